Source: an optimization exercise on an open RTL-to-GDS flow (aim: small area). Production flows keep margins and buffers that such runs may drop.
In this exercise RTL edits were held to simulation tests only and were not proved equivalent to the original.
Order is by start time. A run may have started before the one above it ended, and the first run may already hold edits.
Not every run is shown, and edits may drop behaviour that the tests do not exercise.
The clock cells of runs 12 and 13 come from the design's own scripts or RTL, not from TritonCTS.
The clock port is modelled as an ideal driver, which makes a skipped or thinned clock tree look cheaper than it is; a real chip needs a root buffer or a tree.
Power is estimated from default activity; no workload was simulated.

==> flow/design.v <==
`timescale 1ns / 100ps
module tick_gen #(
    parameter CLK_IN_RATE_HZ = 1_000_000
    )(
    input wire clk_in,
    input wire reset,
    output reg clk_out_1Hz,
    output reg clk_out_5Hz,
    output wire tick_1Hz,
    output wire tick_5Hz
);
    localparam SRC_CYCLES_PER_5HZ_CYCLE = CLK_IN_RATE_HZ / 5;
    parameter COUNTER_WIDTH = $clog2(SRC_CYCLES_PER_5HZ_CYCLE) + 1;
    reg[COUNTER_WIDTH-1:0] counter;
    reg[2:0] counter_1Hz;
    wire half_period_done = counter == SRC_CYCLES_PER_5HZ_CYCLE / 2 - 1;
    assign tick_5Hz = !reset && half_period_done && !clk_out_5Hz;
    assign tick_1Hz = !reset && half_period_done && counter_1Hz == 3'd4 && !clk_out_1Hz;
    always @(posedge clk_in) begin
        if (reset) begin
            counter <= 1'b0;
            counter_1Hz <= 1'b0;
            clk_out_1Hz <= 1'b0;
            clk_out_5Hz <= 1'b0;
        end else begin
            if (half_period_done) begin
                counter <= 1'b0;
                clk_out_5Hz <= ~clk_out_5Hz;
                if (counter_1Hz == 3'd4) begin
                    counter_1Hz <= 1'b0;
                    clk_out_1Hz <= ~clk_out_1Hz;
                end else begin
                    counter_1Hz <= counter_1Hz + 1'b1;
                end
            end else begin
                counter <= counter + 1'b1;
            end
        end
    end
endmodule
`timescale 1ns / 100ps
module time_register #(
    parameter HOURS_STYLE_AMERICAN = 1
    )(
    output wire[23:0] time_bcd,
    input wire[23:0] time_to_load_bcd,
    input wire clk,
    input wire reset,
    input wire enable,
    input wire load_new,
    input wire increment_hours,
    input wire increment_minutes,
    input wire increment_seconds,
    output wire will_wraparound_hours,
    output wire will_wraparound_minutes,
    output wire will_wraparound_seconds
);
    reg[7:0] hours;
    reg[7:0] minutes;
    reg[7:0] seconds;
    function [7:0] inc_bcd;
        input[7:0] bcd_value;
        begin
            inc_bcd = bcd_value[3:0] >= 4'd9
                        ? {bcd_value[7:4] + 4'b1, 4'b0}
                        : bcd_value + 8'b1;
        end
    endfunction
    function should_wrap;
        input[7:0] bcd_value;
        input[7:0] threshold;
        begin
            should_wrap = bcd_value[7:4] > threshold[7:4]
                            || (bcd_value[7:4] == threshold[7:4] && bcd_value[3:0] >= threshold[3:0]); 
        end
    endfunction
    assign time_bcd = {hours, minutes, seconds};
    assign will_wraparound_hours = should_wrap(hours, (HOURS_STYLE_AMERICAN ? 8'h12 : 8'h23));
    assign will_wraparound_minutes = should_wrap(minutes, 8'h59);
    assign will_wraparound_seconds = should_wrap(seconds, 8'h59);
    always @(posedge clk) begin
        if (reset) begin
            {hours, minutes, seconds} <= 24'h0;
        end else if (enable) begin
            if (load_new) begin
                {hours, minutes, seconds} <= time_to_load_bcd;
            end else begin
                if (increment_hours) begin
                    hours <= will_wraparound_hours ? (HOURS_STYLE_AMERICAN ? 8'h1 : 8'h0) : inc_bcd(hours);
                end
                if (increment_minutes) begin
                    minutes <= will_wraparound_minutes ? 8'h0 : inc_bcd(minutes);
                end
                if (increment_seconds) begin
                    seconds <= will_wraparound_seconds ? 8'h0 : inc_bcd(seconds);
                end
            end
        end
    end
endmodule
`timescale 1ns / 100ps
module mode_control(
    input wire next_mode,
    input wire reset,
    input wire timer_clk,
    input wire adjuster_clk,
    input wire clk,
    output reg timer_load,
    output reg adjuster_load,
    output wire reg_select,
    output reg[2:0] adjust_mode
);
    assign reg_select = |adjust_mode;
    reg prev_next_mode;
    reg prev_timer_clk;
    reg prev_adjuster_clk;
    always @(posedge clk) begin
        if (reset) begin
            timer_load <= 1'b0;
            adjuster_load <= 1'b0;
            adjust_mode <= 3'b000;
            prev_next_mode <= 1'b0;
            prev_timer_clk <= 1'b0;
            prev_adjuster_clk <= 1'b0;
        end else begin
            prev_next_mode <= next_mode;
            if (!prev_next_mode && next_mode && !adjuster_load && !timer_load) begin
                case (adjust_mode)
                    3'b000: adjuster_load <= 1'b1;
                    3'b100: adjust_mode <= 3'b010;
                    3'b010: adjust_mode <= 3'b001;
                    3'b001: timer_load <= 1'b1;
                endcase
            end
            prev_timer_clk <= timer_clk;
            if (!prev_timer_clk && timer_clk && timer_load) begin
                timer_load <= 1'b0;
                adjust_mode <= 3'b000;
            end
            prev_adjuster_clk <= adjuster_clk;
            if (!prev_adjuster_clk && adjuster_clk && adjuster_load) begin
                adjuster_load <= 1'b0;
                adjust_mode <= 3'b100;
            end
        end
    end
endmodule
`timescale 1ns / 100ps
module adjust_inc_control #(
    parameter SINGLE_TO_CONTINUOUS_DELAY_TICKS = 5
    )(
    input wire adjust_increment,
    input wire[2:0] adjust_mode,
    input wire clk,
    input wire reset,
    input wire enable,
    output wire increment_hours,
    output wire increment_minutes,
    output wire increment_seconds
);
    parameter TICKS_VAL_WIDTH = $clog2(SINGLE_TO_CONTINUOUS_DELAY_TICKS) + 1;
    reg[TICKS_VAL_WIDTH - 1:0] ticks_to_cont;
    reg[2:0] mode_latch;
    wire do_inc;
    assign {increment_hours, increment_minutes, increment_seconds} =
                mode_latch & {3{do_inc}};
    assign do_inc = adjust_increment
                    && (ticks_to_cont == SINGLE_TO_CONTINUOUS_DELAY_TICKS 
                        || ticks_to_cont == 1'b0);
    always @(posedge clk) begin
        if (reset) begin
            mode_latch <= 3'b000;
            ticks_to_cont <= SINGLE_TO_CONTINUOUS_DELAY_TICKS;
        end else if (enable) begin
            mode_latch <= adjust_mode;
            if (!adjust_increment) begin
                ticks_to_cont <= SINGLE_TO_CONTINUOUS_DELAY_TICKS;
            end else begin
                if (mode_latch != adjust_mode) begin
                    ticks_to_cont <= SINGLE_TO_CONTINUOUS_DELAY_TICKS + 1'b1;
                end else if (ticks_to_cont) begin
                    ticks_to_cont <= ticks_to_cont - {{TICKS_VAL_WIDTH-1{1'b0}}, 1'b1};
                end
            end
        end
    end
endmodule
`timescale 1ns / 100ps
module blinker(
    input wire blink_pulse,
    input wire[2:0] blink_control,
    output wire[5:0] blink_out
);
    assign blink_out = {
        blink_control[2] ? {2{blink_pulse}} : 2'b11,
        blink_control[1] ? {2{blink_pulse}} : 2'b11,
        blink_control[0] ? {2{blink_pulse}} : 2'b11
    };
endmodule
`timescale 1ns/100ps
module led_display_driver #(
    parameter CLK_RATE_HZ = 390625
    )(
    input wire[23:0] data,
    input wire[5:0] digit_enable_mask,
     input wire[5:0] decimal_point_enable_mask, 
    output reg[7:0] display_led_segments,
    output wire[5:0] display_led_enable_mask,
    input wire reset,
    input wire clk
);
    localparam DISPLAY_REFRESH_RATE_HZ = 80;
    localparam DIGIT_REFRESH_RATE_HZ = DISPLAY_REFRESH_RATE_HZ * 6;
    parameter CLK_DIVIDER_STAGES = $clog2(CLK_RATE_HZ / DIGIT_REFRESH_RATE_HZ) - 1;
    reg[CLK_DIVIDER_STAGES-1:0] div_stages;
    always @(posedge clk) begin
        if (reset) begin
            div_stages <= {CLK_DIVIDER_STAGES{1'b0}};
        end else begin
            div_stages <= div_stages + 1'b1;
        end
    end
    wire digit_refresh_tick = !reset
            && div_stages == {1'b0, {CLK_DIVIDER_STAGES-1{1'b1}}};
    function[7:0] bcd_to_7seg;
        input[3:0] bcd;
        begin
            bcd_to_7seg = bcd == 4'h0 ? 8'b11111100 :
                          bcd == 4'h1 ? 8'b01100000 :
                          bcd == 4'h2 ? 8'b11011010 :
                          bcd == 4'h3 ? 8'b11110010 :
                          bcd == 4'h4 ? 8'b01100110 :
                          bcd == 4'h5 ? 8'b10110110 :
                          bcd == 4'h6 ? 8'b10111110 :
                          bcd == 4'h7 ? 8'b11100000 :
                          bcd == 4'h8 ? 8'b11111110 :
                          bcd == 4'h9 ? 8'b11110110 :
                                        8'b00000000;
        end
    endfunction
    reg[5:0] current_active;
    assign display_led_enable_mask = current_active & digit_enable_mask;
    always @(posedge clk) begin
        if (reset) begin
            current_active <= 6'b0;
            display_led_segments <= 8'b0;
        end else if (digit_refresh_tick) begin
        case (current_active)
            6'b1 << 0 : begin
                current_active <= 6'b1 << 1;
                display_led_segments <= bcd_to_7seg(data[7:4])
                                        | decimal_point_enable_mask[1];
            end
            6'b1 << 1 : begin
                current_active <= 6'b1 << 2;
                display_led_segments <= bcd_to_7seg(data[11:8])
                                        | decimal_point_enable_mask[2];
            end
            6'b1 << 2 : begin
                current_active <= 6'b1 << 3;
                display_led_segments <= bcd_to_7seg(data[15:12])
                                        | decimal_point_enable_mask[3];
            end
            6'b1 << 3 : begin
                current_active <= 6'b1 << 4;
                display_led_segments <= bcd_to_7seg(data[19:16])
                                        | decimal_point_enable_mask[4];
            end
            6'b1 << 4 : begin
                current_active <= 6'b1 << 5;
                display_led_segments <= bcd_to_7seg(data[23:20])
                                        | decimal_point_enable_mask[5];
            end
            default : begin
                current_active <= 6'b1 << 0;
                display_led_segments <= bcd_to_7seg(data[3:0])
                                        | decimal_point_enable_mask[0];
            end
        endcase
        end
    end
endmodule
`timescale 1ns / 100ps
module watchdog #(
    parameter NUM_SENSE_INPUTS = 4,
    parameter TICK_TO_BARK = 10
    )(
    input wire[NUM_SENSE_INPUTS-1:0] sense_inputs,
    input clk,
    input wire reset,
    input wire enable,
    output wire bark
);
    parameter COUNTER_WIDTH = $clog2(TICK_TO_BARK) + 1;
    reg[COUNTER_WIDTH-1:0] counter;
    reg out_enable;
    assign bark = out_enable && counter == TICK_TO_BARK;
    always @(posedge clk) begin
        if (reset) begin
            counter <= 1'b1;
            out_enable <= 1'b1;
        end else if (enable) begin
            if (sense_inputs) begin
                counter <= 1'b1;
                out_enable <= 1'b1;
            end else if (counter != TICK_TO_BARK) begin
                counter <= counter + 1'b1;
            end else begin
                out_enable <= 1'b0;
            end
        end
    end
endmodule
`timescale 1ns/100ps
module wall_clock #(
    parameter CLK_RATE_HZ = 32_768,
    parameter HOURS_STYLE_AMERICAN = 0
    )(
    output wire[7:0] display_led_segments,
    output wire[5:0] display_led_enable_mask,
    input wire adjustment_next,
    input wire adjustment_increment,
    input wire clk,
     input wire reset
);
    wire clk_1Hz;
    wire clk_adjust_reg;
    wire tick_1Hz;
    wire tick_adjust_reg;
     wire[5:0] decimal_point_enable_mask;
    tick_gen #(
        .CLK_IN_RATE_HZ(CLK_RATE_HZ)
        ) tick_generator (
        .clk_in(clk), 
        .reset(reset), 
        .clk_out_1Hz(clk_1Hz), 
        .clk_out_5Hz(clk_adjust_reg),
        .tick_1Hz(tick_1Hz),
        .tick_5Hz(tick_adjust_reg)
        );
    wire[23:0] timer_out;
    wire timer_load;
    wire timer_will_wraparound_minutes;
    wire timer_will_wraparound_seconds;
    wire[23:0] adjust_out;
    wire adjust_load;
    wire adjust_increment_hours;
    wire adjust_increment_minutes;
    wire adjust_increment_seconds;
    wire select_reg;
    wire[2:0] adjust_mode;
    wire[5:0] blink_out;
    wire mode_ctrl_reset;
    time_register #(.HOURS_STYLE_AMERICAN(HOURS_STYLE_AMERICAN)) timer_reg (
        .time_bcd(timer_out), 
        .time_to_load_bcd(adjust_out), 
        .clk(clk), 
        .reset(reset), 
        .enable(tick_1Hz), 
        .load_new(timer_load), 
        .increment_hours(timer_will_wraparound_minutes && timer_will_wraparound_seconds), 
        .increment_minutes(timer_will_wraparound_seconds), 
        .increment_seconds(1'b1), 
        .will_wraparound_hours(), 
        .will_wraparound_minutes(timer_will_wraparound_minutes), 
        .will_wraparound_seconds(timer_will_wraparound_seconds)
        );
    time_register #(.HOURS_STYLE_AMERICAN(HOURS_STYLE_AMERICAN)) adjust_reg (
        .time_bcd(adjust_out), 
        .time_to_load_bcd(timer_out), 
        .clk(clk), 
        .reset(reset), 
        .enable(tick_adjust_reg), 
        .load_new(adjust_load), 
        .increment_hours(adjust_increment_hours), 
        .increment_minutes(adjust_increment_minutes), 
        .increment_seconds(adjust_increment_seconds), 
        .will_wraparound_hours(), 
        .will_wraparound_minutes(), 
        .will_wraparound_seconds()
        );
    blinker led_blinker (
        .blink_pulse(clk_1Hz), 
        .blink_control(adjust_mode), 
        .blink_out(blink_out)
        );
     assign decimal_point_enable_mask = {
        1'b0, clk_1Hz, 1'b0, clk_1Hz, 1'b0, 1'b0
    };
    led_display_driver #(.CLK_RATE_HZ(CLK_RATE_HZ)) leds (
        .data(select_reg ? adjust_out : timer_out), 
        .digit_enable_mask(blink_out),
        .decimal_point_enable_mask(decimal_point_enable_mask),
        .display_led_segments(display_led_segments), 
        .display_led_enable_mask(display_led_enable_mask), 
        .reset(reset), 
        .clk(clk)
        );
    adjust_inc_control #(.SINGLE_TO_CONTINUOUS_DELAY_TICKS(5)) adjust_pulse_gen (
        .adjust_increment(adjustment_increment), 
        .adjust_mode(adjust_mode), 
        .clk(clk), 
        .reset(reset), 
        .enable(tick_adjust_reg), 
        .increment_hours(adjust_increment_hours), 
        .increment_minutes(adjust_increment_minutes), 
        .increment_seconds(adjust_increment_seconds)
        );
    mode_control mode_ctrl (
        .next_mode(adjustment_next), 
        .reset(reset || mode_ctrl_reset), 
        .timer_clk(clk_1Hz), 
        .adjuster_clk(clk_adjust_reg), 
        .clk(clk), 
        .timer_load(timer_load), 
        .adjuster_load(adjust_load), 
        .reg_select(select_reg), 
        .adjust_mode(adjust_mode)
        );
    watchdog #(
        .NUM_SENSE_INPUTS(2),
        .TICK_TO_BARK(10)
        ) mode_watchdog (
        .sense_inputs({adjustment_next, adjustment_increment}), 
        .clk(clk), 
        .reset(reset), 
        .enable(tick_1Hz), 
        .bark(mode_ctrl_reset)
        );
endmodule
==> flow/run.sh <==
#!/bin/bash
# synth_recipe.tcl (not shown) runs the flow's synth.tcl, then flattens the netlist and writes it again
# the make line also repeats each setting of config.mk as NAME=value (left out here)
make -C /OpenROAD-flow-scripts/flow DESIGN_CONFIG=/design/flow/config.mk WORK_HOME=/design/flow/orfs CLKGATE_MAP_FILE= SYNTH_SCRIPT=/design/flow/synth_recipe.tcl finish
==> flow/config.mk <==
export PLATFORM = sky130hd
export DESIGN_NAME = wall_clock
export DESIGN_NICKNAME = wall_clock
export VERILOG_FILES = /design/flow/design.v
export SDC_FILE = /design/flow/constraint.sdc
export NUM_CORES = 4
export LEC_CHECK = 0
export CAP_MARGIN = 20
export CORE_MARGIN = 2
export CORE_UTILIZATION = 40
export SLEW_MARGIN = 20
==> flow/constraint.sdc <==
create_clock -name core_clock -period 10.0 [get_ports {clk}]
set_input_delay 2.0000 -clock core_clock [delete_from_list [all_inputs] [get_ports {clk}]]
set_output_delay 2.0000 -clock core_clock [all_outputs]
set_load 0.01 [all_outputs]
==> impl_metrics.tcl, run 1 <==
set metrics [dict create \
    p_sw_mw 0.215 \
    core_mm2 0.0209 \
    rows 53 \
    synth_mux_area_share_pct 5.45 \
    maxCapViolCount 0 \
    synth-simple-area-share_pct 28.1 \
    drc 0 \
    skew_ns 0.0168 \
    clock_latency_ns 0.37 \
    yosys_warnings 6 \
    syn_to_final_growth_pct 5.15 \
    outcome "timing/DRC/antenna clean" \
    holdWs_ns 0.468 \
    arrival_ns 4.22 \
    p_int_mw 0.641 \
    vias 7946 \
    wl_um 23200 \
    avgRoutedWirePerCell_um 17.2 \
    cts.sinks 108 \
    numPortBuffers 17 \
    initial_core_util_pct 40.6 \
    antenna_found_initial 0 \
    p_leak_nw 3.19 \
    synth_top_family_by_area "simple AND/OR/NAND/NOR gates" \
    instances_no_fill 1355 \
    path_clk_slew_ns 0.08 \
    synth-seq-cells 108 \
    first_pass_iters 5 \
    ir_worst_vdd_mv 0.0807 \
    dieHeight_um 150 \
    synthFlopType "dfxtp_1" \
    period_share_pct 40.0 \
    placed_cells 1339 \
    clock_power_share_pct 45.8 \
    dr.first_iter.drc_count 693 \
    die_w_um 150 \
    fin_nets 1121 \
    ctsResizeCount 0 \
    hold_viol_final 0 \
    max_clock_freq_mhz 250 \
    rsz0062_at_grt "no" \
    setup_viol 0 \
    io_pins 18 \
    worst-r2r-cell-count 7 \
    synthesis.area_mm2 0.00848 \
    swShare_pct 25.1 \
    cp.required_ns 10.23 \
    n_antenna_cell 0 \
    seq_power_share_pct 50.7 \
    cts_root_buf "clkbuf_16" \
    power_frac_comb_pct 3.5 \
    dp_hpwl_um 15900 \
    syn_avg_cell_area_um2 7.44 \
    final_layout_size_suffix_gt1_share_pct 5.56 \
    whs_path_depth 1 \
    slew_violations 0 \
    total_power_mw 0.856 \
    cts-htree-levels 3 \
    clk_path_buf_depth 2 \
    synth_xor_area_share_pct 3.82 \
    grt_first_pass_wirelength_um 38900 \
    ant_nets 0 \
    cp_max_fo 16 \
    ys_seq_area_share_pct 25.5 \
    grt_max_degree 84 \
    end_kind "flip-flop" \
    cts_buffers 9 \
    max_slew_margin_pct 38.2 \
    syn-num-nets 1186 \
    synth_fa_ha_area_share_pct 6.20 \
    synthArstFlopShare_pct 0 \
    postSynthCellCount 1140 \
    synth_cell_types 79 \
    powerDensity_mw_per_mm2 96.1 \
    hold_buffers 0 \
    grt-ovfl-total 0 \
    critPathKind "in2reg" \
    track_usage_pct 21.3 \
    gp_congestion 0.846 \
    synth-compound-area-share_pct 23.7 \
    cts_tree "done" \
    worstHoldPathType "reg2reg" \
    fin_crit_ns 4.00 \
    viasPerCell 5.86 \
    synth_edf_count 0 \
    timing.setup.tns_ns 0 \
    cp-start-kind "primary input" \
    worstMarginPinSlew_ns 0.927 \
    dieArea_mm2 0.0224 \
    grt_pass1_vias 7365 \
    cts_setup_buffers 0 \
]
-- path summary, 6_finish.rpt --
kind / startpoint / endpoint / slack [ns]
worst max register to register: mode_ctrl.adjust_mode[1] / leds.display_led_segments[2] / 6.45
worst min register to register: leds.div_stages[0] / leds.div_stages[0] / 0.47
worst min-delay path: leds.div_stages[0] / leds.div_stages[0] / 0.47
worst max-delay path: adjustment_increment / adjust_reg.minutes[2] / 6.00
-- flip-flops by register name, summed over array words and instances (netlist names), 3 cells and up --
register,cells
tick_generator.counter,14
adjust_reg.hours,8
adjust_reg.minutes,8
adjust_reg.seconds,8
leds.display_led_segments,8
timer_reg.hours,8
timer_reg.minutes,8
timer_reg.seconds,8
leds.current_active,6
leds.div_stages,6
mode_watchdog.counter,5
adjust_pulse_gen.ticks_to_cont,4
adjust_pulse_gen.mode_latch,3
mode_ctrl.adjust_mode,3
tick_generator.counter_1Hz,3
-- power groups by stage --
stage | combinational (mW) | clock [mW] | sequential, mW
4_1_cts | 0.0295 | 0.401 | 0.435
2_1_floorplan | 0.0205 | 0 | 0.444
3_5_place_dp | 0.0294 | 0 | 0.445
5_1_grt | 0.0326 | 0.417 | 0.435
6_report | 0.0296 | 0.392 | 0.435
3_3_place_gp | 0.0295 | 0 | 0.445
-- cells by family after synthesis --
group                    Yosys count
flip-flops                       108
AND/OR/NAND/NOR                  456
XOR/XNOR                          37
adder cells (fa/ha/maj)           42
AO/OA/AOI/OAI                    308
multiplexers                      45
buffers and inverters            144
-- metal layers --
layer	share of wire (%)	GRT usage (%)
met5	0	0
met2	47	35.4
met4	2.1	6.38
met1	47	28.7
met3	4.1	2.90
-- layout by cell type, fill, tap and decap left out, types with 16 or more instances in the layout --
cell type	n
xor2_1	20
dfxtp_1	108
inv_1	44
a21oi_1	92
clkdlybuf4s50_1	16
o21ai_0	70
nand2_1	120
and2_1	16
nor3_1	46
ha_1	42
xnor2_1	17
o211ai_1	17
nor2_1	106
nand2b_1	22
a211oi_1	19
nand3_1	51
mux2i_1	36
-- final cells by class --
| class | instances | area [um2] |
|---|---|---|
| flip-flops and latches | 108 | 2160 |
| clock inverters | 7 | 91.3 |
| inverters | 44 | 165 |
| multi-input cells | 888 | 5710 |
| repair buffers | 24 | 220 |
| fillers | 2193 | 12000 |
| well taps | 275 | 344 |
| clock buffers | 9 | 225 |
-- critical path, cell delays in order --
cell,delay [ns]
clkdlybuf4s50_1,0.59
nor2b_1,0.40
a31oi_1,0.20
nor4_4,0.60
o21ai_0,0.19
a22oi_1,0.18
nor2_1,0.05
-- Yosys cell counts (9+ instances only) --
master / instances / area, um2
a211oi_1: 19 / 143
a21oi_1: 92 / 460
a22oi_1: 9 / 67.6
a31oi_1: 13 / 81.3
and2_1: 16 / 100
and3_1: 9 / 56.3
buf_2: 14 / 70.1
clkbuf_1: 70 / 263
dfxtp_1: 108 / 2160
ha_1: 42 / 526
inv_1: 44 / 165
mux2_2: 9 / 101
mux2i_1: 36 / 360
nand2_1: 120 / 450
nand2b_1: 22 / 138
nand3_1: 51 / 255
nor2_1: 106 / 398
nor2b_1: 11 / 68.8
nor3_1: 46 / 230
o211ai_1: 17 / 128
o21ai_0: 70 / 350
or3_1: 14 / 87.6
xnor2_1: 17 / 149
xor2_1: 20 / 175
-- metrics by stage --
| stage | util (%) | setup slack [ns] | area [um2] |
|---|---|---|---|
| after floorplan | - | 6.49 | 8480 |
| after global placement | 41.2 | 5.68 | 8600 |
| after detailed placement | 41.2 | 5.63 | 8600 |
| after CTS | 42.7 | 6.01 | 8910 |
| after global routing | 42.7 | 5.86 | 8910 |
| final | 42.7 | 6.00 | 8910 |
==> inputs of run 2 (changes only) <==
==> flow/design.v (replaced) <==
`timescale 1ns/100ps
module wall_clock #(
    parameter CLK_RATE_HZ = 32_768,
    parameter HOURS_STYLE_AMERICAN = 0
    )(
    output wire[7:0] display_led_segments,
    output wire[5:0] display_led_enable_mask,
    input wire adjustment_next,
    input wire adjustment_increment,
    input wire clk,
    input wire reset
);
    reg[1:0] lo;
    reg[9:0] hp;
    reg[2:0] c1;
    reg clk1;
    reg hd_d;                        
    wire lo_full = &lo;
    wire half_done = lo_full && hp == 10'd818;
    wire clk5 = c1[0] ^ clk1;
    wire c1_last = c1[2];            
    wire tick5 = half_done && !clk5;
    wire tick1 = half_done && c1_last && !clk1;
    wire e5 = hd_d && clk5;
    wire e1 = hd_d && clk1 && c1 == 3'd0;
    always @(posedge clk) begin
        hd_d <= half_done;
        if (reset) begin
            lo <= 2'd0;
            hp <= 10'd0;
            c1 <= 3'd0;
            clk1 <= 1'b0;
        end else begin
            lo <= lo + 2'd1;
            if (half_done) begin
                hp <= 10'd0;
                c1 <= c1_last ? 3'd0 : c1 + 3'd1;
                clk1 <= clk1 ^ c1_last;
            end else if (lo_full) begin
                hp <= hp + 10'd1;
            end
        end
    end
    reg[3:0] wd;
    wire bark = wd == 4'd14;
    always @(posedge clk) begin
        if (reset) begin
            wd <= 4'd5;
        end else if (tick1) begin
            if (adjustment_next || adjustment_increment)
                wd <= 4'd5;
            else if (wd != 4'd15)
                wd <= wd + 4'd1;
        end
    end
    wire mc_reset = reset || bark;
    reg timer_load;
    reg adjuster_load;
    reg[2:0] mode;
    reg prev_next;
    wire select = |mode;
    wire rise = !prev_next && adjustment_next && !adjuster_load && !timer_load;
    wire e5_al = e5 && adjuster_load;
    wire e1_tl = e1 && timer_load;
    always @(posedge clk) begin
        if (mc_reset) begin
            timer_load <= 1'b0;
            adjuster_load <= 1'b0;
            mode <= 3'b000;
            prev_next <= 1'b0;
        end else begin
            prev_next <= adjustment_next;
            if (rise) begin
                case (mode)
                    3'b000: adjuster_load <= 1'b1;
                    3'b100: mode <= 3'b010;
                    3'b010: mode <= 3'b001;
                    3'b001: timer_load <= 1'b1;
                    default: ;
                endcase
            end
            if (e1_tl) begin
                timer_load <= 1'b0;
                mode <= 3'b000;
            end
            if (e5_al) begin
                adjuster_load <= 1'b0;
                mode <= 3'b100;
            end
        end
    end
    reg[2:0] mode_latch;
    reg[2:0] ttc;
    wire do_inc = adjustment_increment && (ttc == 3'd5 || ttc == 3'd0);
    wire[2:0] inc_f = mode_latch & {3{do_inc && tick5}};
    always @(posedge clk) begin
        if (reset) begin
            mode_latch <= 3'b000;
        end else if (tick5) begin
            mode_latch <= mode;
        end
        if (tick5) begin
            if (!adjustment_increment)
                ttc <= 3'd5;
            else if (mode_latch != mode)
                ttc <= 3'd6;
            else if (ttc != 3'd0)
                ttc <= ttc - 3'd1;
        end
    end
    reg[3:0] tm_su, tm_mu, tm_hu;
    reg[2:0] tm_st, tm_mt;
    reg[1:0] tm_ht;
    reg[3:0] ad_su, ad_mu, ad_hu;
    reg[2:0] ad_st, ad_mt;
    reg[1:0] ad_ht;
    wire tm_s59 = tm_su[3] && tm_su[0] && tm_st[2] && tm_st[0];
    wire tm_m59 = tm_mu[3] && tm_mu[0] && tm_mt[2] && tm_mt[0];
    always @(posedge clk) begin
        if (reset) begin
            {tm_ht, tm_hu, tm_mt, tm_mu, tm_st, tm_su} <= 20'd0;
        end else if (tick1) begin
            if (timer_load) begin
                {tm_ht, tm_hu, tm_mt, tm_mu, tm_st, tm_su} <=
                    {ad_ht, ad_hu, ad_mt, ad_mu, ad_st, ad_su};
            end else begin
                if (tm_su[3] && tm_su[0]) begin
                    tm_su <= 4'd0;
                    tm_st <= tm_st[2] && tm_st[0] ? 3'd0 : tm_st + 3'd1;
                end else begin
                    tm_su <= tm_su + 4'd1;
                end
                if (tm_s59) begin
                    if (tm_mu[3] && tm_mu[0]) begin
                        tm_mu <= 4'd0;
                        tm_mt <= tm_mt[2] && tm_mt[0] ? 3'd0 : tm_mt + 3'd1;
                    end else begin
                        tm_mu <= tm_mu + 4'd1;
                    end
                end
                if (tm_s59 && tm_m59) begin
                    if (tm_ht[1] && tm_hu[1] && tm_hu[0]) begin
                        tm_hu <= 4'd0;
                        tm_ht <= 2'd0;
                    end else if (tm_hu[3] && tm_hu[0]) begin
                        tm_hu <= 4'd0;
                        tm_ht <= tm_ht + 2'd1;
                    end else begin
                        tm_hu <= tm_hu + 4'd1;
                    end
                end
            end
        end
    end
    always @(posedge clk) begin
        if (reset) begin
            {ad_ht, ad_hu, ad_mt, ad_mu, ad_st, ad_su} <= 20'd0;
        end else if (tick5 && adjuster_load) begin
            {ad_ht, ad_hu, ad_mt, ad_mu, ad_st, ad_su} <=
                {tm_ht, tm_hu, tm_mt, tm_mu, tm_st, tm_su};
        end else begin
            if (inc_f[0]) begin
                if (ad_su[3] && ad_su[0]) begin
                    ad_su <= 4'd0;
                    ad_st <= ad_st[2] && ad_st[0] ? 3'd0 : ad_st + 3'd1;
                end else begin
                    ad_su <= ad_su + 4'd1;
                end
            end
            if (inc_f[1]) begin
                if (ad_mu[3] && ad_mu[0]) begin
                    ad_mu <= 4'd0;
                    ad_mt <= ad_mt[2] && ad_mt[0] ? 3'd0 : ad_mt + 3'd1;
                end else begin
                    ad_mu <= ad_mu + 4'd1;
                end
            end
            if (inc_f[2]) begin
                if (ad_ht[1] && ad_hu[1] && ad_hu[0]) begin
                    ad_hu <= 4'd0;
                    ad_ht <= 2'd0;
                end else if (ad_hu[3] && ad_hu[0]) begin
                    ad_hu <= 4'd0;
                    ad_ht <= ad_ht + 2'd1;
                end else begin
                    ad_hu <= ad_hu + 4'd1;
                end
            end
        end
    end
    reg[6:0] dq;
    reg[3:0] dig;
    reg dp;
    wire[3:0] d_su = select ? ad_su : tm_su;
    wire[2:0] d_st = select ? ad_st : tm_st;
    wire[3:0] d_mu = select ? ad_mu : tm_mu;
    wire[2:0] d_mt = select ? ad_mt : tm_mt;
    wire[3:0] d_hu = select ? ad_hu : tm_hu;
    wire[1:0] d_ht = select ? ad_ht : tm_ht;
    wire refresh = lo_full && &dq[3:0];
    wire[2:0] slot = dq[6:4];
    always @(posedge clk) begin
        if (reset) begin
            dq <= 7'd120;
        end else if (lo_full) begin
            dq <= dq == 7'd95 ? 7'd0 : dq + 7'd1;
        end
    end
    always @(posedge clk) begin
        if (reset) begin
            dig <= 4'd15;
            dp <= 1'b0;
        end else if (refresh) begin
            case (slot)
                3'd0: begin dig <= {1'b0, d_st}; dp <= 1'b0; end
                3'd1: begin dig <= d_mu;         dp <= clk1; end
                3'd2: begin dig <= {1'b0, d_mt}; dp <= 1'b0; end
                3'd3: begin dig <= d_hu;         dp <= clk1; end
                3'd4: begin dig <= {2'b0, d_ht}; dp <= 1'b0; end
                default: begin dig <= d_su;      dp <= 1'b0; end
            endcase
        end
    end
    wire x3 = dig[3], x2 = dig[2], x1 = dig[1], x0 = dig[0];
    wire[6:0] seg = {
        !x2&!x0 | x2&!x1&x0 | x3&!x2 | !x3&x1,
        !x1&!x0 | !x3&x1&x0 | !x2,
        x2&!x0 | !x3&x0 | !x1,
        !x2&x1 | x3&!x2 | !x2&!x0 | x1&!x0 | x2&!x1&x0,
        !x2&!x0 | x1&!x0,
        !x1&!x0 | x2&!x0 | x3&!x2 | x2&!x1,
        x2&!x0 | !x2&x1 | x3&!x2 | x2&!x1
    };
    assign display_led_segments = {seg, dp};
    wire[5:0] active = {slot == 3'd5, slot == 3'd4, slot == 3'd3,
                        slot == 3'd2, slot == 3'd1, slot == 3'd0};
    wire[5:0] blink = {{2{!mode[2] || clk1}}, {2{!mode[1] || clk1}},
                       {2{!mode[0] || clk1}}};
    assign display_led_enable_mask = active & blink;
endmodule
==> impl_metrics.tcl, run 2 <==
set metrics [dict create \
    outcome "timing/DRC/antenna clean" \
    dieHeight_um 117 \
    cpPeakStageDelay_ns 0.82 \
    grt-ovfl-total 0 \
    grt_first_pass_wirelength_um 22400 \
    synth-seq-cells 85 \
    largest_reg_flops 10 \
    synthFlopType "dfxtp_1" \
    powerDensity_mw_per_mm2 123 \
    ant_nets 0 \
    postLayoutCellArea_mm2 0.00560 \
    vias 4721 \
    fin_crit_ns 4.28 \
    layout_common_cells "nand2_1, dfxtp_1, a21oi_1, nor2_1" \
    dp_hpwl_um 9460 \
    syn_avg_cell_area_um2 7.77 \
    synth.area.top_cells "dfxtp_1, nand2_1, a21oi_1" \
    cts_setup_buffers 0 \
    wl_met1_um 6280 \
    wl_met2_um 6330 \
    holdWs_ns 0.417 \
    cts.sinks 85 \
    dieArea_mm2 0.0136 \
    ctsResizeCount 0 \
    top_regs "hp: 10 flops, dq: 7 flops" \
    final_layout_size_suffix_gt1_share_pct 6.18 \
    synth_common_cells "nand2_1, dfxtp_1, a21oi_1" \
    cts_root_buf "clkbuf_16" \
    setup_viol 0 \
    p_leak_nw 1.95 \
    placed_cells 803 \
    synth_xor_area_share_pct 3.10 \
    rsz0062_at_grt "no" \
    die_w_um 117 \
    io_pins 18 \
    skew_ns 0.00665 \
    initial_core_util_pct 40.7 \
    worstReg2RegEnd "ad_st[2]" \
    route.top_layer_used "met4" \
    grt_pass1_vias 4493 \
    final_common_cell "nand2_1" \
    cts_buffers 9 \
    drc 0 \
    synth_top_area_share_pct 32.3 \
    fillers 1323 \
    gp_congestion 0.828 \
    max_slew_margin_pct 39.2 \
    grt_max_degree 64 \
    period_share_pct 42.8 \
    r2r_slack_ns 6.54 \
    ys_seq_area_share_pct 34.0 \
    hold_buffers 0 \
    synth_area_leader_cell "dfxtp_1" \
    reg2reg_from "lo[0]" \
    worstHoldPathType "reg2reg" \
    antenna_found_initial 0 \
    max_clock_freq_mhz 233 \
    cts-htree-levels 3 \
    avgRoutedWirePerCell_um 16.6 \
    end_kind "output port" \
    first_pass_iters 5 \
    viasPerCell 5.76 \
    synth-simple-area-share_pct 25.9 \
    worst-r2r-cell-count 6 \
    synth_mux_area_share_pct 4.99 \
    n_antenna_cell 0 \
    core_mm2 0.0125 \
    syn_to_final_growth_pct 10.1 \
    hold_viol_final 0 \
    synth-compound-area-share_pct 21.2 \
    instances_no_fill 819 \
    yosys_warnings 1 \
    cp.required_ns 8.00 \
    whs_path_depth 1 \
    maxCapViolCount 0 \
    yosysMostFrequentCell "nand2_1" \
    syn-num-nets 680 \
    crit_path_top_delay_cell "dfxtp_1" \
    synthesis.area_mm2 0.00509 \
    synth_fa_ha_area_share_pct 5.16 \
    track_usage_pct 20.8 \
    cp-start-kind "flip-flop" \
    clock_latency_ns 0.34 \
    slew_violations 0 \
    synth_top_family_by_area "simple AND/OR/NAND/NOR gates" \
    arrival_ns 2.28 \
    worstMarginPinSlew_ns 0.909 \
    synth_edf_count 3 \
    path_cells "nor2b_1 > nor3b_1 > clkdlybuf4s50_1" \
    place_area_mm2 0.00532 \
    cp_max_fo 23 \
    synth_cell_types 63 \
    min_to "lo[0]" \
    clk_path_buf_depth 2 \
    cts_tree "done" \
    wl_um 13600 \
    max_flop_register "hp" \
    synthArstFlopShare_pct 0 \
    ir_worst_vdd_mv 0.0955 \
    final_util_pct 44.8 \
    fin_nets 667 \
    path_clk_slew_ns 0.06 \
    critPathKind "reg2out" \
    rows 41 \
    dr.first_iter.drc_count 298 \
    hp-start "lo[0]" \
    postSynthCellCount 655 \
    numPortBuffers 17 \
    wl_met3_um 670 \
    timing.setup.tns_ns 0 \
]
## run 2: changes by cell type in the layout (fill, tap and decap cells not counted), sizes merged, moves of 20 or more
cell   before  now
nor2      106   56
o21ai      73   26
a21oi      92   59
nand3      51   22
nor3       47   20
dfxtp     108   82
nand2     120   95
mux2i      36   13
ha         42   21
inv        48   28
## run 2: cell families after synthesis
| family | count (synthesis) |
|---|---|
| buffers and inverters | 71 |
| and+or+nand+nor | 271 |
| DFF | 85 |
| AOI/OAI and AO/OA | 168 |
| xor gates and xnor gates | 18 |
| muxes | 21 |
| adders and majority gates | 21 |
## run 2: how the worst max path moves through the flow
stage	start	endpoint	slack [ns]	cells after the start
6_report	dq[4]	display_led_enable_mask[1]	5.72	3
5_1_grt	dq[4]	display_led_enable_mask[1]	5.55	3
4_1_cts	dq[4]	display_led_enable_mask[1]	5.70	3
3_5_place_dp	adjustment_increment	ad_st[2]	6.03	5
3_3_place_gp	adjustment_increment	ad_hu[3]	6.11	6
2_1_floorplan	reset	ad_hu[3]	6.71	6
## run 2: area by class of cell
type                            count  area [um2]  area share [%]
Tap cell                          172         215            3.84
Inverter                           26        97.6            1.74
Multi-Input combinational cell    499        3080            54.9
Sequential cell                    85        1730            30.9
Clock inverter                      6        46.3           0.826
Timing Repair Buffer               21         195            3.48
Clock buffer                       10         239            4.27
## run 2: through the flow
step                      total power, mW  worst slack [ns]
after global routing                0.711              5.55
final                               0.688              5.72
after detailed placement            0.375              6.03
after floorplan                     0.368              6.71
after CTS                           0.696              5.70
after global placement              0.374              6.11
## run 2: routing by layer
| metal | up-vias | global-route usage, % |
|---|---|---|
| li1 | 2330 | - |
| met1 | 2248 | 27.3 |
| met2 | 119 | 33.7 |
| met3 | 24 | 5.25 |
| met4 | 0 | 6.98 |
| met5 | - | 0 |
## run 2: where the power goes
| part | internal (mW) | total (mW) | switching, mW |
|---|---|---|---|
| logic | 0.00675 | 0.0202 | 0.0134 |
| registers | 0.343 | 0.347 | 0.00439 |
| clock network | 0.177 | 0.320 | 0.143 |
## run 2: worst max-delay path: cells and delay by family (launching register included)
family	cells	cell delay, ns
buffers and inverters	1	0.57
flip-flops	1	0.82
AND/OR/NAND/NOR	2	0.55
==> inputs of run 3 (changes only) <==
==> flow/design.v (replaced) <==
`timescale 1ns/100ps
module wall_clock #(
    parameter CLK_RATE_HZ = 32_768,
    parameter HOURS_STYLE_AMERICAN = 0
    )(
    output wire[7:0] display_led_segments,
    output wire[5:0] display_led_enable_mask,
    input wire adjustment_next,
    input wire adjustment_increment,
    input wire clk,
    input wire reset
);
    reg[1:0] lo;
    reg[9:0] hp;
    reg[2:0] c1;
    reg clk1;
    reg hd_d;                        
    wire lo_full = &lo;
    wire half_done = lo_full && hp[9] && hp[8] && hp[5] && hp[4] && hp[1];
    wire clk5 = c1[0] ^ clk1;
    wire c1_last = c1[2];            
    wire tick5 = half_done && !clk5;
    wire tick1 = half_done && c1_last && !clk1;
    wire e5 = hd_d && clk5;
    wire e1 = hd_d && clk1 && c1 == 3'd0;
    always @(posedge clk) begin
        hd_d <= half_done;
        if (reset) begin
            lo <= 2'd0;
            hp <= 10'd0;
            c1 <= 3'd0;
            clk1 <= 1'b0;
        end else begin
            lo <= lo + 2'd1;
            if (half_done) begin
                hp <= 10'd0;
                c1 <= c1_last ? 3'd0 : c1 + 3'd1;
                clk1 <= clk1 ^ c1_last;
            end else begin
                hp <= hp + {9'd0, lo_full};
            end
        end
    end
    reg[3:0] wd;
    wire bark = wd == 4'd14;
    always @(posedge clk) begin
        if (reset) begin
            wd <= 4'd5;
        end else if (tick1) begin
            if (adjustment_next || adjustment_increment)
                wd <= 4'd5;
            else if (wd != 4'd15)
                wd <= wd + 4'd1;
        end
    end
    wire mc_reset = reset || bark;
    reg[2:0] ms;
    reg prev_next;
    wire adjuster_load = !ms[1] && ms[0];
    wire timer_load = ms[2] && !ms[1];
    wire[2:0] mode = {!ms[2] && ms[1], ms[2] && ms[0], ms[2] && !ms[0]};
    wire select = ms[2] || ms[1];
    wire rise = !prev_next && adjustment_next && !adjuster_load && !timer_load;
    wire e5_al = e5 && adjuster_load;
    wire e1_tl = e1 && timer_load;
    always @(posedge clk) begin
        if (mc_reset) begin
            ms <= 3'b000;
            prev_next <= 1'b0;
        end else begin
            prev_next <= adjustment_next;
            if (rise || e5_al || e1_tl)
                ms <= {ms[1], ms[0], !ms[2]};
        end
    end
    reg[2:0] mode_latch;
    reg[2:0] ttc;
    wire do_inc = adjustment_increment && (ttc == 3'd5 || ttc == 3'd0);
    wire[2:0] inc_f = mode_latch & {3{do_inc && tick5}};
    always @(posedge clk) begin
        if (reset) begin
            mode_latch <= 3'b000;
        end else if (tick5) begin
            mode_latch <= mode;
        end
        if (tick5) begin
            if (!adjustment_increment)
                ttc <= 3'd5;
            else if (mode_latch != mode)
                ttc <= 3'd6;
            else if (ttc != 3'd0)
                ttc <= ttc - 3'd1;
        end
    end
    reg[3:0] tm_su, tm_mu, tm_hu;
    reg[2:0] tm_st, tm_mt;
    reg[1:0] tm_ht;
    reg[3:0] ad_su, ad_mu, ad_hu;
    reg[2:0] ad_st, ad_mt;
    reg[1:0] ad_ht;
    function u9;                     
        input[3:0] u;
        u9 = u[3] && u[0];
    endfunction
    function t5;                     
        input[2:0] t;
        t5 = t[2] && !t[1];
    endfunction
    function h23;                    
        input[1:0] t;
        input[3:0] u;
        h23 = t[1] && u[1] && u[0];
    endfunction
    function[2:0] jinc;
        input[2:0] t;
        jinc = {t[1], t[0], !t[2]};
    endfunction
    wire tm_s59 = u9(tm_su) && t5(tm_st);
    wire tm_m59 = u9(tm_mu) && t5(tm_mt);
    always @(posedge clk) begin
        if (reset) begin
            {tm_ht, tm_hu, tm_mt, tm_mu, tm_st, tm_su} <= 20'd0;
        end else if (tick1) begin
            if (timer_load) begin
                {tm_ht, tm_hu, tm_mt, tm_mu, tm_st, tm_su} <=
                    {ad_ht, ad_hu, ad_mt, ad_mu, ad_st, ad_su};
            end else begin
                if (u9(tm_su)) begin
                    tm_su <= 4'd0;
                    tm_st <= t5(tm_st) ? 3'd0 : jinc(tm_st);
                end else begin
                    tm_su <= tm_su + 4'd1;
                end
                if (tm_s59) begin
                    if (u9(tm_mu)) begin
                        tm_mu <= 4'd0;
                        tm_mt <= t5(tm_mt) ? 3'd0 : jinc(tm_mt);
                    end else begin
                        tm_mu <= tm_mu + 4'd1;
                    end
                end
                if (tm_s59 && tm_m59) begin
                    if (h23(tm_ht, tm_hu)) begin
                        tm_hu <= 4'd0;
                        tm_ht <= 2'd0;
                    end else if (u9(tm_hu)) begin
                        tm_hu <= 4'd0;
                        tm_ht <= {tm_ht[0], !tm_ht[1] && !tm_ht[0]};
                    end else begin
                        tm_hu <= tm_hu + 4'd1;
                    end
                end
            end
        end
    end
    always @(posedge clk) begin
        if (reset) begin
            {ad_ht, ad_hu, ad_mt, ad_mu, ad_st, ad_su} <= 20'd0;
        end else if (tick5 && adjuster_load) begin
            {ad_ht, ad_hu, ad_mt, ad_mu, ad_st, ad_su} <=
                {tm_ht, tm_hu, tm_mt, tm_mu, tm_st, tm_su};
        end else begin
            if (inc_f[0]) begin
                if (u9(ad_su)) begin
                    ad_su <= 4'd0;
                    ad_st <= t5(ad_st) ? 3'd0 : jinc(ad_st);
                end else begin
                    ad_su <= ad_su + 4'd1;
                end
            end
            if (inc_f[1]) begin
                if (u9(ad_mu)) begin
                    ad_mu <= 4'd0;
                    ad_mt <= t5(ad_mt) ? 3'd0 : jinc(ad_mt);
                end else begin
                    ad_mu <= ad_mu + 4'd1;
                end
            end
            if (inc_f[2]) begin
                if (h23(ad_ht, ad_hu)) begin
                    ad_hu <= 4'd0;
                    ad_ht <= 2'd0;
                end else if (u9(ad_hu)) begin
                    ad_hu <= 4'd0;
                    ad_ht <= {ad_ht[0], !ad_ht[1] && !ad_ht[0]};
                end else begin
                    ad_hu <= ad_hu + 4'd1;
                end
            end
        end
    end
    reg[6:0] dq;
    reg[3:0] dig;
    reg dp;
    wire refresh = lo_full && &dq[3:0];
    wire[2:0] slot = dq[6:4];
    always @(posedge clk) begin
        if (reset) begin
            dq <= 7'd120;
        end else if (refresh && dq[6] && !dq[5] && dq[4]) begin
            dq <= 7'd0;              
        end else begin
            dq <= dq + {6'd0, lo_full};
        end
    end
    wire[5:0] act = {slot == 3'd5, slot == 3'd4, slot == 3'd3,
                     slot == 3'd2, slot == 3'd1, slot == 3'd0};
    wire to0 = act[5] || slot == 3'd7;
    wire[2:0] nt = {3{act[0]}} & (select ? ad_st : tm_st)
                 | {3{act[2]}} & (select ? ad_mt : tm_mt);
    wire[2:0] nt_bcd = {nt[2] && !nt[0], nt[1] && nt[0], nt[2] ^ nt[1] ^ nt[0]};
    wire[3:0] next_dig =
          {4{to0}}    & (select ? ad_su : tm_su)
        | {4{act[1]}} & (select ? ad_mu : tm_mu)
        | {4{act[3]}} & (select ? ad_hu : tm_hu)
        | {4{act[4]}} & {2'b00, select ? ad_ht : tm_ht}
        | {1'b0, nt_bcd};
    always @(posedge clk) begin
        if (reset) begin
            dig <= 4'd15;
            dp <= 1'b0;
        end else if (refresh) begin
            dig <= next_dig;
            dp <= clk1 && (act[1] || act[3]);
        end
    end
    wire x3 = dig[3], x2 = dig[2], x1 = dig[1], x0 = dig[0];
    wire[6:0] seg = {
        !x2&!x0 | x2&!x1&x0 | x3&!x2 | !x3&x1,
        !x1&!x0 | !x3&x1&x0 | !x2,
        x2&!x0 | !x3&x0 | !x1,
        !x2&x1 | x3&!x2 | !x2&!x0 | x1&!x0 | x2&!x1&x0,
        !x2&!x0 | x1&!x0,
        !x1&!x0 | x2&!x0 | x3&!x2 | x2&!x1,
        x2&!x0 | !x2&x1 | x3&!x2 | x2&!x1
    };
    assign display_led_segments = {seg, dp};
    wire[5:0] blink = {{2{!mode[2] || clk1}}, {2{!mode[1] || clk1}},
                       {2{!mode[0] || clk1}}};
    assign display_led_enable_mask = act & blink;
endmodule
==> impl_metrics.tcl, run 3 <==
set metrics [dict create \
    placed_cells 773 \
    synth_top_area_share_pct 32.3 \
    cts_buffers 9 \
    dieHeight_um 115 \
    synth-seq-cells 83 \
    antenna_found_initial 0 \
    dr.first_iter.drc_count 321 \
    total_power_mw 0.705 \
    syn_avg_cell_area_um2 7.95 \
    ir_worst_vdd_mv 0.0885 \
    grt_max_degree 69 \
    ys_seq_area_share_pct 34.1 \
    critPathKind "reg2out" \
    drc 0 \
    clk_path_buf_depth 2 \
    synthesis.area_mm2 0.00496 \
    synth_area_leader_cell "dfxtp_1" \
    rsz0062_at_grt "no" \
    synth_edf_count 3 \
    cts_setup_buffers 0 \
    worstHoldPathType "reg2reg" \
    postSynthCellCount 624 \
    path_cells "nand2b_1 > nor2_1 > nor4_1 > clkdlybuf4s50_1" \
    largest_reg_flops 10 \
    syn-num-nets 646 \
    maxCapViolCount 0 \
    worst-path-buf-inv 1 \
    grtUsageMet3_pct 4.32 \
    dp_hpwl_um 9260 \
    multi_input_area_mm2 0.00303 \
    grt-ovfl-total 0 \
    synth.area.top_cells "dfxtp_1, nor2_1, a21oi_1" \
    crit_path_top_delay_cell "dfxtp_1" \
    io_pins 18 \
    wl_um 13200 \
    p_leak_nw 1.98 \
    grt_first_pass_wirelength_um 22000 \
    synth_cell_types 69 \
    hold_viol_final 0 \
    slew_violations 0 \
    worstMarginPinSlew_ns 0.936 \
    first_pass_iters 5 \
    fillers 1201 \
    crit_family "flip-flops" \
    cts_root_buf "clkbuf_16" \
    use_met2_pct 34.3 \
    cpPeakStageDelay_ns 0.86 \
    synthArstFlopShare_pct 0 \
    cp_max_fo 26 \
    cts_tree "done" \
    arrival_ns 2.32 \
    viasPerCell 5.85 \
    yosys_warnings 1 \
    holdWs_ns 0.435 \
    path_clk_slew_ns 0.06 \
    ctsResizeCount 0 \
    met1_usage_pct 26.7 \
    startpoint "ms[2]" \
    timing.setup.tns_ns 0 \
    powerDensity_mw_per_mm2 128 \
    n_antenna_cell 0 \
    skew_ns 0.00635 \
    cts.sinks 83 \
    synthFlopType "dfxtp_1" \
    hold_buffers 0 \
    end_kind "output port" \
    numPortBuffers 17 \
    max_flop_register "hp" \
    final_common_cell "dfxtp_1" \
    gp_congestion 0.911 \
    grt_pass1_vias 4360 \
    fin_nets 638 \
    reg2reg_from "ms[2]" \
    cts-htree-levels 3 \
    synth_common_cells "dfxtp_1, nor2_1, nand2_1" \
    track_usage_pct 21.2 \
    syn_to_final_growth_pct 11.3 \
    setup_viol 0 \
    avgRoutedWirePerCell_um 16.8 \
    cp.required_ns 8.00 \
    hp-start "lo[0]" \
    final_layout_size_suffix_gt1_share_pct 7.25 \
    yosysMostFrequentCell "dfxtp_1" \
    die_w_um 115 \
    seqCellArea_mm2 0.00169 \
    initial_core_util_pct 41.2 \
    outcome "timing/DRC/antenna clean" \
    period_share_pct 43.2 \
    core_mm2 0.0121 \
    max_slew_margin_pct 37.3 \
    top_regs "hp: 10 flops, dq: 7 flops" \
    ant_nets 0 \
    layout_common_cells "dfxtp_1, nor2_1, nand2_1, a21oi_1, o21ai_0" \
    instances_no_fill 789 \
    cp-start-kind "flip-flop" \
    max_clock_freq_mhz 231 \
    rows 40 \
    busiest_layer "met2" \
    fin_crit_ns 4.32 \
    final_util_pct 45.8 \
    vias 4612 \
    clock_latency_ns 0.36 \
    dieArea_mm2 0.0133 \
]
run 3: per-stage QoR:
step / instance area [um2] / setup WS (ns)
floorplan: 4960 / 6.64
global placement: 5220 / 6.14
detailed placement: 5220 / 6.05
CTS: 5520 / 5.66
global route: 5520 / 5.52
finish: 5520 / 5.68
run 3: layout make-up:
cell class	count	area share, %
clock buffers	11	4.78
clock inverters	5	0.770
inverters	25	1.70
multi-input cells	476	54.8
flip-flops and latches	83	30.6
well taps	168	3.81
repair buffers	21	3.53
run 3: layer usage:
layer	vias to the layer above	share of wire, %	wire (um)
met3	29	5.9	781
met4	0	3.1	405
met2	165	48	6320
li1	2230	-	-
met5	-	0	0
met1	2188	43	5720
run 3: kinds of logic (layout without fill, tap and decap cells):
kind of cell	after synthesis	after routing	synth area share (%)
AND/OR/NAND/NOR	253	253	26.1
AO/OA/AOI/OAI	160	160	21.0
flip-flops	83	83	34.1
buffers and inverters	65	62	5.04
multiplexers	26	26	5.90
XOR/XNOR	19	19	3.35
adder cells (fa/ha/maj)	18	18	4.54
run 3: worst register-to-register path, delay by kind of cell (launching register included):
family          cells  cell delay (ns)
flops               1             0.86
simple gates        3             0.99
mux                 1             0.24
compound gates      1             0.84
run 3: report_power, final:
| part | switching, mW | internal, mW |
|---|---|---|
| clock network | 0.148 | 0.193 |
| logic | 0.0177 | 0.00812 |
| registers | 0.00333 | 0.334 |
run 3: worst paths after layout:
kind | to | slack, ns | cells past startpoint
worst max-delay path | display_led_enable_mask[4] | 5.68 | 4
worst min-delay path | lo[0] | 0.43 | 1
worst min register to register | lo[0] | 0.43 | 1
worst max register to register | tm_ht[0] | 6.91 | 5
==> inputs of run 4 (changes only) <==
==> flow/flow/run.sh (new file) <==
#!/bin/bash
set -euo pipefail
W=$(pwd)
rm -rf "$W/scripts_area"
cp -r "$FLOW_HOME/scripts" "$W/scripts_area"
cp "$W/flow/abc.script" "$W/scripts_area/abc_speed.script"
cp "$W/flow/abc.script" "$W/scripts_area/abc_area.script"
export SCRIPTS_DIR="$W/scripts_area"
bash standard.sh synth > "$W/synth.log" 2>&1
bash standard.sh finish > "$W/layout.log" 2>&1
test -f "$W/out/final.def"
==> flow/flow/abc.script (new file) <==
strash
&get -n
&deepsyn -T 90
&put
dch -f
amap
topo
==> flow/standard.sh (new file) <==
#!/bin/bash
# synth_recipe.tcl (not shown) runs the flow's synth.tcl, then flattens the netlist and writes it again
# the make line also repeats each setting of config.mk as NAME=value (left out here)
make -C /OpenROAD-flow-scripts/flow DESIGN_CONFIG=/design/flow/config.mk WORK_HOME=/design/flow/orfs CLKGATE_MAP_FILE= SYNTH_SCRIPT=/design/flow/synth_recipe.tcl "${@:-finish}"
removed: flow/run.sh
==> impl_metrics.tcl, run 4 <==
set metrics [dict create \
    worstHoldPathType "reg2reg" \
    synthArstFlopShare_pct 0 \
    path_cells "clkdlybuf4s50_1 > clkinv_1 > nand2_1 > nor2_1 > nor2_1 > clkinv_1 > o22ai_1 > clkinv_1 > o22ai_1" \
    top_regs "hp: 10 flops, dq: 7 flops" \
    cts_root_buf "clkbuf_8" \
    cpMostUsedCell "clkinv_1" \
    hold_buffers 0 \
    synth_mux_area_share_pct 0 \
    cts_tree "done" \
    gp_congestion 0.933 \
    clk_path_buf_depth 2 \
    fin_nets 582 \
    yosys_warnings 1 \
    initial_core_util_pct 41.3 \
    grt_pass1_vias 3610 \
    worst-r2r-cell-count 19 \
    clock_latency_ns 0.37 \
    die_w_um 105 \
    dr.first_iter.drc_count 267 \
    period_share_pct 49.0 \
    hold_viol_final 0 \
    yosysMostFrequentCell "clkinv_1" \
    placed_cells 682 \
    rows 36 \
    syn_to_final_growth_pct 12.3 \
    synth.area.top_cells "dfxtp_1, clkinv_1, nor2_1" \
    final_common_cell "clkinv_1" \
    skew_ns 0.0146 \
    ctsResizeCount 0 \
    numPortBuffers 17 \
    cts_buffers 9 \
    synth-compound-area-share_pct 25.5 \
    setup_viol 0 \
    first_pass_iters 5 \
    synth_common_cells "clkinv_1, nor2_1, dfxtp_1" \
    grt_max_degree 23 \
    track_usage_pct 20.2 \
    ys_seq_area_share_pct 41.7 \
    max_flop_register "hp" \
    drc 0 \
    layout_common_cells "clkinv_1, nor2_1, dfxtp_1, nand2_1, o22ai_1" \
    synth-simple-area-share_pct 18.4 \
    syn_avg_cell_area_um2 7.61 \
    critPathKind "in2reg" \
    dieHeight_um 105 \
    path_clk_slew_ns 0.09 \
    grt_first_pass_wirelength_um 17500 \
    cts.sinks 83 \
    fin_crit_ns 4.90 \
    antenna_found_initial 0 \
    ir_worst_vdd_mv 0.0934 \
    arrival_ns 5.19 \
    cpPeakStageDelay_ns 0.70 \
    instances_no_fill 698 \
    synthFlopType "dfxtp_1" \
    ant_nets 0 \
    synth_fa_ha_area_share_pct 5.55 \
    max_clock_freq_mhz 204 \
    cts_setup_buffers 0 \
    n_antenna_cell 0 \
    crit_path_top_delay_cell "clkdlybuf4s50_1" \
    io_pins 18 \
    vias 3846 \
    min_to "lo[0]" \
    grt-ovfl-total 0 \
    hp-start "lo[0]" \
    cp.required_ns 10.28 \
    core_mm2 0.00982 \
    avgRoutedWirePerCell_um 15.4 \
    synth_top_area_share_pct 39.5 \
    timing.setup.tns_ns 0 \
    postSynthCellCount 533 \
    synth_cell_types 38 \
    reg2reg_from "lo[0]" \
    max_slew_margin_pct 54.1 \
    largest_reg_flops 10 \
    p_leak_nw 1.57 \
    synth_xor_area_share_pct 0 \
    viasPerCell 5.51 \
    slew_violations 0 \
    final_layout_size_suffix_gt1_share_pct 2.48 \
    dieArea_mm2 0.0110 \
    whs_path_depth 1 \
    maxCapViolCount 0 \
    synth_top_family_by_area "compound AO/OA/AOI/OAI gates" \
    cp_max_fo 22 \
    rsz0062_at_grt "no" \
    wl_um 10800 \
    cp-start-kind "primary input" \
    end_kind "flip-flop" \
    syn-num-nets 555 \
    fillers 1037 \
    r2r_slack_ns 5.89 \
    synth-seq-cells 83 \
    outcome "timing/DRC/antenna clean" \
    powerDensity_mw_per_mm2 129 \
    synth_area_leader_cell "dfxtp_1" \
    synth_edf_count 3 \
    dp_hpwl_um 8440 \
    cts-htree-levels 3 \
    worstMarginPinSlew_ns 0.682 \
    worstReg2RegEnd "tm_ht[1]" \
    startpoint "reset" \
    synthesis.area_mm2 0.00406 \
]
## run 4: changes by cell type after synthesis, sizes merged, moves of 9 or more
cell,before,now
a21oi,45,20
nor2,74,86
mux2i,18,0
nand2b,11,0
clkinv,0,94
clkbuf,34,0
inv,25,0
nand2,59,49
nor3,19,10
o22ai,3,46
xnor2,11,0
## run 4: layout make-up
type | instances | area [um2] | area share [%]
repair buffers | 17 | 170 | 3.74
clock inverters | 6 | 42.5 | 0.934
well taps | 133 | 166 | 3.65
flip-flops and latches | 83 | 1690 | 37.1
multi-input cells | 355 | 2000 | 44.0
inverters | 94 | 353 | 7.75
clock buffers | 10 | 128 | 2.80
## run 4: stage by stage
stage                     worst slack, ns  utilization [%]  instance area, um2  total power [mW]  hold slack (ns)
after floorplan                      6.30                -                4060             0.367            0.395
after global placement               4.96             44.6                4380             0.377            0.407
after detailed placement             4.79             44.6                4380             0.378            0.434
after CTS                            5.19             46.4                4550             0.593            0.447
after global routing                 4.82             46.4                4550             0.614            0.465
final                                5.10             46.4                4550             0.588            0.436
## run 4: worst max path at each step
| stage | endpoint | slack (ns) | cells after the start |
|---|---|---|---|
| 6_report | ad_hu[3] | 5.10 | 9 |
| 5_1_grt | ad_hu[3] | 4.82 | 9 |
| 4_1_cts | ad_hu[3] | 5.19 | 9 |
| 3_5_place_dp | ad_hu[3] | 4.79 | 9 |
| 3_3_place_gp | ad_hu[3] | 4.96 | 9 |
| 2_1_floorplan | ad_hu[3] | 6.30 | 8 |
## run 4: power breakdown
part           internal, mW  switching [mW]  total [mW]  leakage [nW]
combinational       0.00936          0.0219      0.0313         0.813
sequential            0.337         0.00286       0.340         0.674
clock                0.0903           0.127       0.217        0.0839
## run 4: cells by family after synthesis
kind of cell | count (synthesis)
flip-flops | 83
buffers and inverters | 95
adder cells (fa/ha/maj) | 18
AO/OA/AOI/OAI | 160
AND/OR/NAND/NOR | 177
## run 4: per-layer routing
metal | global-route usage [%] | vias to the layer above | part of all wire (%)
met3 | 4.05 | 21 | 4.2
met5 | 0 | - | 0
met4 | 7.05 | 0 | 2.1
met2 | 33.9 | 91 | 49
li1 | - | 1957 | -
met1 | 25.8 | 1777 | 45
## run 4: worst max-delay path: cells and delay by family
family | cells | cell delay, ns
compound gates | 2 | 0.51
buf+inv | 4 | 1.79
simple gates | 3 | 0.88
==> inputs of run 5 (changes only) <==
--- a/flow/flow/run.sh
+++ b/flow/flow/run.sh
@@ -5,6 +5,9 @@
 cp -r "$FLOW_HOME/scripts" "$W/scripts_area"
 cp "$W/flow/abc.script" "$W/scripts_area/abc_speed.script"
 cp "$W/flow/abc.script" "$W/scripts_area/abc_area.script"
+# Leave adders to ABC instead of pre-mapping them to half/full adder cells.
+sed -i 's/\[env_var_exists_and_non_empty ADDER_MAP_FILE\] &&/0 \&\&/' "$W/scripts_area/synth.tcl"
+grep -q '^  0 &&$' "$W/scripts_area/synth.tcl"
 export SCRIPTS_DIR="$W/scripts_area"
 bash standard.sh synth > "$W/synth.log" 2>&1
 bash standard.sh finish > "$W/layout.log" 2>&1
==> impl_metrics.tcl, run 5 <==
set metrics [dict create \
    worstHoldPathType "reg2reg" \
    initial_core_util_pct 41.1 \
    max_flop_register "hp" \
    period_share_pct 50.9 \
    syn-num-nets 513 \
    setup_viol 0 \
    rsz0062_at_grt "no" \
    min_to "lo[0]" \
    cp_max_fo 21 \
    fillers 926 \
    antenna_found_initial 0 \
    cts_tree "done" \
    syn_avg_cell_area_um2 7.42 \
    skew_ns 0.0132 \
    worst-r2r-cell-count 21 \
    synth_area_leader_cell "dfxtp_1" \
    cts_buffers 9 \
    top_regs "hp: 10 flops, dq: 7 flops" \
    cts-htree-levels 3 \
    cts_setup_buffers 0 \
    grt_first_pass_wirelength_um 16900 \
    synth_cell_types 41 \
    grt_max_degree 22 \
    dr.first_iter.drc_count 220 \
    worstReg2RegEnd "tm_ht[1]" \
    max_clock_freq_mhz 197 \
    path_clk_slew_ns 0.10 \
    hold_viol_final 0 \
    max_slew_margin_pct 44.2 \
    final_common_cell "nor2_1" \
    dieArea_mm2 0.0102 \
    io_pins 18 \
    arrival_ns 5.31 \
    yosys_warnings 1 \
    dieHeight_um 101 \
    holdWs_ns 0.438 \
    multi_input_area_mm2 0.00178 \
    largest_reg_flops 10 \
    end_kind "flip-flop" \
    p_leak_nw 1.44 \
    outcome "timing/DRC/antenna clean" \
    ctsResizeCount 0 \
    synth-seq-cells 83 \
    hp-start "lo[0]" \
    yosysMostFrequentCell "nor2_1" \
    ys_seq_area_share_pct 44.8 \
    n_antenna_cell 0 \
    worstMarginPinSlew_ns 0.835 \
    grt_pass1_vias 3380 \
    vias 3702 \
    drc 0 \
    fin_crit_ns 5.09 \
    maxCapViolCount 0 \
    first_pass_iters 5 \
    postSynthCellCount 509 \
    layout_common_cells "nor2_1, dfxtp_1, clkinv_1, nand2_1, o21ai_0" \
    fin_nets 540 \
    critPathKind "in2reg" \
    avgRoutedWirePerCell_um 16.0 \
    hold_buffers 0 \
    numPortBuffers 17 \
    ant_nets 0 \
    clk_path_buf_depth 2 \
    core_mm2 0.00920 \
    dp_hpwl_um 7770 \
    cts_root_buf "clkbuf_8" \
    whs_path_depth 1 \
    r2r_slack_ns 5.41 \
    total_power_mw 0.639 \
    synthFlopType "dfxtp_1" \
    cts.sinks 83 \
    powerDensity_mw_per_mm2 149 \
    wl_um 10500 \
    timing.setup.tns_ns 0 \
    ir_worst_vdd_mv 0.0714 \
    seqCellArea_mm2 0.00169 \
    viasPerCell 5.68 \
    slew_violations 0 \
    synth_common_cells "nor2_1, dfxtp_1, clkinv_1" \
    synth_edf_count 3 \
    rows 35 \
    synthesis.area_mm2 0.00378 \
    synth.area.top_cells "dfxtp_1, nor2_1, clkinv_1" \
    die_w_um 101 \
    grt-ovfl-total 0 \
    final_layout_size_suffix_gt1_share_pct 2.96 \
    synth_top_area_share_pct 42.4 \
    cp-start-kind "primary input" \
    synthArstFlopShare_pct 0 \
    gp_congestion 0.925 \
    syn_to_final_growth_pct 13.5 \
    reg2reg_from "lo[0]" \
    cp.required_ns 10.23 \
    track_usage_pct 21.3 \
    clock_latency_ns 0.38 \
]
-- run 5: cell type report --
class | count | share of cell area (%)
inverters | 79 | 6.92
flip-flops and latches | 83 | 39.5
repair buffers | 17 | 3.97
clock inverters | 7 | 1.93
well taps | 111 | 3.24
multi-input cells | 346 | 41.6
clock buffers | 9 | 2.89
-- run 5: metal layers --
metal  track usage [%]  vias up  wire length, um
li1                  -     1843                -
met1              31.0     1721             5220
met2              30.8      119             4390
met3              4.42       19              611
met4              8.42        0              236
met5                 0        -                0
-- run 5: logic make-up after synthesis --
family | share of synthesized area, %
buf+inv | 8.05
simple gates | 24.8
flops | 44.8
compound gates | 22.3
-- run 5: critical path, cell delays in order --
cell	delay (ns)
clkdlybuf4s50_1	0.76
clkinv_1	0.57
nand3_1	0.79
nand2_1	0.41
nor4_1	0.42
and3_1	0.24
o32ai_1	0.09
-- run 5: where the power goes --
part	total (mW)	internal (mW)	switching, mW	leakage (nW)
combinational	0.0379	0.0119	0.0261	0.656
sequential	0.341	0.338	0.00336	0.674
clock	0.259	0.120	0.139	0.107
total	0.639	0.470	0.169	1.44
-- run 5: worst max-delay path by stage --
| stage | start | to | depth (start not counted) |
|---|---|---|---|
| after floorplan | reset | ad_ht[0] | 8 |
| after global placement | reset | ad_ht[0] | 9 |
| after detailed placement | reset | ad_hu[2] | 7 |
| after CTS | reset | ad_hu[2] | 7 |
| after global routing | reset | ad_su[2] | 7 |
| final | reset | ad_hu[2] | 7 |
-- run 5: stage by stage --
stage                     utilization (%)  instance area (um2)  std cells  setup WS, ns
after global placement               44.3                 4080        636          4.75
after CTS                            46.6                 4280        652          4.98
after floorplan                         -                 3780        509          6.23
after global routing                 46.6                 4280        652          4.75
after detailed placement             44.3                 4080        636          4.60
final                                46.6                 4280        652          4.91
==> inputs of run 6 (changes only) <==
--- a/flow/flow/run.sh
+++ b/flow/flow/run.sh
@@ -9,6 +9,9 @@
 sed -i 's/\[env_var_exists_and_non_empty ADDER_MAP_FILE\] &&/0 \&\&/' "$W/scripts_area/synth.tcl"
 grep -q '^  0 &&$' "$W/scripts_area/synth.tcl"
 export SCRIPTS_DIR="$W/scripts_area"
+# Smallest buffer on each port; a small clock tree without dummy loads.
+export BUFFER_PORTS_ARGS="-buffer_cell sky130_fd_sc_hd__buf_1"
+export CTS_ARGS="-sink_clustering_enable -repair_clock_nets -dont_use_dummy_load -buf_list sky130_fd_sc_hd__clkbuf_4 -root_buf sky130_fd_sc_hd__clkbuf_4 -sink_clustering_size 30"
 bash standard.sh synth > "$W/synth.log" 2>&1
 bash standard.sh finish > "$W/layout.log" 2>&1
 test -f "$W/out/final.def"
==> impl_metrics.tcl, run 6 <==
set metrics [dict create \
    antenna_found_initial 0 \
    power_frac_comb_pct 7.0 \
    fillers 943 \
    grt_first_pass_wirelength_um 16300 \
    synthFlopType "dfxtp_1" \
    setup_viol 0 \
    cts_setup_buffers 0 \
    grt_pass1_vias 3203 \
    rows 35 \
    syn-num-nets 513 \
    max_flop_register "hp" \
    seq_power_share_pct 65.6 \
    die_w_um 101 \
    worstHoldPathType "reg2reg" \
    critPathKind "in2reg" \
    synth_cell_types 41 \
    crit_family "simple AND/OR/NAND/NOR gates" \
    p_sw_mw 0.129 \
    io_pins 18 \
    dieArea_mm2 0.0102 \
    worst_slack_ns 5.35 \
    clock_power_share_pct 27.4 \
    top_regs "hp: 10 flops, dq: 7 flops" \
    cts_tree "done" \
    vias 3661 \
    cts-htree-levels 3 \
    worstMarginPinSlew_ns 0.792 \
    end_kind "flip-flop" \
    ir_worst_vdd_mv 0.0510 \
    wl_um 9780 \
    dr.first_iter.drc_count 205 \
    dieHeight_um 101 \
    p_int_mw 0.391 \
    drc 0 \
    synth_edf_count 3 \
    max_clock_freq_mhz 215 \
    crit_path_top_delay_cell "nand3_1" \
    grt_max_degree 22 \
    cp.required_ns 10.32 \
    cts.sinks 83 \
    initial_core_util_pct 41.1 \
    yosys_warnings 1 \
    cp_max_fo 21 \
    cp-start-kind "primary input" \
    final_common_cell "nor2_1" \
    clock_latency_ns 0.42 \
    avgRoutedWirePerCell_um 15.2 \
    arrival_ns 4.97 \
    cpPeakStageDelay_ns 0.75 \
    maxCapViolCount 0 \
    outcome "timing/DRC/antenna clean" \
    slew_violations 0 \
    track_usage_pct 20.4 \
    syn_to_final_growth_pct 6.96 \
    hold_viol_final 0 \
    pre_cts_slack_ns 4.97 \
    fin_crit_ns 4.65 \
    first_pass_iters 4 \
    clk_path_buf_depth 2 \
    r2r_slack_ns 5.47 \
    synth_area_leader_cell "dfxtp_1" \
    path_cells "buf_1 > clkinv_1 > nand3_1 > nand2_1 > nor4_1 > nor2_1 > o32ai_1" \
    synthArstFlopShare_pct 0 \
    synth_common_cells "nor2_1, dfxtp_1, clkinv_1" \
    cts_buffers 9 \
    period_share_pct 46.5 \
    layout_common_cells "nor2_1, dfxtp_1, clkinv_1, nand2_1, o21ai_0" \
    synth.area.top_cells "dfxtp_1, nor2_1, clkinv_1" \
    ant_nets 0 \
    synth_top_area_share_pct 42.4 \
    powerDensity_mw_per_mm2 129 \
    gp_congestion 0.897 \
    hold_buffers 0 \
    fin_nets 540 \
    skew_ns 0.0243 \
    synthesis.area_mm2 0.00378 \
    n_antenna_cell 0 \
    path_clk_slew_ns 0.12 \
    viasPerCell 5.68 \
    syn_avg_cell_area_um2 7.42 \
    cts_root_buf "clkbuf_4" \
    postSynthCellCount 509 \
    ctsResizeCount 0 \
    max_slew_margin_pct 47.0 \
    p_leak_nw 1.33 \
    grt-ovfl-total 0 \
    numPortBuffers 17 \
    timing.setup.tns_ns 0 \
    ys_seq_area_share_pct 44.8 \
    worst-path-buf-inv 2 \
    core_mm2 0.00920 \
    swShare_pct 24.8 \
    yosysMostFrequentCell "nor2_1" \
    synth-seq-cells 83 \
    largest_reg_flops 10 \
    rsz0062_at_grt "no" \
    dp_hpwl_um 7500 \
    final_layout_size_suffix_gt1_share_pct 1.69 \
]
run 6: cell types whose count changed in the layout (fill, tap and decap cells not counted):
| cell | change |
|---|---|
| buf_1 | +17 |
| bufinv_16 | -1 |
| clkbuf_4 | +9 |
| clkbuf_8 | -9 |
| clkdlybuf4s50_1 | -17 |
| clkinv_4 | -2 |
| inv_4 | -1 |
| inv_6 | -2 |
| inv_8 | -1 |
run 6: cell type report:
class | instances | area [um2] | share of cell area (%)
multi-input combinational | 346 | 1780 | 44.1
inverter | 79 | 297 | 7.34
sequential | 83 | 1690 | 41.9
clock buffer | 9 | 67.6 | 1.67
tap | 111 | 139 | 3.44
timing repair buffer | 17 | 63.8 | 1.58
run 6: kinds of logic after synthesis:
kind of cell,Yosys count,share of synthesized area (%)
buffers and inverters,80,8.05
AO/OA/AOI/OAI,128,22.3
flip-flops,83,44.8
AND/OR/NAND/NOR,218,24.8
run 6: power by group through the flow:
stage	Combinational (mW)	Clock, mW	Sequential, mW
3_5_place_dp	0.0363	0	0.349
6_report	0.0366	0.143	0.341
3_3_place_gp	0.0360	0	0.349
2_1_floorplan	0.0265	0	0.348
4_1_cts	0.0364	0.148	0.341
5_1_grt	0.0416	0.158	0.342
run 6: through the flow:
| step | power, mW | util [%] | cell area (um2) | hold WS, ns | cells |
|---|---|---|---|---|---|
| 3_5_place_dp | 0.385 | 43.2 | 3970 | 0.424 | 636 |
| 4_1_cts | 0.526 | 43.9 | 4040 | 0.441 | 645 |
| 5_1_grt | 0.542 | 43.9 | 4040 | 0.457 | 645 |
| 6_report | 0.521 | 43.9 | 4040 | 0.436 | 645 |
| 2_1_floorplan | 0.375 | - | 3780 | 0.403 | 509 |
| 3_3_place_gp | 0.385 | 43.2 | 3970 | 0.419 | 636 |
run 6: metal layers:
layer | GRT usage [%] | wire, um | vias to the layer above | part of all wire [%]
met1 | 31.0 | 4970 | 1695 | 51
met5 | 0 | 0 | - | 0
li1 | - | - | 1844 | -
met3 | 4.49 | 539 | 13 | 5.5
met4 | 6.24 | 157 | 0 | 1.6
met2 | 28.7 | 4120 | 109 | 42
run 6: final timing paths:
check / cells after the start / endpoint / from
max: 7 / ad_hu[2] / reset
min: 1 / lo[0] / lo[0]
max reg2reg: 21 / tm_ht[0] / lo[0]
min reg2reg: 1 / lo[0] / lo[0]
==> inputs of run 7 (changes only) <==
--- a/flow/design.v
+++ b/flow/design.v
@@ -73,20 +73,23 @@
                 ms <= {ms[1], ms[0], !ms[2]};
         end
     end
-    reg[2:0] mode_latch;
+    reg[1:0] mode_latch;
     reg[2:0] ttc;
-    wire do_inc = adjustment_increment && (ttc == 3'd5 || ttc == 3'd0);
-    wire[2:0] inc_f = mode_latch & {3{do_inc && tick5}};
-    always @(posedge clk) begin
-        if (reset) begin
-            mode_latch <= 3'b000;
+    wire[1:0] field = {ms[2], ms[1] && ms[0]};
+    wire do_inc = adjustment_increment && (ttc == 3'd5 || ttc == 3'd0) && tick5;
+    wire[2:0] inc_f = {!mode_latch[1] && mode_latch[0],
+                       mode_latch[1] && mode_latch[0],
+                       mode_latch[1] && !mode_latch[0]} & {3{do_inc}};
+    always @(posedge clk) begin
+        if (reset) begin
+            mode_latch <= 2'b00;
         end else if (tick5) begin
-            mode_latch <= mode;
+            mode_latch <= field;
         end
         if (tick5) begin
             if (!adjustment_increment)
                 ttc <= 3'd5;
-            else if (mode_latch != mode)
+            else if (mode_latch != field)
                 ttc <= 3'd6;
             else if (ttc != 3'd0)
                 ttc <= ttc - 3'd1;
--- a/flow/flow/run.sh
+++ b/flow/flow/run.sh
@@ -11,7 +11,7 @@
 export SCRIPTS_DIR="$W/scripts_area"
 # Smallest buffer on each port; a small clock tree without dummy loads.
 export BUFFER_PORTS_ARGS="-buffer_cell sky130_fd_sc_hd__buf_1"
-export CTS_ARGS="-sink_clustering_enable -repair_clock_nets -dont_use_dummy_load -buf_list sky130_fd_sc_hd__clkbuf_4 -root_buf sky130_fd_sc_hd__clkbuf_4 -sink_clustering_size 30"
+export CTS_ARGS="-sink_clustering_enable -repair_clock_nets -dont_use_dummy_load -buf_list sky130_fd_sc_hd__clkbuf_8 -root_buf sky130_fd_sc_hd__clkbuf_8 -sink_clustering_size 20 -sink_clustering_max_diameter 120"
 bash standard.sh synth > "$W/synth.log" 2>&1
 bash standard.sh finish > "$W/layout.log" 2>&1
 test -f "$W/out/final.def"
==> impl_metrics.tcl, run 7 <==
set metrics [dict create \
    synth-seq-cells 82 \
    grt_pass1_vias 3480 \
    synthesis.area_mm2 0.00378 \
    n_antenna_cell 0 \
    largest_reg_flops 10 \
    top_regs "hp: 10 flops, dq: 7 flops" \
    syn_to_final_growth_pct 8.65 \
    cp.required_ns 10.25 \
    layout_common_cells "nor2_1, clkinv_1, dfxtp_1, o21ai_0, nand2_1" \
    synth_top_family_by_area "simple AND/OR/NAND/NOR gates" \
    gp_congestion 0.901 \
    startpoint "reset" \
    setup_viol 0 \
    dr.first_iter.drc_count 243 \
    cts_setup_buffers 0 \
    end_kind "flip-flop" \
    clk_path_buf_depth 2 \
    place_area_mm2 0.00398 \
    max_flop_register "hp" \
    vias 3661 \
    yosys_warnings 1 \
    max_clock_freq_mhz 212 \
    drc 0 \
    rows 35 \
    first_pass_iters 6 \
    synthFlopType "dfxtp_1" \
    worst_slack_ns 5.28 \
    pre_cts_slack_ns 4.88 \
    antenna_found_initial 0 \
    path_cells "buf_1 > clkinv_1 > nand3_1 > nand2_1 > nor2_1 > clkinv_1 > o32ai_1" \
    hold_viol_final 0 \
    crit_path_top_delay_cell "nand3_1" \
    synth.area.top_cells "dfxtp_1, nor2_1, clkinv_1" \
    ant_nets 0 \
    synth_xor_area_share_pct 0 \
    critPathKind "in2reg" \
    timing.setup.tns_ns 0 \
    period_share_pct 47.2 \
    clock_latency_ns 0.37 \
    hold_buffers 0 \
    path_clk_slew_ns 0.08 \
    ir_worst_vdd_mv 0.0782 \
    final_layout_size_suffix_gt1_share_pct 1.87 \
    syn-num-nets 513 \
    slew_violations 0 \
    synth_fa_ha_area_share_pct 0 \
    cpMostUsedCell "clkinv_1" \
    ys_seq_area_share_pct 44.3 \
    worst-path-buf-inv 3 \
    cts.sinks 82 \
    wl_um 9610 \
    max_slew_margin_pct 48.2 \
    synth_edf_count 3 \
    cts_buffers 9 \
    skew_ns 0.0312 \
    io_pins 18 \
    hp-start "lo[0]" \
    synth_area_leader_cell "dfxtp_1" \
    powerDensity_mw_per_mm2 132 \
    final_common_cell "nor2_1" \
    grt_max_degree 22 \
    crit_family "simple AND/OR/NAND/NOR gates" \
    dieHeight_um 101 \
    dieArea_mm2 0.0102 \
    cts-htree-levels 3 \
    worstMarginPinSlew_ns 0.775 \
    cp_max_fo 21 \
    synth_mux_area_share_pct 0 \
    avgRoutedWirePerCell_um 14.9 \
    synth_top_area_share_pct 41.9 \
    cp-start-kind "primary input" \
    postLayoutCellArea_mm2 0.00410 \
    fin_crit_ns 4.72 \
    syn_avg_cell_area_um2 7.42 \
    numPortBuffers 17 \
    arrival_ns 4.97 \
    synth_cell_types 37 \
    grt-ovfl-total 0 \
    worstHoldPathType "reg2reg" \
    synth-compound-area-share_pct 23.7 \
    fin_nets 541 \
    grt_first_pass_wirelength_um 16300 \
    outcome "timing/DRC/antenna clean" \
    synth-simple-area-share_pct 24.0 \
    p_leak_nw 1.31 \
    die_w_um 101 \
    cpPeakStageDelay_ns 0.76 \
    rsz0062_at_grt "no" \
    initial_core_util_pct 41.1 \
    viasPerCell 5.67 \
    cts_root_buf "clkbuf_8" \
    synthArstFlopShare_pct 0 \
    cts_tree "done" \
    reg2reg_from "lo[0]" \
    postSynthCellCount 509 \
    ctsResizeCount 0 \
    track_usage_pct 20.2 \
    dp_hpwl_um 7220 \
    core_mm2 0.00920 \
    yosysMostFrequentCell "nor2_1" \
    maxCapViolCount 0 \
    synth_common_cells "nor2_1, clkinv_1, dfxtp_1" \
]
## run 7: cell types whose count changed after synthesis, sizes merged, moves of 4 or more
cell	previous run	this run
nor3	26	30
a31oi	4	11
nor2	118	104
o221ai	11	7
o21ai	33	40
o22ai	25	18
## run 7: layout make-up
cell class | count | area, um2
Tap cell | 111 | 139
Multi-Input combinational cell | 347 | 1800
Clock buffer | 9 | 124
Sequential cell | 82 | 1670
Inverter | 79 | 297
Fill cell | 960 | 5090
Timing Repair Buffer | 18 | 71.3
## run 7: cell families (layout without fill, tap and decap cells)
family | after synthesis | in the layout
and+or+nand+nor | 209 | 209
buffers and inverters | 80 | 106
AOI/OAI and AO/OA | 138 | 138
DFF | 82 | 82
## run 7: path summary, 6_finish.rpt
path                                  to  slack [ns]  cells past startpoint
worst max-delay path            ad_mu[2]        5.28                      7
worst min register to register     lo[0]        0.45                      1
worst min-delay path               lo[0]        0.45                      1
worst max register to register  tm_hu[2]        5.41                     19
## run 7: per-layer routing
metal	wire [um]	global-route usage [%]	vias up
li1	-	-	1850
met1	4320	25.3	1692
met2	4600	33.9	100
met3	460	4.97	19
met4	218	6.86	0
met5	0	0	-
## run 7: per-stage QoR
stage / total power, mW / utilization, % / hold WS, ns / std cells
floorplan: 0.354 / - / 0.403 / 509
detailed placement: 0.362 / 43.3 / 0.425 / 637
CTS: 0.546 / 44.6 / 0.446 / 646
finish: 0.540 / 44.6 / 0.447 / 646
global route: 0.565 / 44.6 / 0.496 / 646
global placement: 0.361 / 43.3 / 0.418 / 637
## run 7: where the power goes
group          leakage [nW]  switching (mW)  total [mW]  internal (mW)
clock                0.0647           0.106       0.186         0.0805
sequential            0.665         0.00187       0.333          0.331
combinational         0.578          0.0158      0.0215        0.00565
total                  1.31           0.123       0.540          0.417
==> inputs of run 8 (changes only) <==
==> flow/flow/run.sh (replaced) <==
#!/bin/bash
# The standard layout (standard.sh), except for how synthesis maps the
# logic: ABC runs an area-oriented script (deepsyn, then area mapping) in
# place of ORFS's speed script, adders are left to ABC, and the synthesis is
# run with four deepsyn seeds, keeping the smallest netlist. Registers come
# from the standard synthesis passes unchanged. Port buffers use the smallest
# buffer and the clock tree uses no dummy loads.
set -euo pipefail
W=$(pwd)
SEEDS="1 2 3 4"
rm -rf "$W/scripts_base"
cp -r "$FLOW_HOME/scripts" "$W/scripts_base"
sed -i 's/\[env_var_exists_and_non_empty ADDER_MAP_FILE\] &&/0 \&\&/' "$W/scripts_base/synth.tcl"
grep -q '^  0 &&$' "$W/scripts_base/synth.tcl"
export BUFFER_PORTS_ARGS="-buffer_cell sky130_fd_sc_hd__buf_1"
export CTS_ARGS="-sink_clustering_enable -repair_clock_nets -dont_use_dummy_load -buf_list sky130_fd_sc_hd__clkbuf_4 -root_buf sky130_fd_sc_hd__clkbuf_8 -sink_clustering_size 10 -sink_clustering_max_diameter 60"

for s in $SEEDS; do
  rm -rf "$W/scripts_$s" "$W/try_$s"
  cp -r "$W/scripts_base" "$W/scripts_$s"
  sed "s/@SEED@/$s/" "$W/flow/abc.script" > "$W/scripts_$s/abc_speed.script"
  cp "$W/scripts_$s/abc_speed.script" "$W/scripts_$s/abc_area.script"
  sed "s|$W/orfs|$W/try_$s|g" "$W/standard.sh" > "$W/standard_$s.sh"
  (SCRIPTS_DIR="$W/scripts_$s" bash "$W/standard_$s.sh" synth > "$W/synth_$s.log" 2>&1 || true) &
done
wait

best=""; best_area=""
for s in $SEEDS; do
  f="$W/try_$s/reports/sky130hd/wall_clock/base/synth_stat.txt"
  [[ -f "$f" && -f "$W/try_$s/results/sky130hd/wall_clock/base/1_synth.odb" ]] || continue
  a=$(awk '/Chip area for module/ {print $NF}' "$f" | tail -1)
  echo "seed $s: synthesis area $a" | tee -a "$W/seeds.log"
  if [[ -z "$best" ]] || awk -v a="$a" -v b="$best_area" 'BEGIN {exit !(a < b)}'; then
    best=$s; best_area=$a
  fi
done
[[ -n "$best" ]]
echo "using seed $best" | tee -a "$W/seeds.log"
rm -rf "$W/orfs"
mv "$W/try_$best" "$W/orfs"
export SCRIPTS_DIR="$W/scripts_$best"
bash standard.sh finish > "$W/layout.log" 2>&1
test -f "$W/out/final.def"
==> flow/flow/abc.script (replaced) <==
strash
&get -n
&deepsyn -T 90 -S @SEED@
&put
dch -f
amap
topo
==> impl_metrics.tcl, run 8 <==
set metrics [dict create \
    synth.area.top_cells "dfxtp_1, nor2_1, clkinv_1" \
    wl_um 10200 \
    drc 0 \
    layout_common_cells "nor2_1, clkinv_1, dfxtp_1, o21ai_0, nand2_1" \
    clk_path_buf_depth 2 \
    synth_area_leader_cell "dfxtp_1" \
    hold_buffers 0 \
    worstMarginPinSlew_ns 0.702 \
    cp_max_fo 18 \
    dieHeight_um 101 \
    synthFlopType "dfxtp_1" \
    ctsResizeCount 0 \
    avgRoutedWirePerCell_um 15.7 \
    max_flop_register "hp" \
    powerDensity_mw_per_mm2 135 \
    dp_hpwl_um 7820 \
    path_clk_slew_ns 0.06 \
    cpPeakStageDelay_ns 0.69 \
    synth_common_cells "nor2_1, clkinv_1, dfxtp_1" \
    yosysMostFrequentCell "nor2_1" \
    postSynthCellCount 515 \
    p_leak_nw 1.33 \
    cts_tree "done" \
    worstHoldPathType "reg2reg" \
    dieArea_mm2 0.0102 \
    fin_nets 546 \
    cts_setup_buffers 0 \
    first_pass_iters 6 \
    yosys_warnings 1 \
    synthesis.area_mm2 0.00375 \
    final_util_pct 44.5 \
    cpMostUsedCell "clkinv_1" \
    synthArstFlopShare_pct 0 \
    syn_avg_cell_area_um2 7.28 \
    grt-ovfl-total 0 \
    startpoint "reset" \
    syn_to_final_growth_pct 8.51 \
    cts.sinks 82 \
    clock_latency_ns 0.36 \
    cts_buffers 9 \
    vias 3657 \
    grt_pass1_vias 3500 \
    arrival_ns 5.30 \
    grt_first_pass_wirelength_um 17000 \
    ant_nets 0 \
    core_mm2 0.00915 \
    cts-htree-levels 3 \
    cts_root_buf "clkbuf_8" \
    numPortBuffers 17 \
    largest_reg_flops 10 \
    max_slew_margin_pct 53.1 \
    cp-start-kind "primary input" \
    critPathKind "in2reg" \
    initial_core_util_pct 41.0 \
    die_w_um 101 \
    skew_ns 0.0224 \
    fin_crit_ns 5.05 \
    timing.setup.tns_ns 0 \
    rsz0062_at_grt "no" \
    period_share_pct 50.5 \
    dr.first_iter.drc_count 262 \
    maxCapViolCount 0 \
    crit_family "buffers and inverters" \
    synth_top_area_share_pct 42.2 \
    ys_seq_area_share_pct 44.6 \
    grt_max_degree 19 \
    syn-num-nets 519 \
    synth_edf_count 3 \
    worst-path-buf-inv 4 \
    antenna_found_initial 0 \
    top_regs "hp: 10 flops, dq: 7 flops" \
    track_usage_pct 21.6 \
    setup_viol 0 \
    final_common_cell "nor2_1" \
    synth_cell_types 35 \
    final_layout_size_suffix_gt1_share_pct 1.67 \
    path_cells "buf_1 > clkinv_1 > nand3_1 > clkinv_1 > nor2_1 > clkinv_1 > nor3_1 > nand3_1 > o221ai_1" \
    hold_viol_final 0 \
    ir_worst_vdd_mv 0.0515 \
    slew_violations 0 \
    cp.required_ns 10.25 \
    reg2reg_from "lo[0]" \
    max_clock_freq_mhz 198 \
    viasPerCell 5.62 \
    synth-seq-cells 82 \
    outcome "timing/DRC/antenna clean" \
    crit_path_top_delay_cell "nand3_1" \
    io_pins 18 \
    gp_congestion 0.944 \
    rows 35 \
    n_antenna_cell 0 \
    end_kind "flip-flop" \
    hp-start "lo[0]" \
    fillers 940 \
]
run 8: cell count changes after synthesis, moves of 3 or more:
cell      delta
nor3_1       -4
nand2_1      +4
o211ai_1     -3
clkinv_1     +3
o22ai_1      +9
nor2_1       +9
a31oi_1      -7
o21ai_0      +7
or3_1        -4
o31ai_1      +4
run 8: layout make-up:
cell class | count | area [um2] | share of cell area, %
Sequential cell | 82 | 1670 | 41.1
Clock buffer | 9 | 124 | 3.04
Timing Repair Buffer | 17 | 63.8 | 1.57
Tap cell | 111 | 139 | 3.41
Multi-Input combinational cell | 350 | 1760 | 43.3
Inverter | 82 | 308 | 7.56
run 8: layer usage:
metal  routed length [um]  track usage [%]  part of all wire, %
met3                  479             3.47                  4.7
met2                 4680             35.2                   46
met4                  270             10.3                  2.6
met1                 4770             28.0                   47
met5                    0                0                    0
run 8: worst register-to-register path, cell delays in order (launching register included):
cell and delay, ns:
dfxtp_1 0.34, and2_0 0.31, nand4_1 0.28, clkinv_1 0.13, nand2_1 0.09, nor2_1 0.30
clkinv_1 0.19, nor2_1 0.19, clkinv_1 0.15, nor2_1 0.24, nor2_1 0.16, nor3_1 0.38
nand2_1 0.18, nor2_1 0.22, clkinv_1 0.14, nor3_1 0.41, nand2_1 0.15, nand2_1 0.17
clkinv_1 0.10, o32ai_1 0.26
run 8: worst paths after layout:
kind / cells after the start / end / slack [ns]
worst min register to register: 1 / lo[0] / 0.44
worst max-delay path: 9 / ad_hu[3] / 4.95
worst max register to register: 19 / tm_hu[1] / 5.53
worst min-delay path: 1 / lo[0] / 0.44
run 8: cell families after synthesis:
kind of cell / share of synthesized area (%)
buffers and inverters: 8.41
AOI/OAI and AO/OA: 23.0
DFF: 44.6
and+or+nand+nor: 24.0
run 8: power breakdown:
part / switching [mW] / internal [mW]
registers: 0.00253 / 0.332
logic: 0.0205 / 0.00756
clock network: 0.107 / 0.0806
run 8: through the flow:
stage | cell area, um2 | power (mW) | hold WS (ns) | setup slack (ns) | cells
after floorplan | 3750 | 0.361 | 0.403 | 6.20 | 515
after global placement | 3950 | 0.369 | 0.422 | 4.84 | 642
after detailed placement | 3950 | 0.370 | 0.440 | 4.65 | 642
after CTS | 4070 | 0.554 | 0.449 | 5.00 | 651
after global routing | 4070 | 0.572 | 0.485 | 4.62 | 651
final | 4070 | 0.550 | 0.442 | 4.95 | 651
==> inputs of run 9 (changes only) <==
--- a/flow/flow/run.sh
+++ b/flow/flow/run.sh
@@ -13,7 +13,7 @@
 sed -i 's/\[env_var_exists_and_non_empty ADDER_MAP_FILE\] &&/0 \&\&/' "$W/scripts_base/synth.tcl"
 grep -q '^  0 &&$' "$W/scripts_base/synth.tcl"
 export BUFFER_PORTS_ARGS="-buffer_cell sky130_fd_sc_hd__buf_1"
-export CTS_ARGS="-sink_clustering_enable -repair_clock_nets -dont_use_dummy_load -buf_list sky130_fd_sc_hd__clkbuf_4 -root_buf sky130_fd_sc_hd__clkbuf_8 -sink_clustering_size 10 -sink_clustering_max_diameter 60"
+export CTS_ARGS="-sink_clustering_enable -repair_clock_nets -dont_use_dummy_load -buf_list sky130_fd_sc_hd__clkbuf_4 -root_buf sky130_fd_sc_hd__clkbuf_4"
 
 for s in $SEEDS; do
   rm -rf "$W/scripts_$s" "$W/try_$s"
--- a/flow/config.mk
+++ b/flow/config.mk
@@ -7,5 +7,5 @@
 export LEC_CHECK = 0
 export CAP_MARGIN = 20
 export CORE_MARGIN = 2
-export CORE_UTILIZATION = 40
+export CORE_UTILIZATION = 70
 export SLEW_MARGIN = 20
==> impl_metrics.tcl, run 9 <==
set metrics [dict create \
    worstMarginPinSlew_ns 0.704 \
    synth_area_leader_cell "dfxtp_1" \
    max_flop_register "hp" \
    synth_xor_area_share_pct 0 \
    cts_buffers 9 \
    maxCapViolCount 0 \
    synth-simple-area-share_pct 24.0 \
    viasPerCell 6.33 \
    final_layout_size_suffix_gt1_share_pct 1.67 \
    first_pass_iters 7 \
    rows 26 \
    place_area_mm2 0.00389 \
    dr.first_iter.drc_count 407 \
    synthesis.area_mm2 0.00375 \
    yosys_warnings 1 \
    largest_reg_flops 10 \
    core_mm2 0.00514 \
    postSynthCellCount 515 \
    max_slew_margin_pct 53.0 \
    synthFlopType "dfxtp_1" \
    fin_nets 546 \
    ctsResizeCount 0 \
    initial_core_util_pct 73.0 \
    cp.required_ns 10.32 \
    dieHeight_um 77.2 \
    worstHoldPathType "reg2reg" \
    synth_cell_types 35 \
    cp_max_fo 18 \
    ys_seq_area_share_pct 44.6 \
    cts.sinks 82 \
    final_common_cell "nor2_1" \
    skew_ns 0.0298 \
    clock_latency_ns 0.44 \
    total_power_mw 0.506 \
    critPathKind "in2reg" \
    synth-compound-area-share_pct 23.0 \
    vias 3860 \
    cts_setup_buffers 0 \
    p_leak_nw 1.31 \
    track_usage_pct 33.9 \
    rsz0062_at_grt "no" \
    ir_worst_vdd_mv 0.118 \
    syn-num-nets 519 \
    period_share_pct 48.8 \
    synth_fa_ha_area_share_pct 0 \
    top_regs "hp: 10 flops, dq: 7 flops" \
    synth.area.top_cells "dfxtp_1, nor2_1, clkinv_1" \
    avgRoutedWirePerCell_um 15.8 \
    grt_pass1_vias 3556 \
    synthArstFlopShare_pct 0 \
    synth-seq-cells 82 \
    cts_tree "done" \
    cp-start-kind "primary input" \
    hold_buffers 0 \
    r2r_slack_ns 5.23 \
    end_kind "flip-flop" \
    fin_crit_ns 4.88 \
    postLayoutCellArea_mm2 0.00396 \
    wl_um 9620 \
    cts-htree-levels 3 \
    grt_first_pass_wirelength_um 16000 \
    arrival_ns 5.20 \
    synth_top_area_share_pct 42.2 \
    setup_viol 0 \
    clk_path_buf_depth 2 \
    drc 0 \
    powerDensity_mw_per_mm2 128 \
    outcome "timing/DRC/antenna clean" \
    layout_common_cells "nor2_1, clkinv_1, dfxtp_1, o21ai_0, nand2_1" \
    io_pins 18 \
    holdWs_ns 0.450 \
    numPortBuffers 17 \
    fillers 402 \
    synth_top_family_by_area "simple AND/OR/NAND/NOR gates" \
    n_antenna_cell 0 \
    hold_viol_final 0 \
    syn_to_final_growth_pct 5.64 \
    slew_violations 0 \
    antenna_found_initial 0 \
    ant_nets 0 \
    max_clock_freq_mhz 205 \
    synth_common_cells "nor2_1, clkinv_1, dfxtp_1" \
    syn_avg_cell_area_um2 7.28 \
    cts_root_buf "clkbuf_4" \
    grt_max_degree 19 \
    path_clk_slew_ns 0.12 \
    die_w_um 77.2 \
    timing.setup.tns_ns 0 \
    dieArea_mm2 0.00596 \
    yosysMostFrequentCell "nor2_1" \
    synth_mux_area_share_pct 0 \
    gp_congestion 0.960 \
    synth_edf_count 3 \
    dp_hpwl_um 7330 \
    grt-ovfl-total 0 \
]
==> run 9: cell types whose count changed in the layout (fill, tap and decap cells not counted) <==
cell / before / now
clkbuf_4: 0 / 9
clkbuf_8: 9 / 0
==> run 9: layout make-up <==
cell class	instances	area (um2)	share of cell area (%)
multi-input combinational	350	1760	44.5
sequential	82	1670	42.2
inverter	82	308	7.77
tap	70	87.6	2.21
clock buffer	9	67.6	1.71
timing repair buffer	17	63.8	1.61
==> run 9: metrics by stage <==
stage	std cells	utilization, %	setup WS [ns]
finish	610	77.1	5.12
detailed placement	601	75.8	4.80
global route	610	77.1	4.94
global placement	601	75.8	4.99
CTS	610	77.1	5.25
floorplan	515	-	6.20
==> run 9: cells by family after synthesis <==
kind of cell	Yosys count
AO/OA/AOI/OAI	137
flip-flops	82
buffers and inverters	83
AND/OR/NAND/NOR	213
==> run 9: path summary, 6_finish.rpt <==
check | start | end | cells past startpoint
setup / recovery | reset | ad_hu[2] | 9
hold / removal | lo[0] | lo[0] | 1
setup reg to reg | lo[0] | tm_hu[1] | 19
hold reg to reg | lo[0] | lo[0] | 1
==> run 9: per-layer routing <==
metal / GRT usage [%] / up-vias / share of wire [%]
met5: 0 / - / 0
met4: 13.4 / 0 / 3.6
met3: 9.76 / 37 / 9.4
met2: 56.9 / 230 / 47
met1: 40.9 / 1751 / 40
li1: - / 1842 / -
==> run 9: worst max-delay path: stages <==
cell,delay [ns]
buf_1,0.49
clkinv_1,0.56
nand3_1,0.67
clkinv_1,0.29
nor2_1,0.26
clkinv_1,0.29
nor3_1,0.29
nand3_1,0.14
o221ai_1,0.20
==> run 9: report_power, final <==
part / total (mW) / internal [mW] / switching (mW)
Combinational: 0.0278 / 0.00756 / 0.0202
Sequential: 0.335 / 0.332 / 0.00273
Clock: 0.143 / 0.0419 / 0.101
==> inputs of run 10 (changes only) <==
--- a/flow/flow/run.sh
+++ b/flow/flow/run.sh
@@ -13,7 +13,7 @@
 sed -i 's/\[env_var_exists_and_non_empty ADDER_MAP_FILE\] &&/0 \&\&/' "$W/scripts_base/synth.tcl"
 grep -q '^  0 &&$' "$W/scripts_base/synth.tcl"
 export BUFFER_PORTS_ARGS="-buffer_cell sky130_fd_sc_hd__buf_1"
-export CTS_ARGS="-sink_clustering_enable -repair_clock_nets -dont_use_dummy_load -buf_list sky130_fd_sc_hd__clkbuf_4 -root_buf sky130_fd_sc_hd__clkbuf_4"
+export CTS_ARGS="-sink_clustering_enable -repair_clock_nets -dont_use_dummy_load -buf_list sky130_fd_sc_hd__clkbuf_8 -root_buf sky130_fd_sc_hd__clkbuf_8 -sink_clustering_size 20 -sink_clustering_max_diameter 120"
 
 for s in $SEEDS; do
   rm -rf "$W/scripts_$s" "$W/try_$s"
--- a/flow/config.mk
+++ b/flow/config.mk
@@ -7,5 +7,5 @@
 export LEC_CHECK = 0
 export CAP_MARGIN = 20
 export CORE_MARGIN = 2
-export CORE_UTILIZATION = 70
+export CORE_UTILIZATION = 40
 export SLEW_MARGIN = 20
==> impl_metrics.tcl, run 10 <==
set metrics [dict create \
    cts_tree "done" \
    setup_viol 0 \
    ant_nets 0 \
    slew_violations 0 \
    first_pass_iters 5 \
    cts.sinks 82 \
    grt_max_degree 17 \
    instances_no_fill 627 \
    gp_congestion 0.892 \
    syn-num-nets 494 \
    cp-start-kind "flip-flop" \
    ir_worst_vdd_mv 0.0862 \
    final_layout_size_suffix_gt1_share_pct 1.94 \
    ctsResizeCount 0 \
    synthFlopType "dfxtp_1" \
    path_clk_slew_ns 0.09 \
    top_regs "hp: 10 flops, dq: 7 flops" \
    yosys_warnings 1 \
    postSynthCellCount 490 \
    wl_um 9520 \
    clock_latency_ns 0.36 \
    syn_to_final_growth_pct 8.83 \
    dieHeight_um 100 \
    cp.required_ns 10.22 \
    antenna_found_initial 0 \
    track_usage_pct 19.8 \
    clk_path_buf_depth 2 \
    dr.first_iter.drc_count 165 \
    synth.area.top_cells "dfxtp_1, nor2_1, clkinv_1" \
    fin_nets 522 \
    dieArea_mm2 0.0100 \
    hold_buffers 0 \
    synthArstFlopShare_pct 0 \
    fin_crit_ns 5.05 \
    placed_cells 618 \
    grt_pass1_vias 3346 \
    worstMarginPinSlew_ns 0.773 \
    io_pins 18 \
    postLayoutCellArea_mm2 0.00402 \
    place_area_mm2 0.00390 \
    ys_seq_area_share_pct 45.2 \
    die_w_um 100 \
    cts_setup_buffers 0 \
    grt-ovfl-total 0 \
    timing.setup.tns_ns 0 \
    layout_common_cells "nor2_1, dfxtp_1, clkinv_1, o21ai_0, nand2_1" \
    yosysMostFrequentCell "nor2_1" \
    initial_core_util_pct 40.6 \
    grt_first_pass_wirelength_um 15800 \
    cts_root_buf "clkbuf_8" \
    final_common_cell "nor2_1" \
    max_flop_register "hp" \
    holdWs_ns 0.439 \
    drc 0 \
    powerDensity_mw_per_mm2 135 \
    p_leak_nw 1.30 \
    cts_buffers 9 \
    hold_viol_final 0 \
    syn_avg_cell_area_um2 7.55 \
    synth-seq-cells 82 \
    synthesis.area_mm2 0.00370 \
    core_mm2 0.00911 \
    max_clock_freq_mhz 198 \
    cp_max_fo 7 \
    critPathKind "reg2reg" \
    synth_cell_types 33 \
    arrival_ns 5.27 \
    dp_hpwl_um 7280 \
    outcome "timing/DRC/antenna clean" \
    end_kind "flip-flop" \
    synth_top_area_share_pct 42.8 \
    worstHoldPathType "reg2reg" \
    synth_area_leader_cell "dfxtp_1" \
    avgRoutedWirePerCell_um 15.2 \
    synth_edf_count 3 \
    rsz0062_at_grt "no" \
    max_slew_margin_pct 48.0 \
    viasPerCell 5.65 \
    period_share_pct 50.5 \
    largest_reg_flops 10 \
    numPortBuffers 17 \
    maxCapViolCount 0 \
    cts-htree-levels 3 \
    synth_common_cells "nor2_1, dfxtp_1, clkinv_1" \
    rows 35 \
    n_antenna_cell 0 \
    skew_ns 0.0266 \
    vias 3544 \
]
## run 10: per-stage QoR
step                setup slack, ns  power (mW)  util [%]
finish                         4.95       0.543      44.2
CTS                            4.90       0.550      44.2
global placement               4.89       0.366      42.8
detailed placement             4.71       0.367      42.8
floorplan                      6.18       0.359         -
global route                   4.31       0.564      44.2
## run 10: cells by family (layout without fill, tap and decap cells)
| kind of cell | count (synthesis) | in the layout | synth area share, % |
|---|---|---|---|
| buf+inv | 78 | 104 | 8.02 |
| flops | 82 | 82 | 45.2 |
| compound gates | 142 | 142 | 24.8 |
| simple gates | 188 | 188 | 22.0 |
## run 10: layer usage
layer  global-route usage [%]  wire length (um)
met3                     4.74               468
met5                        0                 0
met1                     25.2              4330
met2                     32.1              4400
met4                     8.54               318
## run 10: critical path: stages (launching register included)
cell and delay (ns):
dfxtp_1 0.35, and2_0 0.32, nand4_1 0.35, nor3_1 0.44, clkinv_1 0.28, nor2_1 0.22
clkinv_1 0.11, nor2_1 0.23, clkinv_1 0.19, nor3_1 0.37, nand2_1 0.20, nor2_1 0.30
clkinv_1 0.20, nor3_1 0.52, nand2_1 0.20, nor2_1 0.28, a21o_1 0.22, o221ai_1 0.11
## run 10: worst paths after layout
kind          from       end  slack, ns  cells past startpoint
max reg2reg  lo[0]  tm_ht[1]       4.95                     17
min          lo[0]     lo[0]       0.44                      1
min reg2reg  lo[0]     lo[0]       0.44                      1
max          lo[0]  tm_ht[1]       4.95                     17
## run 10: power by group
part,total [mW],internal (mW),leakage (nW),switching (mW)
combinational,0.0260,0.00787,0.571,0.0181
clock,0.183,0.0804,0.0647,0.103
sequential,0.334,0.332,0.665,0.00221
total,0.543,0.420,1.30,0.123
## run 10: layout make-up
type                    instances  area [um2]
clock buffers                   9         124
fillers                       938        5080
inverters                      77         289
multi-input cells             330        1730
flip-flops and latches         82        1670
well taps                     111         139
repair buffers                 18        71.3
==> inputs of run 11 (changes only) <==
--- a/flow/flow/run.sh
+++ b/flow/flow/run.sh
@@ -2,12 +2,12 @@
 # The standard layout (standard.sh), except for how synthesis maps the
 # logic: ABC runs an area-oriented script (deepsyn, then area mapping) in
 # place of ORFS's speed script, adders are left to ABC, and the synthesis is
-# run with four deepsyn seeds, keeping the smallest netlist. Registers come
+# run with eight deepsyn seeds, keeping the smallest netlist. Registers come
 # from the standard synthesis passes unchanged. Port buffers use the smallest
 # buffer and the clock tree uses no dummy loads.
 set -euo pipefail
 W=$(pwd)
-SEEDS="1 2 3 4"
+SEEDS="1 2 3 4 5 6 7 8"
 rm -rf "$W/scripts_base"
 cp -r "$FLOW_HOME/scripts" "$W/scripts_base"
 sed -i 's/\[env_var_exists_and_non_empty ADDER_MAP_FILE\] &&/0 \&\&/' "$W/scripts_base/synth.tcl"
@@ -22,6 +22,7 @@
   cp "$W/scripts_$s/abc_speed.script" "$W/scripts_$s/abc_area.script"
   sed "s|$W/orfs|$W/try_$s|g" "$W/standard.sh" > "$W/standard_$s.sh"
   (SCRIPTS_DIR="$W/scripts_$s" bash "$W/standard_$s.sh" synth > "$W/synth_$s.log" 2>&1 || true) &
+  if (( s % 4 == 0 )); then wait; fi
 done
 wait
 
==> flow/flow/abc.script (replaced) <==
strash
&get -n
&deepsyn -T 120 -S @SEED@
&put
dch -f
amap
topo
==> impl_metrics.tcl, run 11 <==
set metrics [dict create \
    synth_common_cells "nor2_1, clkinv_1, dfxtp_1" \
    yosys_warnings 1 \
    wl_um 9560 \
    gp_congestion 0.917 \
    ys_seq_area_share_pct 44.9 \
    synthesis.area_mm2 0.00372 \
    reg2reg_from "lo[0]" \
    io_pins 18 \
    postSynthCellCount 501 \
    outcome "timing/DRC/antenna clean" \
    grt_pass1_vias 3138 \
    numPortBuffers 17 \
    largest_reg_flops 10 \
    dieHeight_um 100 \
    fillers 924 \
    end_kind "flip-flop" \
    worstReg2RegEnd "tm_hu[2]" \
    antenna_found_initial 0 \
    core_mm2 0.00915 \
    top_regs "hp: 10 flops, dq: 7 flops" \
    viasPerCell 5.52 \
    fin_crit_ns 5.13 \
    whs_path_depth 1 \
    vias 3519 \
    final_util_pct 44.2 \
    clock_latency_ns 0.36 \
    timing.setup.tns_ns 0 \
    p_leak_nw 1.30 \
    synthFlopType "dfxtp_1" \
    arrival_ns 5.38 \
    worstHoldPathType "reg2reg" \
    final_layout_size_suffix_gt1_share_pct 1.71 \
    synth_area_leader_cell "dfxtp_1" \
    powerDensity_mw_per_mm2 137 \
    n_antenna_cell 0 \
    cts_setup_buffers 0 \
    synth-seq-cells 82 \
    syn-num-nets 505 \
    postLayoutCellArea_mm2 0.00404 \
    startpoint "reset" \
    skew_ns 0.0324 \
    die_w_um 100 \
    synth_cell_types 35 \
    wl_met2_um 4160 \
    ant_nets 0 \
    holdWs_ns 0.436 \
    rows 35 \
    hp-start "lo[0]" \
    dp_hpwl_um 7300 \
    cp_max_fo 17 \
    cp-start-kind "primary input" \
    ir_worst_vdd_mv 0.0716 \
    initial_core_util_pct 40.7 \
    slew_violations 0 \
    route.top_layer_used "met4" \
    hold_viol_final 0 \
    clk_path_buf_depth 2 \
    ctsResizeCount 0 \
    max_slew_margin_pct 33.7 \
    layout_common_cells "nor2_1, clkinv_1, dfxtp_1, o21ai_0, nand2_1" \
    wl_met3_um 572 \
    min_to "lo[0]" \
    cts_buffers 9 \
    syn_to_final_growth_pct 8.57 \
    hold_buffers 0 \
    r2r_slack_ns 5.80 \
    cts-htree-levels 3 \
    cts_root_buf "clkbuf_8" \
    drc 0 \
    path_clk_slew_ns 0.08 \
    cts.sinks 82 \
    synth_top_area_share_pct 42.5 \
    cp.required_ns 10.25 \
    total_power_mw 0.555 \
    wl_met1_um 4500 \
    track_usage_pct 19.6 \
    place_area_mm2 0.00392 \
    cts_tree "done" \
    fin_nets 532 \
    synth_edf_count 3 \
    grt_first_pass_wirelength_um 15500 \
    period_share_pct 51.3 \
    yosysMostFrequentCell "nor2_1" \
    final_common_cell "nor2_1" \
    grt-ovfl-total 0 \
    worstMarginPinSlew_ns 0.991 \
    setup_viol 0 \
    critPathKind "in2reg" \
    avgRoutedWirePerCell_um 15.0 \
    synth.area.top_cells "dfxtp_1, nor2_1, clkinv_1" \
    dieArea_mm2 0.0101 \
    rsz0062_at_grt "no" \
    first_pass_iters 5 \
    max_clock_freq_mhz 195 \
    worst-r2r-cell-count 20 \
    grt_max_degree 18 \
    dr.first_iter.drc_count 203 \
    max_flop_register "hp" \
    synthArstFlopShare_pct 0 \
    syn_avg_cell_area_um2 7.43 \
    maxCapViolCount 0 \
]
-- run 11: cell families after synthesis --
| family | synth area share [%] |
|---|---|
| flip-flops | 44.9 |
| AND/OR/NAND/NOR | 22.3 |
| buffers and inverters | 8.47 |
| AO/OA/AOI/OAI | 24.3 |
-- run 11: routing by layer --
metal	global-route usage (%)	up-vias
met2	30.2	110
met5	0	-
met3	4.92	26
li1	-	1810
met1	25.9	1573
met4	9.17	0
-- run 11: worst max path at each step --
stage | end | slack, ns | depth (start not counted)
floorplan | ad_su[2] | 6.09 | 8
global placement | ad_su[2] | 4.75 | 9
detailed placement | ad_su[2] | 4.62 | 9
CTS | ad_su[2] | 4.99 | 9
global route | ad_su[2] | 4.58 | 9
finish | ad_su[2] | 4.87 | 9
-- run 11: area by class of cell --
type / instances / area (um2) / share of cell area [%]
clock buffer: 9 / 124 / 3.07
timing repair buffer: 17 / 63.8 / 1.58
tap: 111 / 139 / 3.44
multi-input combinational: 336 / 1740 / 42.9
inverter: 82 / 308 / 7.62
sequential: 82 / 1670 / 41.4
-- run 11: through the flow --
stage,setup slack [ns],instances
finish,4.87,637
global route,4.58,637
CTS,4.99,637
detailed placement,4.62,628
global placement,4.75,628
floorplan,6.09,501
-- run 11: power by group --
part | internal, mW | switching (mW)
clock network | 0.0805 | 0.105
logic | 0.00947 | 0.0219
registers | 0.334 | 0.00440
total | 0.424 | 0.131
-- run 11: critical path, stage by stage --
cell	delay [ns]
buf_1	0.38
clkinv_1	0.45
nand3_1	0.62
clkinv_1	0.41
nor2_1	0.43
clkinv_1	0.35
nor2_1	0.31
clkinv_1	0.13
o32ai_1	0.28
==> inputs of run 12 (changes only) <==
--- a/flow/flow/run.sh
+++ b/flow/flow/run.sh
@@ -4,7 +4,7 @@
 # place of ORFS's speed script, adders are left to ABC, and the synthesis is
 # run with eight deepsyn seeds, keeping the smallest netlist. Registers come
 # from the standard synthesis passes unchanged. Port buffers use the smallest
-# buffer and the clock tree uses no dummy loads.
+# buffer and the clock tree is built by flow/manual_cts.tcl.
 set -euo pipefail
 W=$(pwd)
 SEEDS="1 2 3 4 5 6 7 8"
@@ -12,8 +12,11 @@
 cp -r "$FLOW_HOME/scripts" "$W/scripts_base"
 sed -i 's/\[env_var_exists_and_non_empty ADDER_MAP_FILE\] &&/0 \&\&/' "$W/scripts_base/synth.tcl"
 grep -q '^  0 &&$' "$W/scripts_base/synth.tcl"
+# Clock tree: the hand-built tree of flow/manual_cts.tcl in place of TritonCTS.
+cp "$W/flow/manual_cts.tcl" "$W/scripts_base/manual_cts.tcl"
+sed -i 's|^log_cmd clock_tree_synthesis {\*}$cts_args$|source $::env(SCRIPTS_DIR)/manual_cts.tcl|' "$W/scripts_base/cts.tcl"
+grep -q '^source $::env(SCRIPTS_DIR)/manual_cts.tcl$' "$W/scripts_base/cts.tcl"
 export BUFFER_PORTS_ARGS="-buffer_cell sky130_fd_sc_hd__buf_1"
-export CTS_ARGS="-sink_clustering_enable -repair_clock_nets -dont_use_dummy_load -buf_list sky130_fd_sc_hd__clkbuf_8 -root_buf sky130_fd_sc_hd__clkbuf_8 -sink_clustering_size 20 -sink_clustering_max_diameter 120"
 
 for s in $SEEDS; do
   rm -rf "$W/scripts_$s" "$W/try_$s"
==> flow/flow/manual_cts.tcl (new file) <==
set mcts_buf sky130_fd_sc_hd__clkbuf_4
set mcts_root sky130_fd_sc_hd__clkbuf_8
set mcts_cols 3
set mcts_rows 3
set mcts_block [ord::get_db_block]
set mcts_db [ord::get_db]
set mcts_master [$mcts_db findMaster $::mcts_buf]
set mcts_clk [$mcts_block findNet clk]
set mcts_sinks {}
foreach it [$mcts_clk getITerms] {
  set inst [$it getInst]
  set bb [$inst getBBox]
  lappend mcts_sinks [list [expr {([$bb xMin] + [$bb xMax]) / 2}] [expr {([$bb yMin] + [$bb yMax]) / 2}] $it]
}
set mcts_sinks [lsort -integer -index 0 $mcts_sinks]
set mcts_n [llength $mcts_sinks]
set mcts_groups {}
for {set c 0} {$c < $::mcts_cols} {incr c} {
  set col [lrange $mcts_sinks [expr {$c * $mcts_n / $::mcts_cols}] [expr {($c + 1) * $mcts_n / $::mcts_cols - 1}]]
  set col [lsort -integer -index 1 $col]
  set m [llength $col]
  for {set r 0} {$r < $::mcts_rows} {incr r} {
    lappend mcts_groups [lrange $col [expr {$r * $m / $::mcts_rows}] [expr {($r + 1) * $m / $::mcts_rows - 1}]]
  }
}
set mcts_src $mcts_clk
if {[llength $mcts_groups] > 4} {
  set rmaster [$mcts_db findMaster $::mcts_root]
  set root [odb::dbInst_create $mcts_block $rmaster "clkbuf_root"]
  set rnet [odb::dbNet_create $mcts_block "clknet_root"]
  $rnet setSigType CLOCK
  [$root findITerm A] connect $mcts_clk
  [$root findITerm X] connect $rnet
  set sx 0; set sy 0
  foreach s $mcts_sinks { incr sx [lindex $s 0]; incr sy [lindex $s 1] }
  $root setLocation [expr {$sx / $mcts_n - [$rmaster getWidth] / 2}] [expr {$sy / $mcts_n - [$rmaster getHeight] / 2}]
  $root setPlacementStatus PLACED
  set mcts_src $rnet
}
set k 0
foreach grp $mcts_groups {
  set sx 0; set sy 0
  foreach s $grp { incr sx [lindex $s 0]; incr sy [lindex $s 1] }
  set cx [expr {$sx / [llength $grp]}]
  set cy [expr {$sy / [llength $grp]}]
  set buf [odb::dbInst_create $mcts_block $mcts_master "clkbuf_leaf_$k"]
  set net [odb::dbNet_create $mcts_block "clknet_leaf_$k"]
  $net setSigType CLOCK
  [$buf findITerm A] connect $mcts_src
  [$buf findITerm X] connect $net
  foreach s $grp {
    set it [lindex $s 2]
    $it disconnect
    $it connect $net
  }
  $buf setLocation [expr {$cx - [$mcts_master getWidth] / 2}] [expr {$cy - [$mcts_master getHeight] / 2}]
  $buf setPlacementStatus PLACED
  incr k
}
$mcts_clk setSigType CLOCK
puts "manual clock tree: [llength $mcts_groups] x $::mcts_buf for $mcts_n registers"
==> impl_metrics.tcl, run 12 <==
set metrics [dict create \
    timing.setup.tns_ns 0 \
    dieHeight_um 100 \
    worstMarginPinSlew_ns 0.950 \
    critPathKind "in2reg" \
    initial_core_util_pct 40.7 \
    pre_cts_slack_ns 4.62 \
    skew_ns 0.0122 \
    crit_family "buffers and inverters" \
    first_pass_iters 5 \
    antenna_found_initial 0 \
    core_mm2 0.00915 \
    final_layout_size_suffix_gt1_share_pct 1.90 \
    max_slew_margin_pct 36.4 \
    rsz0062_at_grt "no" \
    grt_max_degree 18 \
    outcome "timing/DRC/antenna clean" \
    largest_reg_flops 10 \
    synthFlopType "dfxtp_1" \
    path_cells "buf_1 > clkinv_1 > nand3_1 > clkinv_1 > nor2_1 > clkinv_1 > nor2_1 > clkinv_1 > o32ai_1" \
    end_kind "flip-flop" \
    cp-start-kind "primary input" \
    setup_viol 0 \
    route.top_layer_used "met4" \
    ys_seq_area_share_pct 44.9 \
    syn-num-nets 505 \
    rows 35 \
    cpPeakStageDelay_ns 0.61 \
    max_flop_register "hp" \
    path_clk_slew_ns 0.10 \
    worstHoldPathType "reg2reg" \
    ant_nets 0 \
    postSynthCellCount 501 \
    cp_max_fo 17 \
    wl_um 9500 \
    gp_congestion 0.917 \
    io_pins 18 \
    synth_area_leader_cell "dfxtp_1" \
    total_power_mw 0.522 \
    syn_to_final_growth_pct 7.43 \
    wl_met2_um 4120 \
    final_common_cell "nor2_1" \
    cpMostUsedCell "clkinv_1" \
    cp.required_ns 10.28 \
    viasPerCell 5.51 \
    powerDensity_mw_per_mm2 130 \
    slew_violations 0 \
    top_regs "hp: 10 flops, dq: 7 flops" \
    layout_common_cells "nor2_1, clkinv_1, dfxtp_1, o21ai_0, nand2_1" \
    fin_nets 533 \
    ctsResizeCount 0 \
    synthArstFlopShare_pct 0 \
    maxCapViolCount 0 \
    worst-path-buf-inv 5 \
    p_leak_nw 1.28 \
    max_clock_freq_mhz 197 \
    arrival_ns 5.35 \
    syn_avg_cell_area_um2 7.43 \
    dr.first_iter.drc_count 202 \
    synth.area.top_cells "dfxtp_1, nor2_1, clkinv_1" \
    die_w_um 100 \
    synth_edf_count 3 \
    hold_buffers 0 \
    cts_setup_buffers 0 \
    synthesis.area_mm2 0.00372 \
    period_share_pct 50.6 \
    dieArea_mm2 0.0101 \
    hold_viol_final 0 \
    ir_worst_vdd_mv 0.0769 \
    dp_hpwl_um 7300 \
    track_usage_pct 18.6 \
    wl_met3_um 452 \
    yosys_warnings 1 \
    crit_path_top_delay_cell "nand3_1" \
    synth-seq-cells 82 \
    vias 3514 \
    n_antenna_cell 0 \
    numPortBuffers 17 \
    synth_common_cells "nor2_1, clkinv_1, dfxtp_1" \
    worst_slack_ns 4.94 \
    drc 0 \
    wl_met1_um 4560 \
    grt_first_pass_wirelength_um 15500 \
    grt_pass1_vias 3163 \
    fin_crit_ns 5.06 \
    grt-ovfl-total 0 \
    synth_cell_types 35 \
    avgRoutedWirePerCell_um 14.9 \
    yosysMostFrequentCell "nor2_1" \
    final_util_pct 43.7 \
    synth_top_area_share_pct 42.5 \
    clock_latency_ns 0.38 \
]
## run 12: final timing paths
kind / start / endpoint / slack, ns / cells past startpoint
min reg2reg: lo[0] / lo[0] / 0.44 / 1
min: lo[0] / lo[0] / 0.44 / 1
max reg2reg: lo[0] / tm_hu[2] / 5.80 / 20
max: reset / ad_su[2] / 4.94 / 9
## run 12: area by class of cell
type | instances | area, um2
Fill cell | 929 | 5150
Multi-Input combinational cell | 336 | 1740
Sequential cell | 82 | 1670
Inverter | 82 | 308
Tap cell | 111 | 139
Buffer | 10 | 81.3
Timing Repair Buffer | 17 | 63.8
## run 12: where the power goes
group / total [mW] / internal [mW] / switching [mW]
Combinational: 0.0311 / 0.00947 / 0.0217
Sequential: 0.338 / 0.334 / 0.00440
Clock: 0.153 / 0.0512 / 0.101
Total: 0.522 / 0.394 / 0.127
## run 12: metal layers
metal	vias up	track usage (%)
met5	-	0
met4	0	6.43
met3	24	2.01
met2	93	29.6
met1	1581	26.4
li1	1816	-
## run 12: cell families (layout without fill, tap and decap cells)
family	count (synthesis)	count (layout)	synth area share (%)
buf+inv	83	109	8.47
simple gates	198	198	22.3
flops	82	82	44.9
compound gates	138	138	24.3
## run 12: metrics by stage
step | area (um2) | hold slack (ns) | cells
floorplan | 3720 | 0.403 | 501
global placement | 3920 | 0.419 | 628
detailed placement | 3920 | 0.429 | 628
CTS | 4000 | 0.429 | 638
global route | 4000 | 0.475 | 638
finish | 4000 | 0.439 | 638
==> inputs of run 13 (changes only) <==
--- a/flow/flow/run.sh
+++ b/flow/flow/run.sh
@@ -2,12 +2,12 @@
 # The standard layout (standard.sh), except for how synthesis maps the
 # logic: ABC runs an area-oriented script (deepsyn, then area mapping) in
 # place of ORFS's speed script, adders are left to ABC, and the synthesis is
-# run with eight deepsyn seeds, keeping the smallest netlist. Registers come
+# run with twelve deepsyn seeds, keeping the smallest netlist. Registers come
 # from the standard synthesis passes unchanged. Port buffers use the smallest
 # buffer and the clock tree is built by flow/manual_cts.tcl.
 set -euo pipefail
 W=$(pwd)
-SEEDS="1 2 3 4 5 6 7 8"
+SEEDS="1 2 3 4 5 6 7 8 9 10 11 12"
 rm -rf "$W/scripts_base"
 cp -r "$FLOW_HOME/scripts" "$W/scripts_base"
 sed -i 's/\[env_var_exists_and_non_empty ADDER_MAP_FILE\] &&/0 \&\&/' "$W/scripts_base/synth.tcl"
==> flow/flow/abc.script (replaced) <==
strash
&get -n
&deepsyn -T 150 -S @SEED@
&put
dch -f
amap
topo
==> impl_metrics.tcl, run 13 <==
set metrics [dict create \
    outcome "timing/DRC/antenna clean" \
    postLayoutCellArea_mm2 0.00397 \
    powerDensity_mw_per_mm2 132 \
    n_antenna_cell 0 \
    worstHoldPathType "reg2reg" \
    synth-seq-cells 82 \
    ant_nets 0 \
    layout_common_cells "nor2_1, dfxtp_1, clkinv_1, o21ai_0, nand2_1" \
    place_area_mm2 0.00388 \
    end_kind "flip-flop" \
    maxCapViolCount 0 \
    cts_setup_buffers 0 \
    slew_violations 0 \
    grt_first_pass_wirelength_um 15900 \
    fin_nets 527 \
    dieHeight_um 100 \
    period_share_pct 45.0 \
    multi_input_area_mm2 0.00173 \
    path_clk_slew_ns 0.10 \
    top_regs "hp: 10 flops, dq: 7 flops" \
    syn_avg_cell_area_um2 7.45 \
    hp-start "lo[0]" \
    worstReg2RegEnd "tm_hu[2]" \
    dp_hpwl_um 7350 \
    rows 35 \
    reg2reg_from "lo[0]" \
    ctsResizeCount 0 \
    ys_seq_area_share_pct 45.3 \
    hold_buffers 0 \
    final_layout_size_suffix_gt1_share_pct 2.11 \
    critPathKind "in2reg" \
    die_w_um 100 \
    grt_pass1_vias 3347 \
    synth_edf_count 3 \
    synth.area.top_cells "dfxtp_1, nor2_1, clkinv_1" \
    wl_um 9590 \
    yosysMostFrequentCell "nor2_1" \
    grt-ovfl-total 0 \
    synth_cell_types 37 \
    synth_area_leader_cell "dfxtp_1" \
    syn-num-nets 499 \
    cp_max_fo 11 \
    largest_reg_flops 10 \
    antenna_found_initial 0 \
    synthArstFlopShare_pct 0 \
    max_slew_margin_pct 52.5 \
    max_flop_register "hp" \
    skew_ns 0.0229 \
    vias 3561 \
    numPortBuffers 17 \
    whs_path_depth 1 \
    core_mm2 0.00911 \
    min_to "lo[0]" \
    avgRoutedWirePerCell_um 15.2 \
    grt_max_degree 18 \
    arrival_ns 4.78 \
    clock_latency_ns 0.38 \
    syn_to_final_growth_pct 7.63 \
    fin_crit_ns 4.50 \
    seqCellArea_mm2 0.00167 \
    viasPerCell 5.63 \
    worst-r2r-cell-count 19 \
    dr.first_iter.drc_count 219 \
    worstMarginPinSlew_ns 0.709 \
    dieArea_mm2 0.0100 \
    r2r_slack_ns 5.84 \
    rsz0062_at_grt "no" \
    synthesis.area_mm2 0.00369 \
    gp_congestion 0.913 \
    yosys_warnings 1 \
    io_pins 18 \
    ir_worst_vdd_mv 0.0763 \
    timing.setup.tns_ns 0 \
    setup_viol 0 \
    initial_core_util_pct 40.5 \
    synthFlopType "dfxtp_1" \
    p_leak_nw 1.29 \
    track_usage_pct 19.2 \
    postSynthCellCount 495 \
    cp.required_ns 10.28 \
    max_clock_freq_mhz 222 \
    synth_top_area_share_pct 42.9 \
    fillers 974 \
    hold_viol_final 0 \
    final_common_cell "nor2_1" \
    drc 0 \
    first_pass_iters 5 \
    synth_common_cells "nor2_1, dfxtp_1, clkinv_1" \
    cp-start-kind "primary input" \
]
-- run 13: cell types whose count changed after synthesis, sizes merged, moves of 5 or more --
cell and delta:
nor3 +5, nand2 -7, a21oi -5, nor2 +6, clkinv -6
-- run 13: final cells by class --
type                       instances  share of cell area [%]
timing repair buffer              17                    1.61
buffer                            10                    2.05
inverter                          76                    7.18
multi-input combinational        336                    43.6
tap                              111                    3.50
sequential                        82                    42.1
-- run 13: stage by stage --
| stage | setup slack, ns | hold slack, ns | utilization, % | total power, mW | cells |
|---|---|---|---|---|---|
| 2_1_floorplan | 6.37 | 0.403 | - | 0.367 | 495 |
| 3_3_place_gp | 5.44 | 0.418 | 42.7 | 0.379 | 622 |
| 6_report | 5.50 | 0.437 | 43.6 | 0.525 | 632 |
| 4_1_cts | 5.21 | 0.426 | 43.5 | 0.487 | 632 |
| 5_1_grt | 5.20 | 0.469 | 43.6 | 0.551 | 632 |
| 3_5_place_dp | 5.22 | 0.426 | 42.7 | 0.378 | 622 |
-- run 13: worst max-delay path by stage --
stage	slack (ns)	endpoint	from
after floorplan	6.37	tm_mt[2]	reset
after global placement	5.44	ad_ht[1]	reset
after detailed placement	5.22	ad_mu[2]	reset
after CTS	5.21	ad_mu[2]	reset
after global routing	5.20	tm_ht[1]	lo[0]
final	5.50	ad_mu[2]	reset
-- run 13: power breakdown --
group / internal [mW] / switching, mW / leakage (nW)
combinational: 0.00863 / 0.0234 / 0.573
clock: 0.0513 / 0.102 / 0.0486
sequential: 0.335 / 0.00499 / 0.666
total: 0.395 / 0.130 / 1.29
-- run 13: metal layers --
metal / up-vias / global-route usage (%) / share of wire (%)
li1: 1804 / - / -
met1: 1636 / 26.4 / 47
met2: 103 / 32.4 / 45
met3: 18 / 1.95 / 5.5
met4: 0 / 4.95 / 2.5
met5: - / 0 / 0
-- run 13: kinds of logic (layout without fill, tap and decap cells) --
logic type / after synthesis / after routing / synth area share [%]
compound gates: 129 / 129 / 22.8
xor+xnor: 1 / 1 / 0.237
buf+inv: 77 / 103 / 7.93
flops: 82 / 82 / 45.3
simple gates: 206 / 206 / 23.7
-- run 13: worst max-delay path, cell delays in order --
cell	delay, ns
buf_1	0.43
clkinv_1	0.41
nand2_1	0.21
nor3_1	0.13
nor2_1	0.40
clkinv_1	0.43
nor2_1	0.35
clkinv_1	0.14
o32ai_1	0.27

[separate check: timing with driven ports]
How much do the figures lean on ideal ports? The routed layouts below were timed once more, with nothing changed but the port constraints. Step 1 sets driving cells, clkbuf_16 on the clock port and buf_2 on the other inputs (assumed; they add their load-dependent delay and slew). Step 2 adds t to the input delays and takes it off the output delays; t is the mean of the earliest and latest rising clock arrival at the registers after step 1. Input paths then give back, and output paths get back, about the clock's delay inside the block. Slacks: ideal / step 1 / step 2; pairs: ideal / step 1.
run	t (ns)	setup WS [ns]	hold WS [ns]
run 1	0.411	6.004 / 6.026 / 5.614	0.468 / 0.468 / 0.468
run 2	0.375	5.715 / 5.678 / 6.024	0.417 / 0.417 / 0.417
run 3	0.388	5.675 / 5.640 / 6.028	0.435 / 0.435 / 0.435
run 4	0.394	5.098 / 5.111 / 4.717	0.436 / 0.436 / 0.436
run 5	0.404	4.915 / 4.919 / 4.515	0.438 / 0.438 / 0.438
run 6	0.437	5.353 / 5.350 / 4.913	0.436 / 0.436 / 0.436
run 7	0.381	5.276 / 5.278 / 4.897	0.447 / 0.447 / 0.447
run 8	0.383	4.951 / 4.958 / 4.575	0.442 / 0.442 / 0.442
run 9	0.452	5.119 / 5.118 / 4.666	0.450 / 0.450 / 0.450
run 10	0.379	4.950 / 4.950 / 4.652	0.439 / 0.439 / 0.439
run 11	0.381	4.870 / 4.879 / 4.498	0.436 / 0.436 / 0.436
run 12	0.401	4.936 / 4.941 / 4.540	0.439 / 0.439 / 0.439
run 13	0.395	5.498 / 5.500 / 5.105	0.437 / 0.437 / 0.437
After both steps every run listed still meets setup and hold. For run 9, which loses most, drivers alone change the setup slack by -0.001 ns; drivers and shift together by -0.453 ns.
